Context: an optimization exercise on an open-source flow, tuned for small area. The choices shown serve that exercise and are no tape-out recipe.
At most, simulation tests tie the RTL to the original design; equivalence was not proved.
The runs stand in the order in which they began. Some may have run side by side, so a run need not build on the results above it, and the first need not be the original design.
The series may have gaps, and a smaller design here may also do less where the tests do not look.
Only the layout flow was run in run 12; the RTL was not checked for function there.
In runs 6 to 13 the design's own scripts or RTL, not TritonCTS, make the clock network.
No driver is modelled on the clock port, so clock power and skew are understated where the tree is cut down; a real chip needs a root buffer or a tree.
Power figures rest on the tool's default switching activity, not on a simulated workload.

==> flow/design.v <==
`timescale 1ns/1ps
`default_nettype none
module top #(
  parameter integer F_CLK_HZ            = 100_000,
  parameter         BTN_ACTIVE_LOW      = 1,   
  parameter         TEST_ACTIVE_LOW     = 0,   
  parameter         LEDEN_ACTIVE_LOW    = 0,   
  parameter integer DB_MS               = 5,
  parameter integer LONG_PRESS_MS       = 1000,  
  parameter integer NORMAL_SECS         = 30,
  parameter integer TEST_SECS           = 3,
  parameter integer DIV_O3_TOGGLE       = F_CLK_HZ/2,  
  parameter integer DIV_LED_TOGGLE      = F_CLK_HZ/2,  
  parameter integer DIV_O5_TOGGLE       = F_CLK_HZ/4   
)(
  input  wire clk,
  input  wire rst,           
  input  wire I1, I2, I3, I4, I5,
  output reg  led,
  output reg  O1, O2, O3, O4, O5
);
  wire start_in = BTN_ACTIVE_LOW   ? ~I1 : I1;
  wire stop_in  = BTN_ACTIVE_LOW   ? ~I2 : I2;
  wire rst_in   = BTN_ACTIVE_LOW   ? ~I3 : I3;
  wire test_in  = TEST_ACTIVE_LOW  ? ~I4 : I4;    
  wire leden_in = LEDEN_ACTIVE_LOW ? ~I5 : I5;    
  reg start_s0, start_s1, stop_s0, stop_s1, rst_s0, rst_s1, test_s0, test_s1, leden_s0, leden_s1;
  always @(posedge clk) begin
    if (rst) begin
      start_s0 <= 1'b0; start_s1 <= 1'b0;
      stop_s0  <= 1'b0; stop_s1  <= 1'b0;
      rst_s0   <= 1'b0; rst_s1   <= 1'b0;
      test_s0  <= 1'b0; test_s1  <= 1'b0;
      leden_s0 <= 1'b0; leden_s1 <= 1'b0;
    end else begin
      start_s0 <= start_in;  start_s1 <= start_s0;
      stop_s0  <= stop_in;   stop_s1  <= stop_s0;
      rst_s0   <= rst_in;    rst_s1   <= rst_s0;
      test_s0  <= test_in;   test_s1  <= test_s0;
      leden_s0 <= leden_in;  leden_s1 <= leden_s0;
    end
  end
  wire start_lvl = start_s1;
  wire stop_lvl  = stop_s1;
  wire rst_lvl   = rst_s1;
  wire test_lvl  = test_s1;      
  wire leden_lvl = leden_s1;     
  localparam integer DB_MAX = (F_CLK_HZ/1000)*DB_MS;
  localparam integer DBW = ( ( (F_CLK_HZ/1000)*DB_MS ) <= 1 ) ? 1 : $clog2( (F_CLK_HZ/1000)*DB_MS );
  reg [DBW-1:0] db_cnt_st, db_cnt_sp, db_cnt_rs;
  reg start_state, stop_state, rst_state;
  always @(posedge clk) begin
    if (rst) begin
      db_cnt_st   <= {DBW{1'b0}};
      start_state <= 1'b0;
    end else if (start_lvl == start_state) db_cnt_st <= {DBW{1'b0}};
    else if (db_cnt_st == DB_MAX-1) begin
      start_state <= start_lvl;
      db_cnt_st   <= {DBW{1'b0}};
    end else db_cnt_st <= db_cnt_st + 1'b1;
  end
  always @(posedge clk) begin
    if (rst) begin
      db_cnt_sp  <= {DBW{1'b0}};
      stop_state <= 1'b0;
    end else if (stop_lvl == stop_state) db_cnt_sp <= {DBW{1'b0}};
    else if (db_cnt_sp == DB_MAX-1) begin
      stop_state <= stop_lvl;
      db_cnt_sp  <= {DBW{1'b0}};
    end else db_cnt_sp <= db_cnt_sp + 1'b1;
  end
  always @(posedge clk) begin
    if (rst) begin
      db_cnt_rs <= {DBW{1'b0}};
      rst_state <= 1'b0;
    end else if (rst_lvl == rst_state) db_cnt_rs <= {DBW{1'b0}};
    else if (db_cnt_rs == DB_MAX-1) begin
      rst_state <= rst_lvl;
      db_cnt_rs <= {DBW{1'b0}};
    end else db_cnt_rs <= db_cnt_rs + 1'b1;
  end
  reg start_state_d, stop_state_d, rst_state_d;
  always @(posedge clk) begin
    if (rst) begin
      start_state_d <= 1'b0;
      stop_state_d  <= 1'b0;
      rst_state_d   <= 1'b0;
    end else begin
      start_state_d <= start_state;
      stop_state_d  <= stop_state;
      rst_state_d   <= rst_state;
    end
  end
  wire start_rise = start_state & ~start_state_d;
  wire stop_rise  = stop_state  & ~stop_state_d;
  wire rst_rise   = rst_state   & ~rst_state_d;
  localparam [1:0] IDLE = 2'd0, M1_ON = 2'd1, M2_ON = 2'd2;
  reg [1:0] st, st_nxt;
  localparam integer MAX_CYC = NORMAL_SECS*F_CLK_HZ;
  localparam integer TW      = (MAX_CYC <= 1) ? 1 : $clog2(MAX_CYC);
  reg [TW-1:0] tcnt;
  reg          timeup;
  wire [TW-1:0] target_cycles = test_lvl ? (TEST_SECS*F_CLK_HZ) : (NORMAL_SECS*F_CLK_HZ);
  wire          timer_en      = (st==M1_ON) || (st==M2_ON);
  always @(posedge clk) begin
    if (rst || !timer_en) begin
      tcnt   <= {TW{1'b0}};
      timeup <= 1'b0;
    end else begin
      if (tcnt == target_cycles-1) begin
        tcnt   <= {TW{1'b0}};
        timeup <= 1'b1;
      end else begin
        tcnt   <= tcnt + 1'b1;
        timeup <= 1'b0;
      end
    end
  end
  always @* begin
    st_nxt = st;
    case (st)
      IDLE:   if (start_rise) st_nxt = M1_ON;
      M1_ON:  if (rst_rise)   st_nxt = IDLE;
              else if (stop_rise)  st_nxt = IDLE;
              else if (timeup)     st_nxt = M2_ON;
      M2_ON:  if (rst_rise)   st_nxt = IDLE;
              else if (stop_rise)  st_nxt = IDLE;
              else if (timeup)     st_nxt = M1_ON;
      default: st_nxt = IDLE;
    endcase
  end
  always @(posedge clk) begin
    if (rst)           st <= IDLE;
    else if (rst_rise) st <= IDLE;
    else               st <= st_nxt;
  end
  always @* begin
    case (st)
      IDLE:   begin O1=1'b0; O2=1'b0; O4=1'b0; end
      M1_ON:  begin O1=1'b1; O2=1'b0; O4=1'b1; end
      M2_ON:  begin O1=1'b0; O2=1'b1; O4=1'b1; end
      default:begin O1=1'b0; O2=1'b0; O4=1'b0; end
    endcase
  end
  localparam integer O3W  = (DIV_O3_TOGGLE  <= 1) ? 1 : $clog2(DIV_O3_TOGGLE );
  localparam integer O5W  = (DIV_O5_TOGGLE  <= 1) ? 1 : $clog2(DIV_O5_TOGGLE );
  localparam integer LEDW = (DIV_LED_TOGGLE <= 1) ? 1 : $clog2(DIV_LED_TOGGLE);
  reg [O3W-1:0]  div_o3;
  reg [O5W-1:0]  div_o5;
  reg [LEDW-1:0] div_led;
  always @(posedge clk) begin
    if (rst || !O4) begin
      div_o3 <= {O3W{1'b0}};
      O3     <= 1'b0;
    end else begin
      if (div_o3 == DIV_O3_TOGGLE-1) begin
        div_o3 <= {O3W{1'b0}};
        O3     <= ~O3;
      end else begin
        div_o3 <= div_o3 + 1'b1;
      end
    end
  end
  always @(posedge clk) begin
    if (rst) begin
      div_o5 <= {O5W{1'b0}};
      O5     <= 1'b0;
    end else if (div_o5 == DIV_O5_TOGGLE-1) begin
      div_o5 <= {O5W{1'b0}};
      O5     <= ~O5;
    end else begin
      div_o5 <= div_o5 + 1'b1;
    end
  end
  always @(posedge clk) begin
    if (rst || !leden_lvl) begin
      div_led <= {LEDW{1'b0}};
      led     <= 1'b0;
    end else begin
      if (div_led == DIV_LED_TOGGLE-1) begin
        div_led <= {LEDW{1'b0}};
        led     <= ~led;
      end else begin
        div_led <= div_led + 1'b1;
      end
    end
  end
endmodule
`default_nettype wire
==> flow/run.sh <==
#!/bin/bash
# synth_recipe.tcl (not shown) runs the flow's synth.tcl, then flattens the netlist and writes it again
# the make line also repeats each setting of config.mk as NAME=value (left out here)
make -C /OpenROAD-flow-scripts/flow DESIGN_CONFIG=/design/flow/config.mk WORK_HOME=/design/flow/orfs CLKGATE_MAP_FILE= SYNTH_SCRIPT=/design/flow/synth_recipe.tcl finish
==> flow/config.mk <==
export PLATFORM = sky130hd
export DESIGN_NAME = top
export DESIGN_NICKNAME = top
export VERILOG_FILES = /design/flow/design.v
export SDC_FILE = /design/flow/constraint.sdc
export NUM_CORES = 4
export LEC_CHECK = 0
export CAP_MARGIN = 20
export CORE_MARGIN = 2
export CORE_UTILIZATION = 40
export SLEW_MARGIN = 20
==> flow/constraint.sdc <==
create_clock -name core_clock -period 10.0 [get_ports {clk}]
set_input_delay 2.0000 -clock core_clock [delete_from_list [all_inputs] [get_ports {clk}]]
set_output_delay 2.0000 -clock core_clock [all_outputs]
set_load 0.01 [all_outputs]
==> impl_metrics.json, run 1 <==
{
  "final_util_pct": 48.2,
  "drc": 0,
  "clkTransAtPathRegs_ns": 0.05,
  "maxCapViolCount": 0,
  "cts_resized": 0,
  "setup.worst_path.end_class": "output port",
  "worst_slack_ns": 6.27,
  "wl_per_cell_um": 11.7,
  "ys.flop_type": "dfxtp_1",
  "reg2reg_depth": 5,
  "routabilityCongestion": 0.798,
  "synth_cells": 562,
  "ir_drop_uv": 163,
  "grt_pass1_wl_mm": 16.0,
  "tightestPinTransition_ns": 0.647,
  "layout.nets": 599,
  "cts-root-buf": "clkbuf_16",
  "cts_num_sinks": 118,
  "core_um2": 12500,
  "finalCritPeriodShare_pct": 37.3,
  "max_freq_mhz": 268,
  "synth_nets": 580,
  "overflow": 0,
  "chipHeight_um": 117,
  "period_minus_slack_ns": 3.73,
  "totalWireLength_mm": 8.95,
  "antenna_found_initial": 0,
  "fill_cells": 1225,
  "cp.required_ns": 8.00,
  "syn_area_um2": 5080,
  "rows": 41,
  "ioPinCount": 13,
  "drive_gt1_share_pct": 8.08,
  "ys_types": 46,
  "crit_path_max_fanout": 4,
  "clkLatencyLatePin_ns": 0.42,
  "via_per_inst": 4.94,
  "n_antenna_cell": 0,
  "postCtsSetupBuffers": 0,
  "postSynth.asyncResetShare_pct": 0,
  "portBuffers": 12,
  "area_growth_pct": 18.7,
  "synth_edf_count": 0,
  "drt_iter0_markers": 212,
  "fin_tns_setup_ns": 0,
  "postRouteAntennaNets": 0,
  "ys_ff_latch": 118,
  "dp_slack_ns": 6.46,
  "die_area_um2": 13600,
  "crit_type": "flop to output port",
  "hold_class": "flop to flop",
  "slew_viol_final": 0,
  "hold-path-cell-count": 1,
  "die_w_um": 117,
  "maxSlewHeadroom_pct": 56.7,
  "dpl.hpwl_mm": 6.01,
  "power_leakage_uw": 0.00195,
  "cts_buffers": 17,
  "vias": 3784,
  "start_kind": "flop",
  "initial_core_util_pct": 40.6,
  "rsz0062_at_grt": "false",
  "cellPowerDensity_nw_per_um2": 198,
  "finalSetupViolCount": 0,
  "synth-seq-area-share_pct": 46.5,
  "postSynthAreaPerCell_um2": 9.05,
  "outcome": "timing/DRC/antenna clean",
  "ctsLongestPathBuffers": 2,
  "finalHoldViolations": 0,
  "postCtsHoldBufs": 0,
  "grt_max_degree": 28,
  "grt_use_total_pct": 15.1,
  "cp.arrival_ns": 1.73,
  "cts_tree": "yes",
  "yosys_warnings": 1,
  "grt_pass1_vias": 3597,
  "htreeDepth": 4,
  "skew_ns": 0.00742,
  "first_pass_iters": 4
}
-- registers in the layout, summed over array words and instances, names as in the netlist, 2 cells and up --
register / count
div_led: 16
st: 2
db_cnt_rs: 9
div_o3: 16
tcnt: 22
db_cnt_sp: 9
div_o5: 15
db_cnt_st: 9
-- cell usage in the layout (no fill, tap or decap), types with 5 or more instances in the layout --
cell type,n
a21oi_1,13
and3_1,12
bufinv_16,5
clkbuf_16,17
clkdlybuf4s50_1,12
dfxtp_1,118
ha_1,11
inv_1,19
nand2_1,30
nand3_1,30
nand4_1,23
nor2_1,101
nor2b_1,15
nor3_1,10
nor4_1,12
nor4bb_1,8
o21ai_0,12
or3_1,9
or4_1,8
xnor2_1,43
xor2_1,32
-- critical path: stages (launching register included) --
cell and delay, ns:
dfxtp_1 0.38, inv_1 0.08, ha_1 0.32, clkdlybuf4s50_1 0.54
-- logic make-up (layout without fill, tap and decap cells) --
| group | after synthesis | after routing | share of synthesized area (%) |
|---|---|---|---|
| fa+ha+maj | 11 | 11 | 2.71 |
| xor+xnor | 75 | 75 | 12.9 |
| simple gates | 288 | 288 | 30.4 |
| flops | 118 | 118 | 46.5 |
| buf+inv | 33 | 65 | 2.90 |
| mux | 4 | 4 | 0.788 |
| compound gates | 33 | 33 | 3.81 |
-- worst paths after layout --
| check | from | endpoint | slack [ns] |
|---|---|---|---|
| max | st[0] | O4 | 6.27 |
| min | rst_s0 | rst_s1 | 0.43 |
| max reg2reg | tcnt[0] | tcnt[18] | 8.00 |
| min reg2reg | rst_s0 | rst_s1 | 0.43 |
-- cell type report --
class	count	area (µm²)	area share (%)
Inverter	19	71.3	1.18
Tap cell	172	215	3.57
Timing Repair Buffer	14	135	2.24
Multi-Input combinational cell	411	2570	42.7
Clock buffer	21	480	7.96
Sequential cell	118	2360	39.2
Clock inverter	11	195	3.24
-- synthesized netlist by cell type, types with 9 or more instances --
cell | number | share of area [%]
dfxtp_1 | 118 | 46
and3_1 | 12 | 1.5
or3_1 | 9 | 1.1
o21ai_0 | 12 | 1.2
nand3_1 | 30 | 3.0
inv_1 | 19 | 1.4
nor2b_1 | 15 | 1.8
nor4_1 | 12 | 1.5
nand4_1 | 23 | 2.8
a21oi_1 | 13 | 1.3
clkbuf_1 | 9 | 0.66
nor3_1 | 10 | 0.98
nor2_1 | 101 | 7.5
ha_1 | 11 | 2.7
nand2_1 | 30 | 2.2
xor2_1 | 32 | 5.5
xnor2_1 | 43 | 7.4
-- metrics by stage --
| stage | instances | cell area [µm²] | total power (µW) | hold WS [ns] |
|---|---|---|---|---|
| CTS | 766 | 6030 | 1210 | 0.436 |
| global route | 766 | 6030 | 1240 | 0.459 |
| floorplan | 562 | 5080 | 512 | 0.413 |
| global placement | 734 | 5360 | 523 | 0.424 |
| finish | 766 | 6030 | 1200 | 0.433 |
| detailed placement | 734 | 5360 | 524 | 0.422 |
-- routing by layer --
layer / up-vias / wire length [µm] / track usage, %
met5: - / 0 / 0
met4: 0 / 159 / 7.06
met3: 12 / 343 / 6.02
met2: 43 / 4040 / 23.3
met1: 1750 / 4410 / 18.6
li1: 1979 / - / -
-- power breakdown --
part	leakage, µW	switching [µW]	internal, µW
registers	0.000953	4.33	476
clock network	0.000322	214	468
logic	0.000674	19.0	14.1
total	0.00195	238	958
==> inputs of run 2 (changes only) <==
==> flow/design.v (replaced) <==
`timescale 1ns/1ps
`default_nettype none
module top (
  input  wire clk,
  input  wire rst,
  input  wire I1, I2, I3, I4, I5,
  output reg  led,
  output wire O1, O2,
  output reg  O3,
  output wire O4,
  output reg  O5
);
  reg st0, st1, sp0, sp1, rs0, rs1, ts0, ts1, le0, le1;
  always @(posedge clk) begin
    if (rst) begin
      st0 <= 1'b0; st1 <= 1'b0; sp0 <= 1'b0; sp1 <= 1'b0; rs0 <= 1'b0; rs1 <= 1'b0;
      ts0 <= 1'b0; ts1 <= 1'b0; le0 <= 1'b0; le1 <= 1'b0;
    end else begin
      st0 <= ~I1; st1 <= st0;
      sp0 <= ~I2; sp1 <= sp0;
      rs0 <= ~I3; rs1 <= rs0;
      ts0 <= I4;  ts1 <= ts0;
      le0 <= I5;  le1 <= le0;
    end
  end
  reg  st_q;
  wire st_m = st1 ^ st_q;
  reg  [8:0] st_c;
  wire st_c_t = ((st_c ^ 9'ha2) & 9'hf7) == 9'h0;
  always @(posedge clk)
    if (rst | ~st_m | st_c_t) st_c <= 9'hec;
    else st_c <= {~st_c[7:0], st_c[8] ^ st_c[4]};
  wire st_f = st_m & st_c_t;
  wire st_r = st_f & ~st_q;    
  always @(posedge clk) st_q <= ~rst & (st_q ^ st_f);
  reg  sp_q;
  wire sp_m = sp1 ^ sp_q;
  reg  [8:0] sp_c;
  wire sp_c_t = ((sp_c ^ 9'ha2) & 9'hf7) == 9'h0;
  always @(posedge clk)
    if (rst | ~sp_m | sp_c_t) sp_c <= 9'hec;
    else sp_c <= {~sp_c[7:0], sp_c[8] ^ sp_c[4]};
  wire sp_f = sp_m & sp_c_t;
  wire sp_r = sp_f & ~sp_q;    
  always @(posedge clk) sp_q <= ~rst & (sp_q ^ sp_f);
  reg  rs_q;
  wire rs_m = rs1 ^ rs_q;
  reg  [8:0] rs_c;
  wire rs_c_t = ((rs_c ^ 9'ha2) & 9'hf7) == 9'h0;
  always @(posedge clk)
    if (rst | ~rs_m | rs_c_t) rs_c <= 9'hec;
    else rs_c <= {~rs_c[7:0], rs_c[8] ^ rs_c[4]};
  wire rs_f = rs_m & rs_c_t;
  wire rs_r = rs_f & ~rs_q;    
  always @(posedge clk) rs_q <= ~rst & (rs_q ^ rs_f);
  reg  [21:0] tm;
  wire [21:0] tx = tm ^ 22'h2aaaaa;    
  wire tz0 = ~|(tx & 22'h1572ab);
  wire tz  = tz0 & ~|(tx & 22'ha8d54);
  wire tmc = tz0 & (((tx ^ 22'h2a8d54) & 22'h2a8954) == 22'h0);
  wire T   = tmc & (tx[10] == ts1);    
  wire tclr = rst | ~O4 | T;
  always @(posedge clk)
    if (tclr) tm <= 22'h2046d7;
    else tm <= {~tm[20:0], ~(tm[21] ^ tm[20]) ^ tz};
  reg nm1, nm2, cm1, cm2;
  wire hold = ~rs_r & ~sp_r;
  always @(posedge clk) begin
    nm1 <= ~rst & ((~nm1 & ~nm2 & st_r & ~rs_r) | (nm1 & hold & ~T) | (nm2 & hold & T));
    nm2 <= ~rst & ((nm1 & hold & T) | (nm2 & hold & ~T));
    cm1 <= ~rst & nm1;
    cm2 <= ~rst & nm2;
  end
  assign O1 = cm1;
  assign O2 = cm2;
  assign O4 = cm1 | cm2;
  reg  [15:0] d3;
  wire d3_t = ((d3 ^ 16'haa82) & 16'hafd7) == 16'h0;
  always @(posedge clk)
    if (rst | ~O4 | d3_t) d3 <= 16'h79ff;
    else d3 <= {~d3[14:0], ~(d3[15] ^ d3[8])};
  always @(posedge clk) O3 <= ~rst & O4 & (O3 ^ d3_t);
  reg  [14:0] d5;
  wire d5_t = ((d5 ^ 15'h2aaa) & 15'h7aaf) == 15'h0;
  always @(posedge clk)
    if (rst | d5_t) d5 <= 15'h7a6f;
    else d5 <= {~d5[13:0], ~(d5[14] ^ d5[13])};
  always @(posedge clk) O5 <= ~rst & (O5 ^ d5_t);
  reg  [15:0] dl;
  wire dl_t = ((dl ^ 16'haa82) & 16'hafd7) == 16'h0;
  always @(posedge clk)
    if (rst | ~le1 | dl_t) dl <= 16'h79ff;
    else dl <= {~dl[14:0], ~(dl[15] ^ dl[8])};
  always @(posedge clk) led <= ~rst & le1 & (led ^ dl_t);
endmodule
`default_nettype wire
==> impl_metrics.json, run 2 <==
{
  "outcome": "timing/DRC/antenna clean",
  "drive_gt1_share_pct": 9.83,
  "area_growth_pct": 25.2,
  "fill_cells": 773,
  "instances_no_fill": 461,
  "postSynth.asyncResetShare_pct": 0,
  "crit_type": "flop to output port",
  "drt_iter0_markers": 56,
  "largestRegisters": "tm x22, d3 x16, dl x16",
  "clkLatencyLatePin_ns": 0.51,
  "ioPinCount": 13,
  "first_pass_iters": 4,
  "ys.flop_type": "dfxtp_1",
  "r2r_slack_ns": 7.76,
  "synth_nets": 327,
  "finalSetupViolCount": 0,
  "chipHeight_um": 96.8,
  "cp.required_ns": 8.00,
  "vias": 2110,
  "core_um2": 8300,
  "most-common-layout-cells": "dfxtp_1 (116), nand2_1 (61), nor2_1 (36)",
  "synth_cells": 320,
  "die_w_um": 96.8,
  "synth.most_common_cell": "dfxtp_1",
  "final_common_cell": "dfxtp_1",
  "die_area_um2": 9360,
  "globalRouteMet3Util_pct": 6.43,
  "drc": 0,
  "synth_edf_count": 0,
  "layout.nets": 350,
  "yosys.area.top_type": "dfxtp_1",
  "finalCritPeriodShare_pct": 36.1,
  "synth_commonest_cells": "dfxtp_1 (116), nand2_1 (61), nor2_1 (36)",
  "placedCellCount": 429,
  "crit_path_max_fanout": 2,
  "cts_num_sinks": 116,
  "slowest_delay_ns": 0.48,
  "met1_usage_pct": 15.2,
  "totalWireLength_mm": 5.30,
  "routabilityCongestion": 0.708,
  "p_sw_uw": 214,
  "yosys_warnings": 1,
  "combPwrFrac_pct": 1.2,
  "finalHoldViolations": 0,
  "grt_pass1_wl_mm": 9.16,
  "period_minus_slack_ns": 3.61,
  "clkTransAtPathRegs_ns": 0.05,
  "syn_area_um2": 3440,
  "overflow": 0,
  "portBuffers": 12,
  "power_leakage_uw": 0.00160,
  "grt_pass1_vias": 2047,
  "slew_viol_final": 0,
  "clkPwrFrac_pct": 57.0,
  "placed_area_um2": 3660,
  "htreeDepth": 4,
  "max_freq_mhz": 277,
  "top_usage_layer": "met2",
  "postCtsSetupBuffers": 0,
  "postRouteAntennaNets": 0,
  "start_kind": "flop",
  "initial_core_util_pct": 41.5,
  "fin_area_um2": 4310,
  "cts_tree": "yes",
  "postCtsHoldBufs": 0,
  "wl_per_cell_um": 11.5,
  "synth-seq-area-share_pct": 67.5,
  "antenna_found_initial": 0,
  "ys_types": 40,
  "via_per_inst": 4.58,
  "rsz0062_at_grt": "false",
  "cp.arrival_ns": 1.61,
  "cts_resized": 0,
  "rows": 33,
  "grt_use_total_pct": 12.6,
  "ir_drop_uv": 115,
  "grt_max_degree": 34,
  "ys_ff_latch": 116,
  "postSynthAreaPerCell_um2": 10.8,
  "dpl.hpwl_mm": 3.42,
  "setup.worst_path.end_class": "output port",
  "crit_chain": "or2_2, clkdlybuf4s50_1",
  "cts-root-buf": "clkbuf_8",
  "cellPowerDensity_nw_per_um2": 263,
  "n_antenna_cell": 0,
  "p_int_uw": 920,
  "yosys-top-cells-area": "dfxtp_1 (67%), nand2_1 (6.7%), nor2_1 (3.9%)",
  "fin_tns_setup_ns": 0,
  "largest_reg_flops": 22,
  "p_sw_share_pct": 18.9,
  "hold_class": "flop to flop",
  "p_seq_share_pct": 41.8,
  "regMostFlops": "tm",
  "maxSlewHeadroom_pct": 41.3,
  "grtUsageMet2_pct": 17.8,
  "cts_buffers": 17,
  "ctsLongestPathBuffers": 2,
  "skew_ns": 0.00760,
  "synth_top_area_share_pct": 67.5,
  "maxCapViolCount": 0,
  "tightestPinTransition_ns": 0.868,
  "slowest_stage": "clkdlybuf4s50_1"
}
## run 2: cell types whose count changed after synthesis, sizes merged, moves of 9 or more
cell	before	now
nand4	25	0
a21oi	15	5
xnor2	43	8
nor2	101	36
or4	10	1
xor2	32	5
nand3	30	4
inv	19	2
nand2	30	61
and3	12	1
nor4	12	2
ha	11	0
## run 2: final cells by class
class                      instances  area (µm²)  share of cell area, %
clock buffer                      20         445                   10.3
clock inverter                    12         203                   4.70
inverter                           2        7.51                  0.174
multi-input combinational        193        1070                   24.9
sequential                       116        2320                   53.9
tap                              105         131                   3.05
timing repair buffer              13         128                   2.96
## run 2: kinds of logic (layout without fill, tap and decap cells)
| group | Yosys count | after routing | share of synthesized area [%] |
|---|---|---|---|
| xor+xnor | 13 | 13 | 3.31 |
| buf+inv | 11 | 47 | 1.34 |
| compound gates | 15 | 15 | 2.80 |
| flops | 116 | 116 | 67.5 |
| mux | 1 | 1 | 0.291 |
| simple gates | 164 | 164 | 24.8 |
## run 2: power groups by stage
| stage | registers [µW] | logic (µW) | clock network, µW |
|---|---|---|---|
| final | 475 | 13.2 | 647 |
| after global routing | 475 | 15.2 | 682 |
| after CTS | 475 | 13.5 | 661 |
| after detailed placement | 485 | 13.4 | 0 |
| after global placement | 484 | 13.2 | 0 |
| after floorplan | 484 | 9.01 | 0 |
## run 2: routing by layer
layer,part of all wire (%),vias to the layer above
li1,-,1098
met1,51,973
met2,44,30
met3,4.0,9
met4,1.6,0
met5,0,-
## run 2: final timing paths
check / from / to / cells after the start
min reg2reg: d3[5] / d3[6] / 1
max reg2reg: tm[8] / tm[16] / 4
max: cm2 / O4 / 2
min: d3[5] / d3[6] / 1
## run 2: stage by stage
stage	hold WS (ns)	worst slack, ns	util, %	power (µW)
6_report	0.361	6.39	51.9	1130
5_1_grt	0.370	6.34	51.9	1170
4_1_cts	0.364	6.36	51.9	1150
3_5_place_dp	0.349	6.40	44.1	498
3_3_place_gp	0.345	6.43	44.1	498
2_1_floorplan	0.343	7.06	-	493
## run 2: worst max-delay path: cells and delay by family (launching register included)
| kind | cells | cell delay (ns) |
|---|---|---|
| buf+inv | 1 | 0.48 |
| flops | 1 | 0.31 |
| simple gates | 1 | 0.31 |
==> inputs of run 3 (changes only) <==
--- a/flow/config.mk
+++ b/flow/config.mk
@@ -10,2 +10,5 @@
 export CORE_UTILIZATION = 40
+export CTS_BUF_LIST = sky130_fd_sc_hd__clkbuf_4
+export CTS_CLUSTER_DIAMETER = 100
+export CTS_CLUSTER_SIZE = 40
 export SLEW_MARGIN = 20
==> impl_metrics.json, run 3 <==
{
  "ioPinCount": 13,
  "cts_num_sinks": 116,
  "synth_nets": 327,
  "largest_reg_flops": 22,
  "synth_edf_count": 0,
  "cts-root-buf": "clkbuf_4",
  "vias": 2120,
  "cellPowerDensity_nw_per_um2": 219,
  "synth-seq-area-share_pct": 67.5,
  "yosys-top-cells-area": "dfxtp_1 (67%), nand2_1 (6.7%), nor2_1 (3.9%)",
  "htreeDepth": 4,
  "via_per_inst": 4.60,
  "first_pass_iters": 4,
  "period_minus_slack_ns": 3.58,
  "die_w_um": 96.8,
  "fill_cells": 801,
  "area_growth_pct": 16.4,
  "grt_pass1_wl_mm": 8.91,
  "core_um2": 8300,
  "grt_pass1_vias": 2006,
  "regMostFlops": "tm",
  "drc": 0,
  "ir_drop_uv": 103,
  "wl_per_cell_um": 11.1,
  "synth.most_common_cell": "dfxtp_1",
  "ys.flop_type": "dfxtp_1",
  "skew_ns": 0.0133,
  "rows": 33,
  "crit_path_max_fanout": 2,
  "outcome": "timing/DRC/antenna clean",
  "yosys_warnings": 1,
  "n_antenna_cell": 0,
  "final_util_pct": 48.3,
  "start_kind": "flop",
  "final_common_cell": "dfxtp_1",
  "drive_gt1_share_pct": 9.55,
  "cp.arrival_ns": 1.58,
  "drt_iter0_markers": 50,
  "portBuffers": 12,
  "dr_wl_met2_mm": 2.21,
  "ys_types": 40,
  "tightestPinTransition_ns": 0.883,
  "hold_slack_ns": 0.373,
  "postRouteAntennaNets": 0,
  "chipHeight_um": 96.8,
  "routabilityCongestion": 0.708,
  "max_freq_mhz": 280,
  "wl_met3_um": 233,
  "crit_type": "flop to output port",
  "wl_met1_mm": 2.60,
  "cts_resized": 0,
  "power_uw": 879,
  "clkTransAtPathRegs_ns": 0.11,
  "cp.required_ns": 8.00,
  "grt_use_total_pct": 11.9,
  "cts_buffers": 17,
  "layout.nets": 350,
  "crit_chain": "or2_2, clkdlybuf4s50_1",
  "finalHoldViolations": 0,
  "overflow": 0,
  "fin_tns_setup_ns": 0,
  "slowest_delay_ns": 0.48,
  "postSynthAreaPerCell_um2": 10.8,
  "synth_commonest_cells": "dfxtp_1 (116), nand2_1 (61), nor2_1 (36)",
  "maxCapViolCount": 0,
  "ff_latch_area_um2": 2320,
  "antenna_found_initial": 0,
  "setup.worst_path.end_class": "output port",
  "cts_tree": "yes",
  "largestRegisters": "tm x22, d3 x16, dl x16",
  "postCtsSetupBuffers": 0,
  "synth_cells": 320,
  "finalSetupViolCount": 0,
  "slew_viol_final": 0,
  "die_area_um2": 9360,
  "syn_area_um2": 3440,
  "most-common-layout-cells": "dfxtp_1 (116), nand2_1 (61), nor2_1 (36)",
  "multiInputGateArea_um2": 1070,
  "ctsLongestPathBuffers": 2,
  "synth_top_area_share_pct": 67.5,
  "totalWireLength_mm": 5.12,
  "ys_ff_latch": 116,
  "slowest_stage": "clkdlybuf4s50_1",
  "initial_core_util_pct": 41.5,
  "yosys.area.top_type": "dfxtp_1",
  "postSynth.asyncResetShare_pct": 0,
  "finalCritPeriodShare_pct": 35.8,
  "top_layer": "met4",
  "clkLatencyLatePin_ns": 0.47,
  "postCtsHoldBufs": 0,
  "hold_class": "flop to flop",
  "power_leakage_uw": 0.00147,
  "rsz0062_at_grt": "false",
  "maxSlewHeadroom_pct": 40.3,
  "dpl.hpwl_mm": 3.42,
  "grt_max_degree": 34
}
==> run 3: path summary, 6_finish.rpt <==
kind / from / end / slack (ns) / cells after the start
min reg2reg: d5[10] / d5[11] / 0.37 / 1
max reg2reg: tm[8] / tm[3] / 7.82 / 4
min: d5[10] / d5[11] / 0.37 / 1
max: cm2 / O4 / 6.42 / 2
==> run 3: per-stage QoR <==
stage	cells	area [µm²]	setup slack, ns
finish	461	4010	6.42
floorplan	320	3440	7.06
global route	461	4010	6.34
detailed placement	429	3660	6.40
global placement	429	3660	6.43
CTS	461	4010	6.37
==> run 3: final cells by class <==
cell class	instances	area share, %
sequential	116	57.9
clock inverter	14	5.25
tap	105	3.28
multi-input combinational	193	26.8
clock buffer	18	3.37
timing repair buffer	13	3.18
inverter	2	0.187
==> run 3: critical path: cells and delay by family, from the launching register on <==
| kind | cells | cell delay (ns) |
|---|---|---|
| buffers and inverters | 1 | 0.48 |
| and+or+nand+nor | 1 | 0.31 |
| DFF | 1 | 0.32 |
==> run 3: routing by layer <==
layer / track usage [%] / vias up
met5: 0 / -
met4: 5.53 / 0
met3: 5.56 / 7
met2: 17.3 / 33
met1: 15.1 / 977
li1: - / 1103
==> run 3: where the power goes <==
group	internal [µW]	switching (µW)
combinational	6.75	6.44
sequential	470	3.66
clock	225	167
total	702	177
==> run 3: kinds of logic (layout without fill, tap and decap cells) <==
group,after synthesis,after routing,synth area share [%]
AO/OA/AOI/OAI,15,15,2.80
buffers and inverters,11,47,1.34
AND/OR/NAND/NOR,164,164,24.8
multiplexers,1,1,0.291
flip-flops,116,116,67.5
XOR/XNOR,13,13,3.31
==> inputs of run 4 (changes only) <==
--- a/flow/config.mk
+++ b/flow/config.mk
@@ -10,5 +10,5 @@
 export CORE_UTILIZATION = 40
-export CTS_BUF_LIST = sky130_fd_sc_hd__clkbuf_4
-export CTS_CLUSTER_DIAMETER = 100
-export CTS_CLUSTER_SIZE = 40
+export CTS_BUF_LIST = sky130_fd_sc_hd__clkbuf_8
+export CTS_CLUSTER_DIAMETER = 500
+export CTS_CLUSTER_SIZE = 100
 export SLEW_MARGIN = 20
==> impl_metrics.json, run 4 <==
{
  "fill_cells": 791,
  "postCtsHoldBufs": 0,
  "postRouteAntennaNets": 0,
  "syn_area_um2": 3440,
  "setup.worst_path.end_class": "output port",
  "clkTransAtPathRegs_ns": 0.07,
  "ys_ff_latch": 116,
  "finalCritPeriodShare_pct": 35.0,
  "grt_pass1_wl_mm": 8.91,
  "slew_viol_final": 0,
  "grtUsageMet2_pct": 17.3,
  "finalSetupViolCount": 0,
  "skew_ns": 0.00723,
  "wl_per_cell_um": 11.1,
  "tightestPinTransition_ns": 0.880,
  "fin_area_um2": 4130,
  "drc": 0,
  "top_usage_layer": "met2",
  "layout.nets": 350,
  "placed_area_um2": 3660,
  "max_freq_mhz": 286,
  "ys.flop_type": "dfxtp_1",
  "yosys_warnings": 1,
  "grt_use_total_pct": 12.0,
  "routabilityCongestion": 0.708,
  "cts_tree": "yes",
  "synth-seq-area-share_pct": 67.5,
  "maxCapViolCount": 0,
  "final_common_cell": "dfxtp_1",
  "via_per_inst": 4.52,
  "cts_num_sinks": 116,
  "synth_top_area_share_pct": 67.5,
  "n_antenna_cell": 0,
  "die_w_um": 96.8,
  "outcome": "timing/DRC/antenna clean",
  "synth_cells": 320,
  "ir_drop_uv": 124,
  "period_minus_slack_ns": 3.50,
  "grt_pass1_vias": 2024,
  "cellPowerDensity_nw_per_um2": 236,
  "largest_reg_flops": 22,
  "core_um2": 8300,
  "start_kind": "flop",
  "cts_resized": 0,
  "regMostFlops": "tm",
  "postSynth.asyncResetShare_pct": 0,
  "power_leakage_uw": 0.00152,
  "synth_edf_count": 0,
  "drt_iter0_markers": 51,
  "hold_class": "flop to flop",
  "rsz0062_at_grt": "false",
  "largestRegisters": "tm x22, d3 x16, dl x16",
  "postSynthAreaPerCell_um2": 10.8,
  "crit_type": "flop to output port",
  "cp.required_ns": 8.00,
  "grt_max_degree": 34,
  "maxSlewHeadroom_pct": 40.5,
  "synth.most_common_cell": "dfxtp_1",
  "cp.arrival_ns": 1.50,
  "die_area_um2": 9360,
  "chipHeight_um": 96.8,
  "area_growth_pct": 20.0,
  "ctsLongestPathBuffers": 2,
  "crit_path_max_fanout": 2,
  "instances_no_fill": 461,
  "initial_core_util_pct": 41.5,
  "antenna_found_initial": 0,
  "fin_tns_setup_ns": 0,
  "vias": 2086,
  "overflow": 0,
  "postCtsSetupBuffers": 0,
  "htreeDepth": 4,
  "rows": 33,
  "portBuffers": 12,
  "placedCellCount": 429,
  "drive_gt1_share_pct": 9.83,
  "cts-root-buf": "clkbuf_8",
  "globalRouteMet3Util_pct": 4.91,
  "yosys-top-cells-area": "dfxtp_1 (67%), nand2_1 (6.7%), nor2_1 (3.9%)",
  "first_pass_iters": 4,
  "most-common-layout-cells": "dfxtp_1 (116), nand2_1 (61), nor2_1 (36)",
  "ioPinCount": 13,
  "finalHoldViolations": 0,
  "clkLatencyLatePin_ns": 0.41,
  "totalWireLength_mm": 5.13,
  "ys_types": 40,
  "yosys.area.top_type": "dfxtp_1",
  "synth_nets": 327,
  "synth_commonest_cells": "dfxtp_1 (116), nand2_1 (61), nor2_1 (36)",
  "met1_usage_pct": 15.0,
  "dpl.hpwl_mm": 3.42,
  "cts_buffers": 17
}
-- run 4: cell types whose count changed in the layout (fill, tap and decap cells not counted) --
cell / change
clkbuf_8: +19
clkbuf_4: -18
clkinv_1: -2
inv_1: +1
-- run 4: cells by family (layout without fill, tap and decap cells) --
kind of cell	count (synthesis)	in the layout	synth area share, %
AND/OR/NAND/NOR	164	164	24.8
buffers and inverters	11	47	1.34
multiplexers	1	1	0.291
AO/OA/AOI/OAI	15	15	2.80
flip-flops	116	116	67.5
XOR/XNOR	13	13	3.31
-- run 4: routing by layer --
layer  routed length (µm)  up-vias  share of wire (%)
met2                 2200       25                 43
met4                   79        0                1.5
met1                 2660      956                 52
met5                    0        -                  0
li1                     -     1097                  -
met3                  187        8                3.6
-- run 4: worst max-delay path: stages (launching register included) --
cell	delay, ns
dfxtp_1	0.31
or2_2	0.31
clkdlybuf4s50_1	0.48
-- run 4: cell type report --
type                       count  area (µm²)  share of cell area, %
sequential                   116        2320                   56.2
clock inverter                13         206                   5.00
timing repair buffer          13         128                   3.09
clock buffer                  19         262                   6.33
inverter                       2        7.51                  0.182
multi-input combinational    193        1070                   26.0
tap                          105         131                   3.18
-- run 4: worst paths after layout --
kind	start	endpoint	slack, ns	cells after the start
setup reg to reg	tm[8]	tm[3]	7.81	4
hold reg to reg	d3[5]	d3[6]	0.36	1
hold / removal	d3[5]	d3[6]	0.36	1
setup / recovery	cm2	O4	6.50	2
-- run 4: through the flow --
step	hold slack, ns	utilization (%)	total power [µW]	setup WS (ns)
after floorplan	0.343	-	493	7.06
after global placement	0.345	44.1	498	6.43
after detailed placement	0.349	44.1	498	6.40
after CTS	0.366	49.8	989	6.46
after global routing	0.374	49.8	1010	6.44
final	0.364	49.8	976	6.50
-- run 4: power breakdown --
group,leakage (µW),switching [µW],internal (µW)
Clock,0.000225,180,309
Sequential,0.000945,3.66,471
Combinational,0.000352,6.45,6.75
Total,0.00152,190,787
==> inputs of run 5 (changes only) <==
==> flow/design.v (replaced) <==
`timescale 1ns/1ps
`default_nettype none
module top (
  input  wire clk,
  input  wire rst,
  input  wire I1, I2, I3, I4, I5,
  output reg  led,
  output wire O1, O2,
  output reg  O3,
  output wire O4,
  output reg  O5
);
  reg st0, st1n, sp0, sp1n, rs0, rs1n, ts0n, ts1, le0n, le1;
  always @(posedge clk) begin
    st0 <= ~rst & ~I1;  st1n <= rst | ~st0;
    sp0 <= ~rst & ~I2;  sp1n <= rst | ~sp0;
    rs0 <= ~rst & ~I3;  rs1n <= rst | ~rs0;
    ts0n <= rst | ~I4;  ts1 <= ~rst & ~ts0n;
    le0n <= rst | ~I5;  le1 <= ~rst & ~le0n;
  end
  reg  st_q;
  wire st_m = ~st1n ^ st_q;
  reg  [8:0] st_c;
  wire st_c_t = ((st_c ^ 9'h1fd) & 9'h1fd) == 9'h0;
  always @(posedge clk)
    if (rst | ~st_m | st_c_t) st_c <= 9'h1f0;
    else st_c <= {~st_c[7:0], ~(st_c[8] ^ st_c[3])};
  wire st_f = st_m & st_c_t;
  wire st_r = st_f & ~st_q;    
  always @(posedge clk) st_q <= ~rst & (st_q ^ st_f);
  reg  sp_q;
  wire sp_m = ~sp1n ^ sp_q;
  reg  [8:0] sp_c;
  wire sp_c_t = ((sp_c ^ 9'h1fd) & 9'h1fd) == 9'h0;
  always @(posedge clk)
    if (rst | ~sp_m | sp_c_t) sp_c <= 9'h1f0;
    else sp_c <= {~sp_c[7:0], ~(sp_c[8] ^ sp_c[3])};
  wire sp_f = sp_m & sp_c_t;
  wire sp_r = sp_f & ~sp_q;    
  always @(posedge clk) sp_q <= ~rst & (sp_q ^ sp_f);
  reg  rs_q;
  wire rs_m = ~rs1n ^ rs_q;
  reg  [8:0] rs_c;
  wire rs_c_t = ((rs_c ^ 9'h1fd) & 9'h1fd) == 9'h0;
  always @(posedge clk)
    if (rst | ~rs_m | rs_c_t) rs_c <= 9'h1f0;
    else rs_c <= {~rs_c[7:0], ~(rs_c[8] ^ rs_c[3])};
  wire rs_f = rs_m & rs_c_t;
  wire rs_r = rs_f & ~rs_q;    
  always @(posedge clk) rs_q <= ~rst & (rs_q ^ rs_f);
  reg  [21:0] tm;
  wire [21:0] tx = tm ^ 22'h2aaaaa;    
  wire tz0 = ~|(tx & 22'h1572ab);
  wire tz  = tz0 & ~|(tx & 22'ha8d54);
  wire tmc = tz0 & (((tx ^ 22'h2a8d54) & 22'h2a8954) == 22'h0);
  wire T   = tmc & (tx[10] == ts1);    
  wire tclr = rst | ~O4 | T;
  always @(posedge clk)
    if (tclr) tm <= 22'h2046d7;
    else tm <= {~tm[20:0], ~(tm[21] ^ tm[20]) ^ tz};
  reg nm1, nm2, cm1, cm2;
  wire hold = ~rs_r & ~sp_r;
  always @(posedge clk) begin
    nm1 <= ~rst & ((~nm1 & ~nm2 & st_r & ~rs_r) | (nm1 & hold & ~T) | (nm2 & hold & T));
    nm2 <= ~rst & ((nm1 & hold & T) | (nm2 & hold & ~T));
    cm1 <= ~rst & nm1;
    cm2 <= ~rst & nm2;
  end
  assign O1 = cm1;
  assign O2 = cm2;
  assign O4 = cm1 | cm2;
  reg  [15:0] d3;
  wire d3_t = ((d3 ^ 16'hfb75) & 16'hff75) == 16'h0;
  always @(posedge clk)
    if (rst | ~O4 | d3_t) d3 <= 16'h68e8;
    else d3 <= {~d3[14:0], ~(d3[15] ^ d3[8])};
  always @(posedge clk) O3 <= ~rst & O4 & (O3 ^ d3_t);
  reg  [14:0] d5;
  wire d5_t = ((d5 ^ 15'h55ff) & 15'h55ff) == 15'h0;
  always @(posedge clk)
    if (rst | d5_t) d5 <= 15'h362f;
    else d5 <= {~d5[13:0], d5[14] ^ d5[0]};
  always @(posedge clk) O5 <= ~rst & (O5 ^ d5_t);
  reg  [15:0] dl;
  wire dl_t = ((dl ^ 16'hfb75) & 16'hff75) == 16'h0;
  always @(posedge clk)
    if (rst | ~le1 | dl_t) dl <= 16'h68e8;
    else dl <= {~dl[14:0], ~(dl[15] ^ dl[8])};
  always @(posedge clk) led <= ~rst & le1 & (led ^ dl_t);
endmodule
`default_nettype wire
==> flow/flow/run.sh (new file) <==
#!/bin/bash
# Standard layout (standard.sh: standard synthesis, floorplan, place,
# CTS, route) with two changes: ports are buffered with buf_1, and CTS uses
# clkbuf_4 only and inserts no dummy loads.
set -euo pipefail
export BUFFER_PORTS_ARGS="-buffer_cell sky130_fd_sc_hd__buf_1"
export CTS_ARGS="-sink_clustering_enable -repair_clock_nets -dont_use_dummy_load -buf_list sky130_fd_sc_hd__clkbuf_4 -root_buf sky130_fd_sc_hd__clkbuf_4"
bash standard.sh > standard.log 2>&1
==> flow/standard.sh (new file) <==
#!/bin/bash
# synth_recipe.tcl (not shown) runs the flow's synth.tcl, then flattens the netlist and writes it again
# the make line also repeats each setting of config.mk as NAME=value (left out here)
make -C /OpenROAD-flow-scripts/flow DESIGN_CONFIG=/design/flow/config.mk WORK_HOME=/design/flow/orfs CLKGATE_MAP_FILE= SYNTH_SCRIPT=/design/flow/synth_recipe.tcl "${@:-finish}"
--- a/flow/config.mk
+++ b/flow/config.mk
@@ -9,6 +9,3 @@
 export CORE_MARGIN = 2
-export CORE_UTILIZATION = 40
-export CTS_BUF_LIST = sky130_fd_sc_hd__clkbuf_8
-export CTS_CLUSTER_DIAMETER = 500
-export CTS_CLUSTER_SIZE = 100
+export CORE_UTILIZATION = 70
 export SLEW_MARGIN = 20
removed: flow/run.sh
==> impl_metrics.json, run 5 <==
{
  "ys.flop_type": "dfxtp_1",
  "crit_start": "cm2",
  "cts-root-buf": "clkbuf_4",
  "start_kind": "flop",
  "initial_core_util_pct": 72.5,
  "yosys-top-cells-area": "dfxtp_1 (68%), nor2_1 (7.5%), nand2_1 (5.5%)",
  "most-common-layout-cells": "dfxtp_1 (116), nor2_1 (68), nand2_1 (50)",
  "combPwrFrac_pct": 1.7,
  "drive_gt1_share_pct": 7.71,
  "grt_pass1_wl_mm": 8.58,
  "p_sw_share_pct": 20.2,
  "ys_types": 37,
  "fin_area_um2": 3660,
  "r2r_slack_ns": 8.43,
  "synth_commonest_cells": "dfxtp_1 (116), nor2_1 (68), nand2_1 (50)",
  "maxCapViolCount": 0,
  "antenna_found_initial": 0,
  "hold-path-cell-count": 1,
  "postRouteAntennaNets": 0,
  "clkTransAtPathRegs_ns": 0.09,
  "rr_endpoint": "tm[12]",
  "synth.most_common_cell": "dfxtp_1",
  "postSynthAreaPerCell_um2": 10.5,
  "cts_buffers": 17,
  "hold_end": "tm[4]",
  "reg2reg_depth": 4,
  "via_per_inst": 5.10,
  "finalSetupViolCount": 0,
  "period_minus_slack_ns": 3.24,
  "yosys.area.top_type": "dfxtp_1",
  "fin_tns_setup_ns": 0,
  "synth_nets": 335,
  "dp_slack_ns": 6.77,
  "largest_reg_flops": 22,
  "r2r_start": "tm[18]",
  "outcome": "timing/DRC/antenna clean",
  "cts_tree": "yes",
  "final_common_cell": "dfxtp_1",
  "vias": 2125,
  "die_w_um": 73.9,
  "placedCellCount": 400,
  "synth_edf_count": 0,
  "grt_pass1_vias": 2076,
  "wl_per_cell_um": 11.6,
  "min_from": "tm[3]",
  "largestRegisters": "tm x22, d3 x16, dl x16",
  "grt_use_total_pct": 21.5,
  "power_leakage_uw": 0.00140,
  "clkLatencyLatePin_ns": 0.49,
  "worst_slack_ns": 6.76,
  "max_freq_mhz": 308,
  "syn_area_um2": 3420,
  "hold_class": "flop to flop",
  "skew_ns": 0.0333,
  "yosys_warnings": 1,
  "routabilityCongestion": 0.794,
  "layout.nets": 360,
  "cts_resized": 0,
  "crit_path_max_fanout": 2,
  "cp.arrival_ns": 1.24,
  "fill_cells": 343,
  "final_util_pct": 77.5,
  "tightestPinTransition_ns": 0.539,
  "crit_type": "flop to output port",
  "overflow": 0,
  "ff_latch_area_um2": 2320,
  "placed_area_um2": 3530,
  "p_int_uw": 553,
  "maxSlewHeadroom_pct": 63.7,
  "postSynth.asyncResetShare_pct": 0,
  "finalHoldViolations": 0,
  "ctsLongestPathBuffers": 2,
  "p_seq_share_pct": 68.5,
  "synth_top_area_share_pct": 67.8,
  "cellPowerDensity_nw_per_um2": 189,
  "cts_num_sinks": 116,
  "rows": 25,
  "synth-seq-area-share_pct": 67.8,
  "drt_iter0_markers": 52,
  "instances_no_fill": 417,
  "area_growth_pct": 6.87,
  "regMostFlops": "tm",
  "ys_ff_latch": 116,
  "rsz0062_at_grt": "false",
  "n_antenna_cell": 0,
  "clkPwrFrac_pct": 29.8,
  "setup.worst_path.end_class": "output port",
  "slew_viol_final": 0,
  "totalWireLength_mm": 4.85,
  "ioPinCount": 13,
  "multiInputGateArea_um2": 1070,
  "first_pass_iters": 5,
  "drc": 0,
  "ir_drop_uv": 138,
  "grt_max_degree": 34,
  "portBuffers": 12,
  "p_sw_uw": 140,
  "finalCritPeriodShare_pct": 32.4,
  "htreeDepth": 4,
  "postCtsSetupBuffers": 0,
  "core_um2": 4720,
  "synth_cells": 327,
  "dpl.hpwl_mm": 3.45,
  "cp.required_ns": 8.00,
  "chipHeight_um": 73.9,
  "die_area_um2": 5470,
  "postCtsHoldBufs": 0
}
[run 5: area by class of cell]
cell class / instances / share of cell area [%]
Sequential cell: 116 / 63.5
Multi-Input combinational cell: 203 / 29.2
Clock buffer: 17 / 3.49
Tap cell: 67 / 2.29
Timing Repair Buffer: 13 / 1.44
Inverter: 1 / 0.103
[run 5: metrics by stage]
step                hold slack (ns)  power, µW
floorplan                     0.343        493
global placement              0.349        497
detailed placement            0.356        497
CTS                           0.352        702
global route                  0.361        721
finish                        0.354        693
[run 5: worst max path at each step]
stage | end | slack (ns) | cells after the start
after detailed placement | tm[16] | 6.77 | 5
after floorplan | d3[0] | 7.14 | 5
final | O4 | 6.76 | 2
after CTS | O4 | 6.71 | 2
after global routing | O4 | 6.68 | 2
after global placement | tm[14] | 6.78 | 5
[run 5: logic make-up after synthesis]
| kind of cell | Yosys count | synth area share (%) |
|---|---|---|
| fa+ha+maj | 1 | 0.365 |
| xor+xnor | 14 | 3.58 |
| flops | 116 | 67.8 |
| compound gates | 11 | 2.30 |
| simple gates | 177 | 25.0 |
| buf+inv | 8 | 0.950 |
[run 5: critical path, stage by stage, from the launching register on]
cell	delay, ns
dfxtp_1	0.32
or2_2	0.31
buf_1	0.13
[run 5: power by group through the flow]
stage          registers, µW  clock network, µW  logic (µW)
6_report                 475                206        11.6
2_1_floorplan            484                  0        8.98
3_3_place_gp             485                  0        11.4
3_5_place_dp             486                  0        11.8
4_1_cts                  475                215        11.8
5_1_grt                  476                231        13.8
[run 5: layer usage]
metal	GRT usage, %	up-vias	wire [µm]	part of all wire (%)
met1	26.4	954	2340	48
met4	12.5	0	88	1.8
li1	-	1126	-	-
met2	31.0	32	2200	45
met3	10.2	13	221	4.6
met5	0	-	0	0
==> inputs of run 6 (changes only) <==
--- a/flow/design.v
+++ b/flow/design.v
@@ -12,8 +12,4 @@
 );
-  reg st0, st1n, sp0, sp1n, rs0, rs1n, ts0n, ts1, le0n, le1;
+  reg le0n, le1;
   always @(posedge clk) begin
-    st0 <= ~rst & ~I1;  st1n <= rst | ~st0;
-    sp0 <= ~rst & ~I2;  sp1n <= rst | ~sp0;
-    rs0 <= ~rst & ~I3;  rs1n <= rst | ~rs0;
-    ts0n <= rst | ~I4;  ts1 <= ~rst & ~ts0n;
     le0n <= rst | ~I5;  le1 <= ~rst & ~le0n;
@@ -21,3 +17,3 @@
   reg  st_q;
-  wire st_m = ~st1n ^ st_q;
+  wire st_m = ~I1 ^ st_q;
   reg  [8:0] st_c;
@@ -31,3 +27,3 @@
   reg  sp_q;
-  wire sp_m = ~sp1n ^ sp_q;
+  wire sp_m = ~I2 ^ sp_q;
   reg  [8:0] sp_c;
@@ -41,3 +37,3 @@
   reg  rs_q;
-  wire rs_m = ~rs1n ^ rs_q;
+  wire rs_m = ~I3 ^ rs_q;
   reg  [8:0] rs_c;
@@ -55,4 +51,4 @@
   wire tmc = tz0 & (((tx ^ 22'h2a8d54) & 22'h2a8954) == 22'h0);
-  wire T   = tmc & (tx[10] == ts1);    
-  wire tclr = rst | ~O4 | T;
+  wire T   = tmc & (tx[10] == I4);    
+  wire tclr = rst | ~(s2m1 | s2m2) | T;
   always @(posedge clk)
@@ -60,13 +56,17 @@
     else tm <= {~tm[20:0], ~(tm[21] ^ tm[20]) ^ tz};
-  reg nm1, nm2, cm1, cm2;
+  reg s3m1, s3m2, s2m1, s2m2, s1m1, s1m2, s0m1, s0m2;
   wire hold = ~rs_r & ~sp_r;
   always @(posedge clk) begin
-    nm1 <= ~rst & ((~nm1 & ~nm2 & st_r & ~rs_r) | (nm1 & hold & ~T) | (nm2 & hold & T));
-    nm2 <= ~rst & ((nm1 & hold & T) | (nm2 & hold & ~T));
-    cm1 <= ~rst & nm1;
-    cm2 <= ~rst & nm2;
+    s3m1 <= ~rst & ((~s3m1 & ~s3m2 & st_r & ~rs_r) | (s3m1 & hold & ~T) | (s3m2 & hold & T));
+    s3m2 <= ~rst & ((s3m1 & hold & T) | (s3m2 & hold & ~T));
+    s2m1 <= ~rst & s3m1;
+    s2m2 <= ~rst & s3m2;
+    s1m1 <= ~rst & s2m1;
+    s1m2 <= ~rst & s2m2;
+    s0m1 <= ~rst & s1m1;
+    s0m2 <= ~rst & s1m2;
   end
-  assign O1 = cm1;
-  assign O2 = cm2;
-  assign O4 = cm1 | cm2;
+  assign O1 = s0m1;
+  assign O2 = s0m2;
+  assign O4 = s0m1 | s0m2;
   reg  [15:0] d3;
==> flow/flow/run.sh (replaced) <==
#!/bin/bash
# The standard layout (standard.sh) with these changes:
#  - synthesis: synth_recipe.tcl unchanged, except that its one ABC mapping of
#    the combinational logic runs flow/area.abc (area-oriented mapping, no
#    buffering or upsizing) instead of ORFS's abc_speed.script; registers are
#    mapped exactly as in the standard synthesis;
#  - ports are buffered with buf_1;
#  - the clock tree is built by flow/cts.tcl (one root buffer, one leaf
#    buffer per group of flip-flops) in place of TritonCTS.
# Each tool's output goes to a log file in this folder (and ORFS's own logs
# under orfs/logs).
set -euo pipefail
W=$PWD
export AREA_ABC_SCRIPT=$W/flow/area.abc
{
  cat <<'TCL'
proc abc {args} {
  set i [lsearch -exact $args -script]
  if {$i >= 0} { lset args [expr {$i + 1}] $::env(AREA_ABC_SCRIPT) }
  puts "area abc: $args"
  yosys abc {*}$args
}
TCL
  cat synth_recipe.tcl
} > synth_recipe_area.tcl
sed 's#/synth_recipe\.tcl #/synth_recipe_area.tcl #' standard.sh > standard_area.sh
grep -q synth_recipe_area.tcl standard_area.sh
export BUFFER_PORTS_ARGS="-buffer_cell sky130_fd_sc_hd__buf_1"
bash standard_area.sh place > standard_place.log 2>&1
R=$W/orfs/results/$FLOW_PLATFORM/top/base
RESULTS_DIR=$R PLATFORM_DIR=$FLOW_HOME/platforms/$FLOW_PLATFORM CLK_PORT=clk \
  CLK_GX=3 CLK_GY=2 CLK_ROOT=sky130_fd_sc_hd__clkbuf_2 CLK_LEAF=sky130_fd_sc_hd__clkbuf_8 \
  openroad -no_init -exit $W/flow/cts.tcl > cts.log 2>&1
cp $R/4_1_cts.odb $R/4_cts.odb
bash standard_area.sh finish > standard_finish.log 2>&1
==> flow/flow/area.abc (new file) <==
strash
&get -n
&dch
&nf -R 1000
&put
topo
==> flow/flow/cts.tcl (new file) <==
# Clock tree in place of TritonCTS: the clock port drives one root buffer,
# which drives one leaf buffer per group of flip-flops; the flip-flops are
# split into GX columns by x and each column into GY groups by y (groups of
# equal size), and each leaf buffer is placed at its group's centre.
# Reads 3_place.odb/.sdc, writes 4_1_cts.odb and 4_cts.sdc.
set plat $::env(PLATFORM_DIR)
set res $::env(RESULTS_DIR)
read_lef $plat/lef/sky130_fd_sc_hd.tlef
read_lef $plat/lef/sky130_fd_sc_hd_merged.lef
read_liberty $plat/lib/sky130_fd_sc_hd__tt_025C_1v80.lib
read_db $res/3_place.odb
read_sdc $res/3_place.sdc
source $plat/setRC.tcl
set gx $::env(CLK_GX); set gy $::env(CLK_GY)
set block [ord::get_db_block]
set db [ord::get_db]
set clknet [$block findNet $::env(CLK_PORT)]
set sinks {}
foreach it [$clknet getITerms] {
  set l [[$it getInst] getLocation]
  lappend sinks [list [lindex $l 0] [lindex $l 1] $it]
}
set sinks [lsort -integer -index 0 $sinks]
set n [llength $sinks]
set groups {}
for {set c 0} {$c < $gx} {incr c} {
  set col [lsort -integer -index 1 [lrange $sinks [expr {$c*$n/$gx}] [expr {($c+1)*$n/$gx-1}]]]
  set m [llength $col]
  for {set r 0} {$r < $gy} {incr r} { lappend groups [lrange $col [expr {$r*$m/$gy}] [expr {($r+1)*$m/$gy-1}]] }
}
proc add_buf {block db cell name in_net out_name x y} {
  set b [odb::dbInst_create $block [$db findMaster $cell] $name]
  set net [odb::dbNet_create $block $out_name]
  $net setSigType CLOCK
  [$b findITerm A] connect $in_net
  [$b findITerm X] connect $net
  $b setLocation $x $y
  $b setPlacementStatus PLACED
  return $net
}
# root at the centre of the sinks
set sx 0; set sy 0
foreach s $sinks { incr sx [lindex $s 0]; incr sy [lindex $s 1] }
set root [add_buf $block $db $::env(CLK_ROOT) clkbuf_root $clknet clknet_root [expr {$sx/$n}] [expr {$sy/$n}]]
set k 0
foreach grp $groups {
  set sx 0; set sy 0
  foreach s $grp { incr sx [lindex $s 0]; incr sy [lindex $s 1] }
  set g [llength $grp]
  set net [add_buf $block $db $::env(CLK_LEAF) clkbuf_leaf_$k $root clknet_leaf_$k [expr {$sx/$g}] [expr {$sy/$g}]]
  foreach s $grp { set it [lindex $s 2]; $it disconnect; $it connect $net }
  incr k
}
detailed_placement
check_placement -verbose
set_propagated_clock [all_clocks]
estimate_parasitics -placement
report_clock_skew
report_worst_slack -max
report_worst_slack -min
write_db $res/4_1_cts.odb
unset_propagated_clock [all_clocks]
write_sdc $res/4_cts.sdc
==> impl_metrics.json, run 6 <==
{
  "largest_reg_flops": 22,
  "core_um2": 4410,
  "final_common_cell": "dfxtp_1",
  "slew_viol_final": 0,
  "cp.arrival_ns": 1.17,
  "ys.flop_type": "dfxtp_1",
  "hold_class": "flop to flop",
  "maxSlewHeadroom_pct": 34.5,
  "max_freq_mhz": 316,
  "layout.nets": 344,
  "yosys-top-cells-area": "dfxtp_1 (69%), nor2_1 (7.7%), nand2_1 (6.4%)",
  "crit_chain": "or2_0, buf_1",
  "yosys.area.top_type": "dfxtp_1",
  "postRouteAntennaNets": 0,
  "cp.required_ns": 8.00,
  "final_util_pct": 77.9,
  "most-common-layout-cells": "dfxtp_1 (112), nor2_1 (66), nand2_1 (55)",
  "grt_max_degree": 28,
  "crit_type": "flop to output port",
  "syn_area_um2": 3230,
  "ir_drop_uv": 168,
  "finalHoldViolations": 0,
  "synth-seq-area-share_pct": 69.3,
  "outcome": "timing/DRC/antenna clean",
  "synth.most_common_cell": "dfxtp_1",
  "crit_path_max_fanout": 2,
  "yosys_warnings": 1,
  "grt_pass1_wl_mm": 8.01,
  "postSynthAreaPerCell_um2": 10.3,
  "dp_slack_ns": 6.53,
  "portBuffers": 12,
  "synth_commonest_cells": "dfxtp_1 (112), nor2_1 (66), nand2_1 (55)",
  "cp_top_family": "flip-flops",
  "drive_gt1_share_pct": 2.40,
  "routabilityCongestion": 0.811,
  "cellPowerDensity_nw_per_um2": 188,
  "clkTransAtPathRegs_ns": 0.11,
  "worst_slack_ns": 6.83,
  "ioPinCount": 13,
  "antenna_found_initial": 0,
  "slowest_delay_ns": 0.32,
  "slowest_stage": "dfxtp_1",
  "drt_iter0_markers": 72,
  "totalWireLength_mm": 4.62,
  "finalCritPeriodShare_pct": 31.7,
  "skew_ns": 0.00985,
  "synth_top_area_share_pct": 69.3,
  "fin_tns_setup_ns": 0,
  "path_buf_inv": 1,
  "synth_edf_count": 0,
  "area_growth_pct": 6.35,
  "first_pass_iters": 4,
  "power_leakage_uw": 0.00131,
  "clkLatencyLatePin_ns": 0.48,
  "ys_types": 23,
  "regMostFlops": "tm",
  "postSynth.asyncResetShare_pct": 0,
  "via_per_inst": 5.26,
  "rows": 24,
  "grt_use_total_pct": 18.6,
  "period_minus_slack_ns": 3.17,
  "vias": 2029,
  "initial_core_util_pct": 73.2,
  "tightestPinTransition_ns": 0.974,
  "synth_cells": 314,
  "die_w_um": 72.0,
  "setup.worst_path.end_class": "output port",
  "start_kind": "flop",
  "drc": 0,
  "n_antenna_cell": 0,
  "chipHeight_um": 72.0,
  "grt_pass1_vias": 1933,
  "largestRegisters": "tm x22, d3 x16, dl x16",
  "wl_per_cell_um": 12.0,
  "ys_ff_latch": 112,
  "overflow": 0,
  "power_uw": 648,
  "dpl.hpwl_mm": 3.29,
  "maxCapViolCount": 0,
  "die_area_um2": 5180,
  "rsz0062_at_grt": "false",
  "finalSetupViolCount": 0,
  "synth_nets": 322
}
run 6: metal layers:
layer,global-route usage [%],vias to the layer above,wire length (µm)
met3,2.64,4,147
met4,2.94,0,48
li1,-,1062,-
met1,23.2,948,2100
met2,34.9,15,2330
met5,0,-,0
run 6: power breakdown:
group          switching, µW  total, µW  internal [µW]
Sequential              5.82        463            457
Clock                    115        171           56.0
Combinational           8.41       14.1           5.67
run 6: final cells by class:
class	count	area, µm²
Buffer	7	87.6
Fill cell	298	976
Inverter	3	11.3
Multi-Input combinational cell	199	980
Sequential cell	112	2240
Tap cell	52	65.1
Timing Repair Buffer	13	52.6
run 6: through the flow:
step	cell area (µm²)	hold slack, ns	cells
global placement	3350	0.346	379
finish	3440	0.374	386
floorplan	3230	0.343	314
detailed placement	3350	0.350	379
global route	3440	0.380	386
run 6: cells by family (layout without fill, tap and decap cells):
group | after synthesis | after routing | synth area share, %
buffers and inverters | 3 | 23 | 0.348
DFF | 112 | 112 | 69.3
and+or+nand+nor | 176 | 176 | 24.7
AOI/OAI and AO/OA | 10 | 10 | 1.93
adders and majority gates | 1 | 1 | 0.387
xor gates and xnor gates | 12 | 12 | 3.25
run 6: worst paths after layout:
check | start | endpoint | cells past startpoint | slack [ns]
max | s0m2 | O4 | 2 | 6.83
min | d5[11] | d5[12] | 1 | 0.37
max reg2reg | tm[18] | tm[15] | 5 | 8.16
min reg2reg | d5[11] | d5[12] | 1 | 0.37
==> inputs of run 7 (changes only) <==
--- a/flow/design.v
+++ b/flow/design.v
@@ -56,13 +56,14 @@
     else tm <= {~tm[20:0], ~(tm[21] ^ tm[20]) ^ tz};
-  reg s3m1, s3m2, s2m1, s2m2, s1m1, s1m2, s0m1, s0m2;
+  reg s3m1n, s3m2n, s2m1, s2m2, s1m1n, s1m2n, s0m1, s0m2;
+  wire s3m1 = ~s3m1n, s3m2 = ~s3m2n;
   wire hold = ~rs_r & ~sp_r;
   always @(posedge clk) begin
-    s3m1 <= ~rst & ((~s3m1 & ~s3m2 & st_r & ~rs_r) | (s3m1 & hold & ~T) | (s3m2 & hold & T));
-    s3m2 <= ~rst & ((s3m1 & hold & T) | (s3m2 & hold & ~T));
-    s2m1 <= ~rst & s3m1;
-    s2m2 <= ~rst & s3m2;
-    s1m1 <= ~rst & s2m1;
-    s1m2 <= ~rst & s2m2;
-    s0m1 <= ~rst & s1m1;
-    s0m2 <= ~rst & s1m2;
+    s3m1n <= rst | ~((~s3m1 & ~s3m2 & st_r & ~rs_r) | (s3m1 & hold & ~T) | (s3m2 & hold & T));
+    s3m2n <= rst | ~((s3m1 & hold & T) | (s3m2 & hold & ~T));
+    s2m1  <= ~rst & ~s3m1n;
+    s2m2  <= ~rst & ~s3m2n;
+    s1m1n <= rst | ~s2m1;
+    s1m2n <= rst | ~s2m2;
+    s0m1  <= ~rst & ~s1m1n;
+    s0m2  <= ~rst & ~s1m2n;
   end
==> flow/flow/area.abc (replaced) <==
strash
&get -n
&dch
&nf -R 1000
&put
strash
&get -n
&dch
&nf -R 1000
&put
topo
--- a/flow/config.mk
+++ b/flow/config.mk
@@ -9,3 +9,3 @@
 export CORE_MARGIN = 2
-export CORE_UTILIZATION = 70
+export CORE_UTILIZATION = 85
 export SLEW_MARGIN = 20
==> impl_metrics.json, run 7 <==
{
  "outcome": "timing/DRC/antenna clean",
  "drt_iter0_markers": 88,
  "start_kind": "flop",
  "synth-simple-area-share_pct": 24.2,
  "synth_top_family_by_area": "simple AND/OR/NAND/NOR gates",
  "grtUsageMet2_pct": 64.2,
  "wl_per_cell_um": 17.1,
  "final_common_cell": "dfxtp_1",
  "ys_types": 24,
  "setup.worst_path.end_class": "output port",
  "slew_viol_final": 0,
  "synth-compound-area-share_pct": 2.03,
  "ys.flop_type": "dfxtp_1",
  "clkTransAtPathRegs_ns": 0.11,
  "yosys.area.top_type": "dfxtp_1",
  "slowest_stage": "dfxtp_1",
  "regMostFlops": "tm",
  "postRouteAntennaNets": 0,
  "synth-seq-area-share_pct": 69.8,
  "maxSlewHeadroom_pct": 58.9,
  "initial_core_util_pct": 88.4,
  "cellPowerDensity_nw_per_um2": 192,
  "synthXorXnorAreaFrac_pct": 3.27,
  "yosys-mux-area-fraction_pct": 0,
  "routabilityCongestion": 0.822,
  "tightestPinTransition_ns": 0.610,
  "grt_use_total_pct": 32.2,
  "layout.nets": 342,
  "finalHoldViolations": 0,
  "period_minus_slack_ns": 3.20,
  "synth_edf_count": 0,
  "synth_top_area_share_pct": 69.8,
  "slowest_delay_ns": 0.33,
  "overflow": 0,
  "n_antenna_cell": 0,
  "yosys-top-cells-area": "dfxtp_1 (70%), nor2_1 (8.1%), nand2_1 (6.0%)",
  "postSynth.asyncResetShare_pct": 0,
  "skew_ns": 0.0111,
  "area_growth_pct": 6.23,
  "largest_reg_flops": 22,
  "synth.most_common_cell": "dfxtp_1",
  "synth_commonest_cells": "dfxtp_1 (112), nor2_1 (69), nand2_1 (51)",
  "r2r_slack_ns": 7.86,
  "first_pass_iters": 4,
  "synthAdderAreaFrac_pct": 0.390,
  "synth_nets": 320,
  "max_freq_mhz": 312,
  "drive_gt1_share_pct": 2.41,
  "power_uw": 656,
  "rsz0062_at_grt": "false",
  "grt_pass1_vias": 2360,
  "clkLatencyLatePin_ns": 0.50,
  "core_um2": 3630,
  "rows": 22,
  "top_usage_layer": "met2",
  "die_area_um2": 4290,
  "yosys_warnings": 1,
  "crit_type": "flop to output port",
  "cp.arrival_ns": 1.20,
  "met1_usage_pct": 34.0,
  "via_per_inst": 5.76,
  "antenna_found_initial": 0,
  "crit_path_max_fanout": 2,
  "fin_tns_setup_ns": 0,
  "maxCapViolCount": 0,
  "grt_max_degree": 27,
  "power_leakage_uw": 0.00132,
  "globalRouteMet3Util_pct": 3.94,
  "die_w_um": 65.5,
  "crit_chain": "or2_0, buf_1",
  "totalWireLength_mm": 6.52,
  "drc": 0,
  "finalSetupViolCount": 0,
  "grt_pass1_wl_mm": 10.6,
  "fill_cells": 117,
  "dpl.hpwl_mm": 4.83,
  "syn_area_um2": 3210,
  "hold_class": "flop to flop",
  "portBuffers": 12,
  "ioPinCount": 13,
  "largestRegisters": "tm x22, d3 x16, dl x16",
  "postSynthAreaPerCell_um2": 10.3,
  "ir_drop_uv": 207,
  "most-common-layout-cells": "dfxtp_1 (112), nor2_1 (69), nand2_1 (51)",
  "vias": 2187,
  "ys_ff_latch": 112,
  "cp.required_ns": 8.00,
  "synth_cells": 312,
  "finalCritPeriodShare_pct": 32.0,
  "chipHeight_um": 65.5
}
## run 7: cells by family after synthesis
family	after synthesis
simple gates	174
flops	112
xor+xnor	12
compound gates	10
buf+inv	3
fa+ha+maj	1
## run 7: per-layer routing
layer / share of wire [%] / vias up
met5: 0 / -
met4: 4.2 / 0
met3: 4.0 / 32
met2: 54 / 59
met1: 38 / 1035
li1: - / 1061
## run 7: path summary, 6_finish.rpt
kind | from | end | cells after the start
max | s0m2 | O4 | 2
min | d5[9] | d5[10] | 1
max reg2reg | tm[15] | tm[16] | 7
min reg2reg | d5[9] | d5[10] | 1
## run 7: cell type report
type | count | area [µm²] | area share [%]
Sequential cell | 112 | 2240 | 65.7
Inverter | 3 | 11.3 | 0.330
Timing Repair Buffer | 13 | 52.6 | 1.54
Tap cell | 48 | 60.1 | 1.76
Multi-Input combinational cell | 197 | 958 | 28.1
Buffer | 7 | 87.6 | 2.57
## run 7: power by group
part	total (µW)	internal (µW)	switching, µW
Clock	176	56.0	120
Combinational	16.3	5.88	10.4
Sequential	464	457	7.01
Total	656	519	137
## run 7: stage by stage
step	utilization (%)	setup WS [ns]	hold WS (ns)	instance area, µm²	instances
2_1_floorplan	-	6.85	0.343	3210	312
3_3_place_gp	91.5	6.58	0.346	3320	373
3_5_place_dp	91.5	6.28	0.365	3320	373
5_1_grt	93.9	6.65	0.397	3410	380
6_report	93.9	6.80	0.389	3410	380
## run 7: critical path: cells and delay by family, from the launching register on
family                 cells  cell delay (ns)
buffers and inverters      1             0.14
and+or+nand+nor            1             0.24
DFF                        1             0.33
==> inputs of run 8 (changes only) <==
--- a/flow/config.mk
+++ b/flow/config.mk
@@ -9,3 +9,3 @@
 export CORE_MARGIN = 2
-export CORE_UTILIZATION = 85
+export CORE_UTILIZATION = 70
 export SLEW_MARGIN = 20
==> impl_metrics.json, run 8 <==
{
  "largestRegisters": "tm x22, d3 x16, dl x16",
  "outcome": "timing/DRC/antenna clean",
  "ir_drop_uv": 150,
  "postRouteAntennaNets": 0,
  "layout.nets": 342,
  "most-common-layout-cells": "dfxtp_1 (112), nor2_1 (69), nand2_1 (51)",
  "totalWireLength_mm": 4.72,
  "drt_iter0_markers": 95,
  "synth_commonest_cells": "dfxtp_1 (112), nor2_1 (69), nand2_1 (51)",
  "via_per_inst": 5.36,
  "placedCellCount": 377,
  "synth_cells": 312,
  "cp.required_ns": 8.00,
  "finalSetupViolCount": 0,
  "grt_pass1_vias": 1958,
  "instances_no_fill": 384,
  "n_antenna_cell": 0,
  "die_w_um": 71.7,
  "synth_top_area_share_pct": 69.8,
  "largest_reg_flops": 22,
  "power_leakage_uw": 0.00132,
  "grt_max_degree": 27,
  "yosys.area.top_type": "dfxtp_1",
  "maxSlewHeadroom_pct": 56.4,
  "hold-path-cell-count": 1,
  "hold_class": "flop to flop",
  "overflow": 0,
  "synth_nets": 320,
  "ys_types": 24,
  "start_kind": "flop",
  "ys_ff_latch": 112,
  "synth_edf_count": 0,
  "crit_type": "flop to output port",
  "postSynthAreaPerCell_um2": 10.3,
  "final_common_cell": "dfxtp_1",
  "rsz0062_at_grt": "false",
  "worst_slack_ns": 6.79,
  "postSynth.asyncResetShare_pct": 0,
  "ioPinCount": 13,
  "synth-seq-area-share_pct": 69.8,
  "drive_gt1_share_pct": 2.41,
  "power_uw": 649,
  "finalHoldViolations": 0,
  "initial_core_util_pct": 73.3,
  "portBuffers": 12,
  "placed_area_um2": 3330,
  "regMostFlops": "tm",
  "ys.flop_type": "dfxtp_1",
  "syn_area_um2": 3210,
  "clkPwrFrac_pct": 26.5,
  "crit_path_max_fanout": 2,
  "fill_cells": 297,
  "skew_ns": 0.00644,
  "first_pass_iters": 4,
  "core_um2": 4380,
  "dp_slack_ns": 6.50,
  "chipHeight_um": 71.7,
  "dpl.hpwl_mm": 3.44,
  "vias": 2060,
  "area_growth_pct": 6.39,
  "grt_use_total_pct": 19.2,
  "drc": 0,
  "cellPowerDensity_nw_per_um2": 190,
  "combPwrFrac_pct": 2.2,
  "setup.worst_path.end_class": "output port",
  "antenna_found_initial": 0,
  "tightestPinTransition_ns": 0.654,
  "reg2reg_depth": 7,
  "routabilityCongestion": 0.749,
  "wl_per_cell_um": 12.3,
  "clkTransAtPathRegs_ns": 0.11,
  "fin_area_um2": 3420,
  "finalCritPeriodShare_pct": 32.1,
  "fin_tns_setup_ns": 0,
  "rows": 24,
  "p_sw_uw": 130,
  "synth.most_common_cell": "dfxtp_1",
  "max_freq_mhz": 312,
  "die_area_um2": 5150,
  "maxCapViolCount": 0,
  "cp.arrival_ns": 1.21,
  "yosys_warnings": 1,
  "p_int_uw": 519,
  "p_sw_share_pct": 20.1,
  "p_seq_share_pct": 71.3,
  "period_minus_slack_ns": 3.21,
  "yosys-top-cells-area": "dfxtp_1 (70%), nor2_1 (8.1%), nand2_1 (6.0%)",
  "slew_viol_final": 0,
  "clkLatencyLatePin_ns": 0.48,
  "grt_pass1_wl_mm": 8.25
}
==> run 8: cell type report <==
type	count	area (µm²)	share of cell area [%]
plain buffers	7	87.6	2.56
multi-input cells	197	958	28.0
inverters	3	11.3	0.330
well taps	52	65.1	1.90
flip-flops and latches	112	2240	65.6
repair buffers	13	52.6	1.54
==> run 8: logic make-up after synthesis <==
group,Yosys count,synth area share (%)
AOI/OAI and AO/OA,10,2.03
xor gates and xnor gates,12,3.27
adders and majority gates,1,0.389
buffers and inverters,3,0.351
DFF,112,69.8
and+or+nand+nor,174,24.2
==> run 8: final timing paths <==
path | from | to | slack (ns)
worst min register to register | d5[11] | d5[12] | 0.37
worst max register to register | tm[15] | tm[17] | 8.10
worst min-delay path | d5[11] | d5[12] | 0.37
worst max-delay path | s0m2 | O4 | 6.79
==> run 8: critical path: stages, from the launching register on <==
cell and delay [ns]:
dfxtp_1 0.33, or2_0 0.26, buf_1 0.14
==> run 8: per-layer routing <==
layer	global-route usage (%)	wire, µm
met3	2.81	162
met4	3.14	52
met2	34.0	2230
met5	0	0
met1	25.7	2270
==> run 8: stage by stage <==
| step | utilization, % | hold WS [ns] |
|---|---|---|
| after global placement | 75.9 | 0.348 |
| after global routing | 77.9 | 0.382 |
| final | 77.9 | 0.370 |
| after detailed placement | 75.9 | 0.353 |
| after floorplan | - | 0.343 |
==> run 8: power groups by stage <==
| stage | logic (µW) | clock network [µW] | registers [µW] |
|---|---|---|---|
| global placement | 13.8 | 0 | 472 |
| finish | 14.5 | 172 | 463 |
| global route | 17.0 | 193 | 464 |
| detailed placement | 14.6 | 0 | 473 |
| floorplan | 9.74 | 0 | 471 |
==> inputs of run 9 (changes only) <==
--- a/flow/design.v
+++ b/flow/design.v
@@ -48,5 +48,5 @@
   wire [21:0] tx = tm ^ 22'h2aaaaa;    
-  wire tz0 = ~|(tx & 22'h1572ab);
+  wire tz0 = ~|(tx & 22'h572ab);
   wire tz  = tz0 & ~|(tx & 22'ha8d54);
-  wire tmc = tz0 & (((tx ^ 22'h2a8d54) & 22'h2a8954) == 22'h0);
+  wire tmc = tz0 & (((tx ^ 22'h2a8d54) & 22'h3a8954) == 22'h0);
   wire T   = tmc & (tx[10] == I4);    
@@ -55,3 +55,3 @@
     if (tclr) tm <= 22'h2046d7;
-    else tm <= {~tm[20:0], ~(tm[21] ^ tm[20]) ^ tz};
+    else tm <= {~tm[20:0], ~(tm[21] ^ (tm[20] | tz))};
   reg s3m1n, s3m2n, s2m1, s2m2, s1m1n, s1m2n, s0m1, s0m2;
==> impl_metrics.json, run 9 <==
{
  "portBuffers": 12,
  "largest_reg_flops": 22,
  "r2r_slack_ns": 7.99,
  "via_per_inst": 5.33,
  "overflow": 0,
  "grtUsageMet2_pct": 32.5,
  "vias": 2037,
  "cp-endpoint": "O4",
  "ys_types": 23,
  "clkTransAtPathRegs_ns": 0.11,
  "met1_usage_pct": 28.1,
  "finalCritPeriodShare_pct": 31.7,
  "drt_iter0_markers": 102,
  "n_antenna_cell": 0,
  "finalSetupViolCount": 0,
  "cp.arrival_ns": 1.17,
  "grt_use_total_pct": 19.7,
  "final_common_cell": "dfxtp_1",
  "rr_endpoint": "tm[12]",
  "hold_class": "flop to flop",
  "cp.required_ns": 8.00,
  "synth_edf_count": 0,
  "crit_type": "flop to output port",
  "synth_nets": 318,
  "antenna_found_initial": 0,
  "rows": 24,
  "fin_tns_setup_ns": 0,
  "synth.most_common_cell": "dfxtp_1",
  "synth-seq-area-share_pct": 70.0,
  "area_growth_pct": 6.41,
  "die_area_um2": 5130,
  "grt_pass1_vias": 1977,
  "yosys_warnings": 1,
  "synth_cells": 310,
  "period_minus_slack_ns": 3.17,
  "regMostFlops": "tm",
  "drc": 0,
  "totalWireLength_mm": 4.70,
  "most-common-layout-cells": "dfxtp_1 (112), nor2_1 (68), nand2_1 (54)",
  "die_w_um": 71.6,
  "yosys-top-cells-area": "dfxtp_1 (70%), nor2_1 (8.0%), nand2_1 (6.3%)",
  "synth_commonest_cells": "dfxtp_1 (112), nor2_1 (68), nand2_1 (54)",
  "reg2reg_depth": 6,
  "grt_pass1_wl_mm": 8.47,
  "ioPinCount": 13,
  "synth_top_area_share_pct": 70.0,
  "outcome": "timing/DRC/antenna clean",
  "rsz0062_at_grt": "false",
  "wl_per_cell_um": 12.3,
  "postRouteAntennaNets": 0,
  "cellPowerDensity_nw_per_um2": 190,
  "core_um2": 4380,
  "finalHoldViolations": 0,
  "grt_max_degree": 27,
  "initial_core_util_pct": 73.0,
  "dpl.hpwl_mm": 3.30,
  "globalRouteMet3Util_pct": 2.67,
  "maxCapViolCount": 0,
  "ys.flop_type": "dfxtp_1",
  "first_pass_iters": 4,
  "ys_ff_latch": 112,
  "ir_drop_uv": 149,
  "placed_area_um2": 3320,
  "power_leakage_uw": 0.00131,
  "crit_start": "s0m2",
  "fin_area_um2": 3410,
  "tightestPinTransition_ns": 0.628,
  "drive_gt1_share_pct": 2.42,
  "crit_path_max_fanout": 2,
  "start_kind": "flop",
  "setup.worst_path.end_class": "output port",
  "postSynth.asyncResetShare_pct": 0,
  "r2r_start": "tm[18]",
  "postSynthAreaPerCell_um2": 10.3,
  "slew_viol_final": 0,
  "yosys.area.top_type": "dfxtp_1",
  "largestRegisters": "tm x22, d3 x16, dl x16",
  "skew_ns": 0.0118,
  "max_freq_mhz": 316,
  "fill_cells": 326,
  "maxSlewHeadroom_pct": 58.1,
  "chipHeight_um": 71.6,
  "layout.nets": 340,
  "clkLatencyLatePin_ns": 0.49,
  "routabilityCongestion": 0.796,
  "syn_area_um2": 3200,
  "top_usage_layer": "met2"
}
-- run 9: cell count changes after synthesis, moves of 2 or more --
cell / delta
clkinv_1: -2
nand2_1: +3
nand4_1: -2
nor2b_1: +2
nor3_1: -3
nor4_1: +4
-- run 9: stage by stage --
step | std cells | power (µW) | setup slack [ns] | utilization (%) | hold WS, ns
5_1_grt | 382 | 676 | 6.75 | 77.7 | 0.392
2_1_floorplan | 310 | 481 | 6.91 | - | 0.343
3_5_place_dp | 375 | 487 | 6.59 | 75.7 | 0.356
6_report | 382 | 648 | 6.83 | 77.7 | 0.373
3_3_place_gp | 375 | 486 | 6.66 | 75.7 | 0.345
-- run 9: worst min path at each step --
| stage | from | endpoint | depth (start not counted) |
|---|---|---|---|
| 5_1_grt | rs_c[5] | rs_c[6] | 1 |
| 6_report | d5[9] | d5[10] | 1 |
| 3_3_place_gp | d5[9] | d5[10] | 1 |
| 3_5_place_dp | d5[9] | d5[10] | 1 |
| 2_1_floorplan | d5[9] | d5[10] | 1 |
-- run 9: where the power goes --
part / internal [µW] / switching (µW) / leakage (µW)
registers: 457 / 5.84 / 0.000914
clock network: 55.9 / 115 / 0.0000473
logic: 5.95 / 8.48 / 0.000346
-- run 9: final cells by class --
type / count / area (µm²) / area share, %
buffer: 7 / 87.6 / 2.57
sequential: 112 / 2240 / 65.8
inverter: 1 / 3.75 / 0.110
timing repair buffer: 13 / 52.6 / 1.54
tap: 52 / 65.1 / 1.91
multi-input combinational: 197 / 956 / 28.1
-- run 9: cells by family (layout without fill, tap and decap cells) --
kind of cell,Yosys count,count (layout),synth area share (%)
and+or+nand+nor,177,177,24.7
DFF,112,112,70.0
xor gates and xnor gates,12,12,3.28
AOI/OAI and AO/OA,7,7,1.45
adders and majority gates,1,1,0.391
buffers and inverters,1,21,0.117
-- run 9: layer usage --
| layer | vias up | part of all wire, % |
|---|---|---|
| met4 | 0 | 1.6 |
| met2 | 31 | 47 |
| met1 | 947 | 47 |
| li1 | 1052 | - |
| met3 | 7 | 4.4 |
| met5 | - | 0 |
-- run 9: critical path, stage by stage, from the launching register on --
cell and delay [ns]:
dfxtp_1 0.32, or2_0 0.23, buf_1 0.13
==> inputs of run 10 (changes only) <==
--- a/flow/flow/run.sh
+++ b/flow/flow/run.sh
@@ -31,3 +31,3 @@
 RESULTS_DIR=$R PLATFORM_DIR=$FLOW_HOME/platforms/$FLOW_PLATFORM CLK_PORT=clk \
-  CLK_GX=3 CLK_GY=2 CLK_ROOT=sky130_fd_sc_hd__clkbuf_2 CLK_LEAF=sky130_fd_sc_hd__clkbuf_8 \
+  CLK_GX=5 CLK_GY=2 CLK_ROOT=sky130_fd_sc_hd__clkbuf_2 CLK_LEAF=sky130_fd_sc_hd__clkbuf_4 \
   openroad -no_init -exit $W/flow/cts.tcl > cts.log 2>&1
==> flow/flow/area.abc (replaced) <==
strash
&get -n
&deepsyn -T 10
&dch
&nf -R 1000
&put
strash
&get -n
&dch
&nf -R 1000
&put
topo
==> impl_metrics.json, run 10 <==
{
  "outcome": "timing/DRC/antenna clean",
  "cp.arrival_ns": 3.90,
  "vias": 2073,
  "chipHeight_um": 71.7,
  "slew_viol_final": 0,
  "synth_top_area_share_pct": 70.0,
  "finalCritPeriodShare_pct": 35.3,
  "postSynth.asyncResetShare_pct": 0,
  "cellPowerDensity_nw_per_um2": 187,
  "syn_area_um2": 3200,
  "synth-seq-area-share_pct": 70.0,
  "drive_gt1_share_pct": 3.61,
  "first_pass_iters": 4,
  "wl_per_cell_um": 11.8,
  "start_kind": "primary input",
  "yosys.area.top_type": "dfxtp_1",
  "ys_ff_latch": 112,
  "largest_reg_flops": 22,
  "grt_pass1_vias": 2031,
  "tightestPinTransition_ns": 0.744,
  "postSynthAreaPerCell_um2": 10.4,
  "yosys-top-cells-area": "dfxtp_1 (70%), nor2_1 (7.4%), nand2_1 (6.6%)",
  "synth_cells": 308,
  "p_seq_share_pct": 72.6,
  "p_sw_uw": 127,
  "crit_path_max_fanout": 13,
  "finalHoldViolations": 0,
  "most-common-layout-cells": "dfxtp_1 (112), nor2_1 (63), nand2_1 (56)",
  "drt_iter0_markers": 45,
  "finalSetupViolCount": 0,
  "die_w_um": 71.7,
  "synth_commonest_cells": "dfxtp_1 (112), nor2_1 (63), nand2_1 (56)",
  "crit_type": "primary input to flop",
  "fill_cells": 303,
  "maxSlewHeadroom_pct": 50.0,
  "p_sw_share_pct": 19.9,
  "p_int_uw": 511,
  "combPwrFrac_pct": 2.3,
  "fin_tns_setup_ns": 0,
  "largestRegisters": "tm x22, d3 x16, dl x16",
  "ys.flop_type": "dfxtp_1",
  "routabilityCongestion": 0.788,
  "synth.most_common_cell": "dfxtp_1",
  "core_um2": 4380,
  "final_common_cell": "dfxtp_1",
  "clkPwrFrac_pct": 25.2,
  "initial_core_util_pct": 73.1,
  "die_area_um2": 5130,
  "rsz0062_at_grt": "false",
  "portBuffers": 12,
  "drc": 0,
  "yosys_warnings": 1,
  "clkTransAtPathRegs_ns": 0.11,
  "postRouteAntennaNets": 0,
  "ys_types": 28,
  "area_growth_pct": 6.17,
  "hold_class": "flop to flop",
  "layout.nets": 342,
  "maxCapViolCount": 0,
  "period_minus_slack_ns": 3.53,
  "cp.required_ns": 10.37,
  "antenna_found_initial": 0,
  "synth_edf_count": 0,
  "n_antenna_cell": 0,
  "final_util_pct": 77.6,
  "grt_max_degree": 30,
  "via_per_inst": 5.40,
  "clkLatencyLatePin_ns": 0.51,
  "synth_nets": 316,
  "regMostFlops": "tm",
  "totalWireLength_mm": 4.53,
  "grt_use_total_pct": 18.5,
  "max_freq_mhz": 283,
  "setup.worst_path.end_class": "flop",
  "ir_drop_uv": 152,
  "skew_ns": 0.0104,
  "ioPinCount": 13,
  "dpl.hpwl_mm": 3.27,
  "overflow": 0,
  "rows": 24,
  "power_leakage_uw": 0.00132,
  "grt_pass1_wl_mm": 8.07
}
-- run 10: cell types whose count changed after synthesis, sizes merged, moves of 2 or more --
cell	delta
nor2	-5
nand2	+2
nor4	-2
a211oi	+3
a21oi	+3
mux2i	+2
xnor2	-3
or3	-2
nand3	-3
-- run 10: power groups by stage --
stage | logic, µW | clock network (µW) | registers, µW
detailed placement | 14.8 | 0 | 473
finish | 14.5 | 160 | 463
global route | 17.0 | 186 | 464
floorplan | 9.74 | 0 | 471
global placement | 14.0 | 0 | 472
-- run 10: area by class of cell --
| class | count | area [µm²] | area share (%) |
|---|---|---|---|
| Tap cell | 52 | 65.1 | 1.91 |
| Sequential cell | 112 | 2240 | 65.9 |
| Inverter | 2 | 7.51 | 0.221 |
| Timing Repair Buffer | 13 | 52.6 | 1.54 |
| Multi-Input combinational cell | 194 | 955 | 28.1 |
| Buffer | 11 | 80.1 | 2.35 |
-- run 10: path summary, 6_finish.rpt --
| kind | startpoint | to | slack [ns] | cells past startpoint |
|---|---|---|---|---|
| setup / recovery | I4 | tm[16] | 6.47 | 6 |
| hold / removal | d5[11] | d5[12] | 0.37 | 1 |
| setup reg to reg | tm[2] | tm[16] | 7.41 | 7 |
| hold reg to reg | d5[11] | d5[12] | 0.37 | 1 |
-- run 10: kinds of logic (layout without fill, tap and decap cells) --
logic type | Yosys count | in the layout | synth area share [%]
flip-flops | 112 | 112 | 70.0
adder cells (fa/ha/maj) | 1 | 1 | 0.390
buffers and inverters | 2 | 26 | 0.234
multiplexers | 2 | 2 | 0.625
XOR/XNOR | 9 | 9 | 2.46
AO/OA/AOI/OAI | 15 | 15 | 3.08
AND/OR/NAND/NOR | 167 | 167 | 23.2
-- run 10: metrics by stage --
| step | hold slack, ns | cells | total power, µW | area [µm²] | setup slack (ns) |
|---|---|---|---|---|---|
| finish | 0.367 | 384 | 638 | 3400 | 6.47 |
| global route | 0.376 | 384 | 667 | 3400 | 6.36 |
| detailed placement | 0.353 | 373 | 488 | 3320 | 5.95 |
| global placement | 0.347 | 373 | 486 | 3320 | 6.01 |
| floorplan | 0.343 | 308 | 481 | 3200 | 6.32 |
-- run 10: worst max-delay path, cell delays in order --
cell	delay [ns]
buf_1	0.08
xor2_1	0.13
or4_1	0.39
nor4_1	0.58
or2_0	0.62
nor2_1	0.10
-- run 10: layer usage --
metal / global-route usage, % / vias to the layer above / routed length [µm]
met3: 3.38 / 4 / 222
met4: 4.19 / 0 / 44
met2: 34.1 / 36 / 2280
met5: 0 / - / 0
met1: 22.4 / 967 / 1990
li1: - / 1066 / -
==> inputs of run 11 (changes only) <==
==> flow/flow/area.abc (replaced) <==
strash
&get -n
&dch
&nf -R 1000
&put
strash
&get -n
&dch
&nf -R 1000
&put
topo
==> impl_metrics.json, run 11 <==
{
  "dpl.hpwl_mm": 3.30,
  "finalSetupViolCount": 0,
  "most-common-layout-cells": "dfxtp_1 (112), nor2_1 (68), nand2_1 (54)",
  "portBuffers": 12,
  "crit_type": "flop to output port",
  "core_um2": 4380,
  "p_int_uw": 511,
  "vias": 2020,
  "largestRegisters": "tm x22, d3 x16, dl x16",
  "cp.required_ns": 8.00,
  "crit_path_max_fanout": 2,
  "layout.nets": 344,
  "power_leakage_uw": 0.00131,
  "chipHeight_um": 71.6,
  "clkPwrFrac_pct": 25.2,
  "power_uw": 638,
  "yosys-top-cells-area": "dfxtp_1 (70%), nor2_1 (8.0%), nand2_1 (6.3%)",
  "postRouteAntennaNets": 0,
  "grtUsageMet2_pct": 33.7,
  "synth_top_family_by_area": "simple AND/OR/NAND/NOR gates",
  "grt_max_degree": 27,
  "ys_ff_latch": 112,
  "largest_reg_flops": 22,
  "die_w_um": 71.6,
  "synth-seq-area-share_pct": 70.0,
  "synth_nets": 318,
  "synth_commonest_cells": "dfxtp_1 (112), nor2_1 (68), nand2_1 (54)",
  "tightestPinTransition_ns": 0.641,
  "grt_pass1_vias": 2025,
  "postSynthAreaPerCell_um2": 10.3,
  "cellPowerDensity_nw_per_um2": 188,
  "slew_viol_final": 0,
  "grt_use_total_pct": 19.2,
  "synthAdderAreaFrac_pct": 0.391,
  "yosys.area.top_type": "dfxtp_1",
  "synthXorXnorAreaFrac_pct": 3.28,
  "grt_pass1_wl_mm": 8.34,
  "finalCritPeriodShare_pct": 31.9,
  "yosys_warnings": 1,
  "multiInputGateArea_um2": 956,
  "period_minus_slack_ns": 3.19,
  "clkLatencyLatePin_ns": 0.51,
  "skew_ns": 0.0111,
  "combPwrFrac_pct": 2.2,
  "start_kind": "flop",
  "synth-compound-area-share_pct": 1.45,
  "p_seq_share_pct": 72.5,
  "antenna_found_initial": 0,
  "final_common_cell": "dfxtp_1",
  "p_sw_share_pct": 19.9,
  "ys.flop_type": "dfxtp_1",
  "totalWireLength_mm": 4.54,
  "via_per_inst": 5.23,
  "rows": 24,
  "hold-path-cell-count": 1,
  "top_usage_layer": "met2",
  "cp.arrival_ns": 1.19,
  "outcome": "timing/DRC/antenna clean",
  "max_freq_mhz": 314,
  "rsz0062_at_grt": "false",
  "drt_iter0_markers": 95,
  "maxSlewHeadroom_pct": 57.3,
  "fill_cells": 327,
  "setup.worst_path.end_class": "output port",
  "finalHoldViolations": 0,
  "synth_edf_count": 0,
  "yosys-mux-area-fraction_pct": 0,
  "p_sw_uw": 127,
  "n_antenna_cell": 0,
  "first_pass_iters": 4,
  "maxCapViolCount": 0,
  "postSynth.asyncResetShare_pct": 0,
  "ys_types": 23,
  "initial_core_util_pct": 73.0,
  "routabilityCongestion": 0.796,
  "globalRouteMet3Util_pct": 3.09,
  "hold_class": "flop to flop",
  "regMostFlops": "tm",
  "drc": 0,
  "synth_cells": 310,
  "met1_usage_pct": 25.7,
  "ff_latch_area_um2": 2240,
  "drive_gt1_share_pct": 3.59,
  "reg2reg_depth": 6,
  "syn_area_um2": 3200,
  "ioPinCount": 13,
  "synth_top_area_share_pct": 70.0,
  "wl_per_cell_um": 11.8,
  "ir_drop_uv": 126,
  "clkTransAtPathRegs_ns": 0.11,
  "synth.most_common_cell": "dfxtp_1",
  "overflow": 0,
  "synth-simple-area-share_pct": 24.7,
  "fin_tns_setup_ns": 0,
  "area_growth_pct": 6.17,
  "die_area_um2": 5130
}
==> run 11: path summary, 6_finish.rpt <==
path | from | endpoint | slack (ns)
worst max-delay path | s0m2 | O4 | 6.81
worst min-delay path | d5[9] | d5[10] | 0.38
worst max register to register | tm[18] | tm[12] | 7.99
worst min register to register | d5[9] | d5[10] | 0.38
==> run 11: critical path: stages (launching register included) <==
cell     delay (ns)
dfxtp_1        0.32
or2_0          0.23
buf_1          0.13
==> run 11: power groups by stage <==
stage / Sequential (µW) / Clock (µW) / Combinational (µW)
finish: 463 / 161 / 14.3
global route: 464 / 187 / 16.6
detailed placement: 473 / 0 / 14.7
global placement: 472 / 0 / 13.8
floorplan: 471 / 0 / 9.76
==> run 11: cell type report <==
cell class	count	area share (%)
flip-flops and latches	112	66.0
multi-input cells	197	28.1
plain buffers	11	2.36
well taps	52	1.91
repair buffers	13	1.55
inverters	1	0.110
==> run 11: cells by family (layout without fill, tap and decap cells) <==
logic type,Yosys count,in the layout
simple gates,177,177
flops,112,112
xor+xnor,12,12
compound gates,7,7
fa+ha+maj,1,1
buf+inv,1,25
==> run 11: routing by layer <==
metal	wire length (µm)	share of wire (%)
met1	2140	47
met2	2170	48
met3	192	4.2
met4	40	0.88
met5	0	0
==> run 11: per-stage QoR <==
stage	area [µm²]	utilization [%]	cells	setup slack, ns	hold slack [ns]
2_1_floorplan	3200	-	310	6.91	0.343
3_3_place_gp	3320	75.7	375	6.66	0.345
3_5_place_dp	3320	75.7	375	6.59	0.356
5_1_grt	3400	77.5	386	6.70	0.393
6_report	3400	77.5	386	6.81	0.377
==> inputs of run 12 (changes only) <==
--- a/flow/design.v
+++ b/flow/design.v
@@ -52,3 +52,3 @@
   wire T   = tmc & (tx[10] == I4);    
-  wire tclr = rst | ~(s2m1 | s2m2) | T;
+  wire tclr = rst | ~s2a | T;
   always @(posedge clk)
@@ -56,18 +56,17 @@
     else tm <= {~tm[20:0], ~(tm[21] ^ (tm[20] | tz))};
-  reg s3m1n, s3m2n, s2m1, s2m2, s1m1n, s1m2n, s0m1, s0m2;
-  wire s3m1 = ~s3m1n, s3m2 = ~s3m2n;
+  reg s3a, s3w, s2a, s2w, s1a, s1w, s0a, s0w;
   wire hold = ~rs_r & ~sp_r;
   always @(posedge clk) begin
-    s3m1n <= rst | ~((~s3m1 & ~s3m2 & st_r & ~rs_r) | (s3m1 & hold & ~T) | (s3m2 & hold & T));
-    s3m2n <= rst | ~((s3m1 & hold & T) | (s3m2 & hold & ~T));
-    s2m1  <= ~rst & ~s3m1n;
-    s2m2  <= ~rst & ~s3m2n;
-    s1m1n <= rst | ~s2m1;
-    s1m2n <= rst | ~s2m2;
-    s0m1  <= ~rst & ~s1m1n;
-    s0m2  <= ~rst & ~s1m2n;
+    s3a <= ~rst & ~rs_r & (s3a ? ~sp_r : st_r);
+    s3w <= ~rst & s3a & hold & (s3w ^ T);
+    s2a <= ~rst & s3a;
+    s2w <= ~rst & s3w;
+    s1a <= ~rst & s2a;
+    s1w <= ~rst & s2w;
+    s0a <= ~rst & s1a;
+    s0w <= ~rst & s1w;
   end
-  assign O1 = s0m1;
-  assign O2 = s0m2;
-  assign O4 = s0m1 | s0m2;
+  assign O1 = s0a & ~s0w;
+  assign O2 = s0w;
+  assign O4 = s0a;
   reg  [15:0] d3;
==> impl_metrics.json, run 12 <==
{
  "outcome": "timing/DRC/antenna clean",
  "vias": 1975,
  "yosys-mux-area-fraction_pct": 0,
  "grt_max_degree": 29,
  "clkLatencyLatePin_ns": 0.50,
  "grt_pass1_wl_mm": 8.24,
  "period_minus_slack_ns": 3.13,
  "slew_viol_final": 0,
  "syn_area_um2": 3200,
  "initial_core_util_pct": 72.9,
  "ir_drop_uv": 128,
  "ys.flop_type": "dfxtp_1",
  "cp.arrival_ns": 1.13,
  "yosys-top-cells-area": "dfxtp_1 (70%), nor2_1 (7.6%), nand2_1 (6.0%)",
  "placedCellCount": 369,
  "synth-seq-area-share_pct": 70.2,
  "rsz0062_at_grt": "false",
  "placed_area_um2": 3310,
  "routabilityCongestion": 0.823,
  "skew_ns": 0.0136,
  "largest_reg_flops": 22,
  "crit_path_max_fanout": 3,
  "postSynth.asyncResetShare_pct": 0,
  "finalSetupViolCount": 0,
  "first_pass_iters": 4,
  "instances_no_fill": 380,
  "die_area_um2": 5120,
  "finalHoldViolations": 0,
  "yosys.area.top_type": "dfxtp_1",
  "fill_cells": 302,
  "cellPowerDensity_nw_per_um2": 188,
  "synth-simple-area-share_pct": 24.6,
  "synth_top_family_by_area": "simple AND/OR/NAND/NOR gates",
  "drc": 0,
  "largestRegisters": "tm x22, d3 x16, dl x16",
  "ioPinCount": 13,
  "final_util_pct": 77.4,
  "wl_per_cell_um": 12.1,
  "rows": 24,
  "area_growth_pct": 6.19,
  "synth_cells": 304,
  "via_per_inst": 5.20,
  "regMostFlops": "tm",
  "synth_nets": 312,
  "power_leakage_uw": 0.00130,
  "ys_ff_latch": 112,
  "postSynthAreaPerCell_um2": 10.5,
  "ys_types": 23,
  "synth-compound-area-share_pct": 0.626,
  "maxCapViolCount": 0,
  "core_um2": 4380,
  "finalCritPeriodShare_pct": 31.3,
  "fin_tns_setup_ns": 0,
  "die_w_um": 71.6,
  "layout.nets": 338,
  "grt_pass1_vias": 1911,
  "synth_commonest_cells": "dfxtp_1 (112), nor2_1 (65), nand2_1 (51)",
  "synth_edf_count": 0,
  "clkTransAtPathRegs_ns": 0.11,
  "max_freq_mhz": 320,
  "yosys_warnings": 1,
  "most-common-layout-cells": "dfxtp_1 (112), nor2_1 (65), nand2_1 (51)",
  "setup.worst_path.end_class": "output port",
  "synth_top_area_share_pct": 70.2,
  "fin_area_um2": 3390,
  "crit_type": "flop to output port",
  "synthXorXnorAreaFrac_pct": 4.11,
  "n_antenna_cell": 0,
  "antenna_found_initial": 0,
  "synth.most_common_cell": "dfxtp_1",
  "chipHeight_um": 71.6,
  "maxSlewHeadroom_pct": 57.5,
  "portBuffers": 12,
  "overflow": 0,
  "totalWireLength_mm": 4.59,
  "start_kind": "flop",
  "tightestPinTransition_ns": 0.636,
  "final_common_cell": "dfxtp_1",
  "postRouteAntennaNets": 0,
  "hold_class": "flop to flop",
  "drt_iter0_markers": 77,
  "synthAdderAreaFrac_pct": 0.392,
  "dpl.hpwl_mm": 3.20,
  "cp.required_ns": 8.00,
  "grt_use_total_pct": 19.4,
  "drive_gt1_share_pct": 3.66
}
[run 12: cells by family after synthesis]
| kind of cell | after synthesis |
|---|---|
| buffers and inverters | 1 |
| xor gates and xnor gates | 15 |
| and+or+nand+nor | 172 |
| AOI/OAI and AO/OA | 3 |
| DFF | 112 |
| adders and majority gates | 1 |
[run 12: routing by layer]
metal / vias up / GRT usage (%) / wire (µm)
met3: 2 / 2.25 / 134
met5: - / 0 / 0
met4: 0 / 3.56 / 30
met1: 905 / 26.1 / 2170
li1: 1045 / - / -
met2: 23 / 34.3 / 2260
[run 12: power by group]
| group | switching (µW) | internal [µW] |
|---|---|---|
| sequential | 5.71 | 457 |
| combinational | 8.55 | 5.64 |
| clock | 113 | 48.3 |
[run 12: cell type report]
cell class                 count  area (µm²)  share of cell area, %
timing repair buffer          13        52.6                   1.55
multi-input combinational    191         950                   28.0
sequential                   112        2240                   66.1
tap                           52        65.1                   1.92
inverter                       1        3.75                  0.111
buffer                        11        80.1                   2.36
[run 12: path summary, 6_finish.rpt]
path / cells past startpoint / slack, ns / endpoint / start
worst min-delay path: 1 / 0.37 / dl[11] / dl[10]
worst min register to register: 1 / 0.37 / dl[11] / dl[10]
worst max register to register: 5 / 7.72 / tm[5] / tm[18]
worst max-delay path: 2 / 6.87 / O1 / s0a
[run 12: critical path: stages, from the launching register on]
cell     delay, ns
dfxtp_1       0.36
nor2b_1       0.13
buf_1         0.15
[run 12: metrics by stage]
stage,worst slack [ns],power [µW],hold slack (ns)
2_1_floorplan,7.08,481,0.343
3_3_place_gp,6.78,486,0.346
3_5_place_dp,6.73,487,0.353
5_1_grt,6.76,671,0.390
6_report,6.87,638,0.374
==> inputs of run 13 (changes only) <==
--- a/flow/design.v
+++ b/flow/design.v
@@ -56,13 +56,14 @@
     else tm <= {~tm[20:0], ~(tm[21] ^ (tm[20] | tz))};
-  reg s3a, s3w, s2a, s2w, s1a, s1w, s0a, s0w;
+  reg s3an, s3wn, s2a, s2w, s1an, s1wn, s0a, s0w;
+  wire s3a = ~s3an, s3w = ~s3wn;
   wire hold = ~rs_r & ~sp_r;
   always @(posedge clk) begin
-    s3a <= ~rst & ~rs_r & (s3a ? ~sp_r : st_r);
-    s3w <= ~rst & s3a & hold & (s3w ^ T);
-    s2a <= ~rst & s3a;
-    s2w <= ~rst & s3w;
-    s1a <= ~rst & s2a;
-    s1w <= ~rst & s2w;
-    s0a <= ~rst & s1a;
-    s0w <= ~rst & s1w;
+    s3an <= rst | ~(~rs_r & (s3a ? ~sp_r : st_r));
+    s3wn <= rst | ~(s3a & hold & (s3w ^ T));
+    s2a  <= ~rst & ~s3an;
+    s2w  <= ~rst & ~s3wn;
+    s1an <= rst | ~s2a;
+    s1wn <= rst | ~s2w;
+    s0a  <= ~rst & ~s1an;
+    s0w  <= ~rst & ~s1wn;
   end
==> impl_metrics.json, run 13 <==
{
  "n_antenna_cell": 0,
  "yosys.area.top_type": "dfxtp_1",
  "cp.arrival_ns": 1.18,
  "wl_per_cell_um": 11.5,
  "slowest_stage": "dfxtp_1",
  "hold_class": "flop to flop",
  "synth-seq-area-share_pct": 70.6,
  "drt_iter0_markers": 50,
  "fin_tns_setup_ns": 0,
  "crit_type": "flop to output port",
  "portBuffers": 12,
  "antenna_found_initial": 0,
  "grt_use_total_pct": 18.0,
  "area_growth_pct": 6.23,
  "dpl.hpwl_mm": 3.19,
  "die_w_um": 71.3,
  "synth_nets": 310,
  "synth_edf_count": 0,
  "ff_latch_area_um2": 2240,
  "yosys-top-cells-area": "dfxtp_1 (71%), nor2_1 (8.0%), nand2_1 (5.9%)",
  "grt_pass1_vias": 1947,
  "rows": 24,
  "max_freq_mhz": 315,
  "drive_gt1_share_pct": 3.68,
  "slowest_delay_ns": 0.38,
  "hold-path-cell-count": 1,
  "maxCapViolCount": 0,
  "reg2reg_depth": 6,
  "placed_area_um2": 3290,
  "rsz0062_at_grt": "false",
  "fin_area_um2": 3370,
  "grt_max_degree": 26,
  "chipHeight_um": 71.3,
  "synth_cells": 302,
  "r2r_start": "tm[16]",
  "setup.worst_path.end_class": "output port",
  "regMostFlops": "tm",
  "drc": 0,
  "finalHoldViolations": 0,
  "postSynthAreaPerCell_um2": 10.5,
  "power_leakage_uw": 0.00131,
  "largest_reg_flops": 22,
  "grt_pass1_wl_mm": 7.79,
  "period_minus_slack_ns": 3.18,
  "clkLatencyLatePin_ns": 0.50,
  "postRouteAntennaNets": 0,
  "die_area_um2": 5090,
  "ir_drop_uv": 139,
  "syn_area_um2": 3170,
  "multiInputGateArea_um2": 925,
  "first_pass_iters": 4,
  "ioPinCount": 13,
  "maxSlewHeadroom_pct": 62.9,
  "slew_viol_final": 0,
  "cp.required_ns": 8.00,
  "rr_endpoint": "tm[0]",
  "crit_chain": "nor2b_1, buf_1",
  "clkTransAtPathRegs_ns": 0.10,
  "yosys_warnings": 1,
  "finalSetupViolCount": 0,
  "via_per_inst": 5.28,
  "fill_cells": 301,
  "outcome": "timing/DRC/antenna clean",
  "ys.flop_type": "dfxtp_1",
  "tightestPinTransition_ns": 0.555,
  "r2r_slack_ns": 8.13,
  "routabilityCongestion": 0.804,
  "min_from": "d5[9]",
  "ys_ff_latch": 112,
  "crit_path_max_fanout": 3,
  "largestRegisters": "tm x22, d3 x16, dl x16",
  "totalWireLength_mm": 4.36,
  "start_kind": "flop",
  "finalCritPeriodShare_pct": 31.8,
  "core_um2": 4350,
  "skew_ns": 0.0126,
  "layout.nets": 336,
  "synth.most_common_cell": "dfxtp_1",
  "cellPowerDensity_nw_per_um2": 189,
  "synth_commonest_cells": "dfxtp_1 (112), nor2_1 (68), nand2_1 (50)",
  "overflow": 0,
  "most-common-layout-cells": "dfxtp_1 (112), nor2_1 (68), nand2_1 (50)",
  "vias": 1996,
  "final_common_cell": "dfxtp_1",
  "initial_core_util_pct": 72.9,
  "postSynth.asyncResetShare_pct": 0,
  "hold_end": "d5[10]",
  "synth_top_area_share_pct": 70.6,
  "ys_types": 23
}
## run 13: cell types whose count changed after synthesis, moves of 2 or more
cell      change
nor2_1        +3
nor3_1        -3
nor4_1        -2
or4_1         +2
nor2b_1       -6
nand2b_1      +2
## run 13: layout make-up
| class | instances | area share [%] |
|---|---|---|
| flip-flops and latches | 112 | 66.5 |
| multi-input cells | 188 | 27.4 |
| plain buffers | 11 | 2.37 |
| well taps | 52 | 1.93 |
| repair buffers | 13 | 1.56 |
| inverters | 2 | 0.223 |
## run 13: how the worst max path moves through the flow
stage,from,cells past startpoint,end
finish,s0a,2,O1
global route,s0a,2,O1
detailed placement,rst,6,tm[0]
global placement,rst,5,tm[1]
floorplan,I1,6,s3an
## run 13: per-layer routing
| metal | GRT usage (%) | routed length (µm) | share of wire (%) | vias up |
|---|---|---|---|---|
| met1 | 23.4 | 2040 | 47 | 927 |
| met3 | 2.95 | 182 | 4.2 | 4 |
| met2 | 32.2 | 2100 | 48 | 26 |
| met5 | 0 | 0 | 0 | - |
| li1 | - | - | - | 1039 |
| met4 | 2.94 | 31 | 0.71 | 0 |
## run 13: kinds of logic (layout without fill, tap and decap cells)
group	Yosys count	after routing	share of synthesized area, %
compound gates	7	7	1.46
flops	112	112	70.6
buf+inv	2	26	0.237
xor+xnor	14	14	3.86
simple gates	166	166	23.4
fa+ha+maj	1	1	0.394
## run 13: stage by stage
step,instances,utilization (%),hold slack (ns),power [µW],setup WS [ns]
floorplan,302,-,0.343,481,7.18
global placement,367,75.6,0.345,486,6.78
detailed placement,367,75.6,0.350,487,6.76
global route,378,77.4,0.396,667,6.68
finish,378,77.4,0.376,637,6.82
## run 13: power breakdown
group	total (µW)	switching, µW	internal [µW]
Sequential	463	5.76	457
Clock	160	112	48.3
Combinational	14.3	8.39	5.89
## run 13: critical path, delay by kind of cell, from the launching register on
kind	cells	cell delay, ns
DFF	1	0.38
and+or+nand+nor	1	0.14
buffers and inverters	1	0.15

==> port drivers added, routing unchanged <==
Ports are ideal in the flow. The routed layouts listed here were re-timed in OpenROAD.
Step 1 sets driving cells, clkbuf_16 on the clock port and buf_2 on the other inputs (assumed; they add their load-dependent delay and slew).
Step 2 adds t to the input delays and takes it off the output delays; t is the mean of the earliest and latest rising clock arrival at the registers after step 1. Input paths then give back, and output paths get back, about the clock's delay inside the block.
a / b / c = ideal / step 1 / step 2; a / b = the first two.
run	shift t [ns]	setup WS [ns]	worst setup path after step 2	latest minus earliest clock arrival (ns)
run 1	0.457	6.267 / 6.227 / 6.464	input to register	0.008 / 0.009
run 2	0.536	6.394 / 6.363 / 6.343	input to register	0.010 / 0.010
run 3	0.498	6.423 / 6.391 / 6.424	input to register	0.016 / 0.016
run 4	0.434	6.501 / 6.472 / 6.406	input to register	0.011 / 0.010
run 5	0.497	6.757 / 6.731 / 6.759	input to register	0.034 / 0.033
run 6	0.504	6.833 / 6.808 / 6.565	input to register	0.012 / 0.011
run 7	0.516	6.797 / 6.773 / 6.279	input to register	0.014 / 0.013
run 8	0.500	6.793 / 6.769 / 6.480	input to register	0.008 / 0.007
run 9	0.512	6.831 / 6.806 / 6.572	input to register	0.012 / 0.012
run 10	0.532	6.470 / 6.476 / 5.943	input to register	0.014 / 0.013
run 11	0.530	6.814 / 6.789 / 6.571	input to register	0.014 / 0.014
run 12	0.519	6.870 / 6.844 / 6.715	input to register	0.014 / 0.014
run 13	0.524	6.824 / 6.799 / 6.759	input to register	0.012 / 0.013
After both steps every run listed still meets setup and hold. For run 10, which loses most, drivers alone change the setup slack by +0.006 ns; drivers and shift together by -0.527 ns.
